This is an optimization exercise on Yosys and OpenROAD, whose aim is small area, not a production implementation. At most, simulation tests tie the RTL to the original design; equivalence was not proved. Order is by start time. A run may have started before the one above it ended, and the first run may already hold edits. The series may have gaps, and a smaller design here may also do less where the tests do not look. The RTL of runs 3 to 6 was laid out without a check of its function. Power and IR drop assume default switching activity.

--- flow/run.sh ---
#!/bin/bash
# synth_recipe.tcl (not shown) runs the flow's synth.tcl, then flattens the netlist and writes it again
# the make line also repeats each setting of config.mk as NAME=value (left out here)
make -C /OpenROAD-flow-scripts/flow DESIGN_CONFIG=/design/flow/config.mk WORK_HOME=/design/flow/orfs CLKGATE_MAP_FILE= SYNTH_SCRIPT=/design/flow/synth_recipe.tcl finish
--- flow/config.mk ---
export PLATFORM = sky130hd
export DESIGN_NAME = MIPS_ALU
export DESIGN_NICKNAME = MIPS_ALU
export VERILOG_FILES = /design/flow/design.v
export SDC_FILE = /design/flow/constraint.sdc
export NUM_CORES = 4
export LEC_CHECK = 0
export CAP_MARGIN = 20
export CORE_MARGIN = 2
export CORE_UTILIZATION = 40
export SLEW_MARGIN = 20
--- flow/constraint.sdc ---
create_clock -name core_clock -period 6.0 [get_ports {clk}]
set_input_delay 1.2000 -clock core_clock [delete_from_list [all_inputs] [get_ports {clk}]]
set_output_delay 1.2000 -clock core_clock [all_outputs]
set_load 0.01 [all_outputs]
--- flow/design.v ---
module MIPS_ALU (
    input clk,
    input pipeline_flush_i,
    input r_type_i,
    input [6 - 1 : 0] opcode_i,
    input [6 - 1 : 0] funct_i,
    input [32 - 1 : 0] alu_input1_i,
    input [32 - 1 : 0] alu_input2_i,
    input [32 - 1 : 0] pc_i,
    output overflow_o,
    output zero_o,
    output negative_o,
    output [32 - 1 : 0] alu_result_o
);
    reg overflow;
    reg zero;
    reg negative;
    reg [32 - 1 : 0] alu_result;
    assign alu_result_o = alu_result;
    assign overflow_o = overflow;
    assign zero_o = zero;
    assign negative_o = negative;
    always @(posedge clk) begin
        if (r_type_i) begin
            case (funct_i)
                6'h20: begin
                    alu_result = alu_input1_i + alu_input2_i;
                    overflow = (~alu_result[32 - 1] & alu_input1_i[32 - 1] 
                    & alu_input2_i[32 - 1]) | (alu_result[32 - 1] 
                    & ~alu_input1_i[32 - 1] & ~alu_input2_i[32 - 1]);
                end 
                6'h21: begin
                    alu_result = alu_input1_i + alu_input2_i;
                end
                6'h22: begin
                    alu_result = alu_input1_i - alu_input2_i;
                    overflow = (~alu_result[32 - 1] & ~alu_input1_i[32 - 1] 
                    & alu_input2_i[32 - 1]) | (alu_result[32 - 1] 
                    & alu_input1_i[32 - 1] & ~alu_input2_i[32 - 1]);
                end
                6'h23: begin
                    alu_result = alu_input1_i - alu_input2_i;
                end
                6'h24: begin  
                    alu_result = alu_input1_i & alu_input2_i;
                end
                6'h27: begin  
                    alu_result = ~(alu_input1_i | alu_input2_i);
                end
                6'h25: begin  
                    alu_result = alu_input1_i | alu_input2_i;
                end
                6'h26: begin  
                    alu_result = alu_input1_i ^ alu_input2_i;
                end
                6'h00: begin  
                    alu_result = alu_input1_i << alu_input2_i[4:0];
                end
                6'h04: begin  
                    alu_result = alu_input1_i << alu_input2_i[4:0];
                end
                6'h02: begin  
                    alu_result = alu_input1_i >> alu_input2_i[4:0];
                end
                6'h06: begin  
                    alu_result = alu_input1_i >> alu_input2_i[4:0];
                end
                6'h03: begin  
                    alu_result = $signed(alu_input1_i) >>> alu_input2_i[4:0];
                end
                6'h07: begin  
                    alu_result = $signed(alu_input1_i) >>> alu_input2_i[4:0];
                end
                6'h2A: begin  
                    alu_result <= $signed(alu_input1_i) < $signed(alu_input2_i);
                    negative <= $signed(alu_input1_i) < $signed(alu_input2_i);
                end
                6'h08: begin  
                    alu_result = alu_input1_i;
                end
            endcase
        end
        else begin
            case (opcode_i)
                6'h08: begin
                    alu_result = alu_input1_i + alu_input2_i;
                    overflow = (~alu_result[32 - 1] & alu_input1_i[32 - 1] 
                    & alu_input2_i[32 - 1]) | (alu_result[32 - 1] 
                    & ~alu_input1_i[32 - 1] & ~alu_input2_i[32 - 1]);
                end
                6'h09: begin
                    alu_result = alu_input1_i + alu_input2_i;
                end
                6'h0C: begin
                    alu_result = alu_input1_i & alu_input2_i;
                end
                6'h0D: begin
                    alu_result = alu_input1_i | alu_input2_i;
                end
                6'h0E: begin
                    alu_result = alu_input1_i ^ alu_input2_i;
                end
                6'h04: begin
                    alu_result <= alu_input1_i == alu_input2_i;
                    zero <= alu_input1_i == alu_input2_i;
                end
                6'h05: begin
                    alu_result <= alu_input1_i != alu_input2_i;
                    zero <= alu_input1_i == alu_input2_i;
                end
                6'h23: begin
                    alu_result = alu_input1_i + alu_input2_i;
                end
                6'h2B: begin
                    alu_result = alu_input1_i + alu_input2_i;
                end
            endcase
        end
    end
endmodule
==> flow_summary.toml, run 1 <==
[floorplan]
pin_count = 146
rows = 62
die_w_um = 175.8
start_util = 0.4091
core_sq_mm = 0.02886
die_h_um = 175.8
die_area_sq_mm = 0.03091

[drt]
ant_nets = 0
wl_mm = 59.62
drt_iter0_drc = 2329
vias_per_cell = 6.944
vias = 14160
routedWlPerCell_um = 29.24
drcViolationCount = 0
first_pass_iters = 9

[global_route]
antenna_found_initial = 0
grt_max_degree = 63
grt_busiest_layer = "met2"
grt_pass1_wl_mm = 86.82
use_met2 = 0.5427
grtUsageTotal = 0.3776
globalRoute.totalOverflow = 0
grt_use_met3 = 0.1061
use_met1 = 0.5346
grt_pass1_vias = 12860

[critical_path]
critPathCaptureType = "register"
crit_arrival_ns = 5.13
crit_end = "alu_result[29]$_DFFE_PP_"
path_max_fanout = 11
start_kind = "input pin"
critPathRequiredTime_ns = 6.05
path_class = "input pin to register"
slowest_stage = "clkdlybuf4s50_1"
cp_slowest_stage_delay_ns = 0.73
cp_cell_sequence = "clkdlybuf4s50_1 > inv_1 > ha_1 > and3_1 > a21boi_1 > nor4_2 > o21ai_1 > a31oi_1 > o41ai_1 > xnor2_1 > a221oi_1 > o22ai_1"
cp-startpoint = "alu_input1_i[4]"
critical_path.top_delay_family = "compound AO/OA/AOI/OAI gates"
crit_cells = 12
path_buf_inv = 2

[finish]
seq_area_sq_mm = 0.001051
multi_input_area_sq_mm = 0.009819
final_common_cell = "nor2_1"
area_growth_pct = 15.27
num-nets-final = 1863
layout_common_cells = "nor2_1 (184), a21oi_1 (142), nand2_1 (117)"
fillers = 2983
drive_above_1_share = 0.1325

[pwr]
ir_worst_vdd_mv = 0.09255
power_density_mw_per_mm2 = 136.8
p_leak_uw = 0.005238

[clock_tree]
hold_buffers = 0
cts.sink_count = 35
cts_tree = "done"
cts.repair.resized = 0
clk_path_buf_depth = 2
post_cts_buffers = 0
cts_root_buf = "clkbuf_16"
cts_max_level = 2
path_clk_slew_ns = 0.07
cts_buffers = 5

[synth]
synth_edf_count = 35
synth_area_sq_mm = 0.01181
syn_inst = 1585
ys.flop_type = "edfxtp_1"
async_reset_ff_frac = 0
synth_seq_cells = 35
ys.warnings.count = 1
postSynthAreaPerCell_sq_um = 7.449
yosysSeqAreaShare = 0.08902
synth_fp_nets = 1796
yosysUniqueCellTypes = 100

[sta]
fmax_mhz = 197.1
worst_slew_pin_slew_ns = 1.008
maxSlewHeadroom = 0.3231
period_minus_slack_ns = 5.074
final-setup-viol-count = 0
period_share = 0.8457
rsz0062_at_grt = "no"
maxSlewViolCount = 0
whs_ns = 1.600
tns_ns = 0
hold_violations = 0

[job]
maxCapViolCount = 0

[placed_design]
gp_congestion = 1.052
hpwlAfterDp_mm = 45.58
port_buffers = 112

[hold_path]
hold_path_class = "input pin to register"

[run_status]
run_status = "complete, no violations"
## worst min-delay path by stage
stage / from / endpoint / cells past startpoint
after floorplan: opcode_i[3] / zero$_DFFE_PP_ / 1
after global placement: r_type_i / alu_result[24]$_DFFE_PP_ / 3
after detailed placement: r_type_i / alu_result[24]$_DFFE_PP_ / 3
after CTS: r_type_i / alu_result[24]$_DFFE_PP_ / 3
after global routing: r_type_i / alu_result[24]$_DFFE_PP_ / 3
final: r_type_i / alu_result[24]$_DFFE_PP_ / 3
## logic make-up after synthesis
logic type	synth area share
simple gates	0.2024
buf+inv	0.08277
flops	0.08902
mux	0.1611
xor+xnor	0.02300
fa+ha+maj	0.1072
compound gates	0.3345
## per-layer routing
| layer | wire length, um | vias to the layer above |
|---|---|---|
| met2 | 24890 | 1029 |
| met1 | 24380 | 6821 |
| li1 | - | 6182 |
| met5 | 0 | - |
| met3 | 8144 | 126 |
| met4 | 2206 | 0 |
## through the flow
stage	setup WS, ns	power [uW]	utilization	cell area, sq um	cells
finish	0.9259	1862	0.4716	13610	2039
global route	0.7488	1942	0.4714	13600	2037
CTS	1.094	1823	0.4714	13600	2037
detailed placement	0.7827	1492	0.4657	13440	2029
global placement	0.7455	1489	0.4657	13440	2029
floorplan	1.265	1058	-	11810	1585
## cell usage after synthesis (6+ instances only)
cell / instances / area, sq um
nor2_1: 184 / 690.7
a21oi_1: 142 / 710.7
nand2_1: 117 / 439.2
ha_1: 98 / 1226
inv_1: 96 / 360.4
o21ai_0: 95 / 475.5
clkbuf_1: 82 / 307.8
mux4_2: 65 / 1464
nand3_1: 48 / 240.2
nor3_1: 48 / 240.2
a211oi_1: 39 / 292.8
mux2i_1: 37 / 370.4
edfxtp_1: 35 / 1051
buf_2: 28 / 140.1
xnor2_1: 28 / 245.2
o22ai_1: 26 / 162.7
o211ai_1: 22 / 165.2
a21o_1: 20 / 150.1
a221oi_1: 20 / 175.2
a31oi_1: 20 / 125.1
o31ai_1: 18 / 135.1
o21bai_1: 17 / 127.6
a222oi_1: 16 / 160.2
and3_1: 15 / 93.84
o221ai_1: 15 / 131.4
or3_1: 14 / 87.58
nand4_1: 13 / 81.33
nor4_1: 13 / 81.33
buf_1: 12 / 45.04
nand2b_1: 10 / 62.56
and2_1: 9 / 56.30
nor2b_1: 9 / 56.30
o2111ai_1: 8 / 70.07
buf_4: 6 / 45.04
mux2_2: 6 / 67.56
o21ai_1: 6 / 30.03
## state kept, by name (all words and copies together), names as in the netlist
signal,flops
negative,1
zero,1
alu_result,32
overflow,1
## area by class of cell
type / count / share of cell area
Sequential cell: 35 / 0.07723
Tap cell: 384 / 0.03530
Clock inverter: 3 / 0.002850
Clock buffer: 5 / 0.009194
Timing Repair Buffer: 193 / 0.1254
Multi-Input combinational cell: 1315 / 0.7215
Inverter: 102 / 0.02813
Antenna cell: 2 / 0.0003677
## power breakdown
| group | leakage [uW] | switching, uW | internal (uW) | total (uW) |
|---|---|---|---|---|
| clock | 0.0000812 | 133 | 195 | 327 |
| combinational | 0.00484 | 764 | 462 | 1230 |
| sequential | 0.000312 | 5.76 | 303 | 309 |
==> run 2, diff against run 1 <==
==> flow/design.v (replaced) <==
module MIPS_ALU (
    input clk,
    input pipeline_flush_i,
    input r_type_i,
    input [6 - 1 : 0] opcode_i,
    input [6 - 1 : 0] funct_i,
    input [32 - 1 : 0] alu_input1_i,
    input [32 - 1 : 0] alu_input2_i,
    input [32 - 1 : 0] pc_i,
    output overflow_o,
    output zero_o,
    output negative_o,
    output [32 - 1 : 0] alu_result_o
);
    reg overflow;
    reg zero;
    reg negative;
    reg [32 - 1 : 0] alu_result;
    assign alu_result_o = alu_result;
    assign overflow_o = overflow;
    assign zero_o = zero;
    assign negative_o = negative;
    wire [31:0] a = alu_input1_i;
    wire [31:0] b = alu_input2_i;
    wire [5:0] f = funct_i;
    wire [5:0] o = opcode_i;
    wire r_add  = r_type_i & (f == 6'h20);
    wire r_addu = r_type_i & (f == 6'h21);
    wire r_sub  = r_type_i & (f == 6'h22);
    wire r_subu = r_type_i & (f == 6'h23);
    wire r_and  = r_type_i & (f == 6'h24);
    wire r_or   = r_type_i & (f == 6'h25);
    wire r_xor  = r_type_i & (f == 6'h26);
    wire r_nor  = r_type_i & (f == 6'h27);
    wire r_sll  = r_type_i & (f[5:3] == 3'b000) & (f[1:0] == 2'b00);
    wire r_srl  = r_type_i & (f[5:3] == 3'b000) & (f[1:0] == 2'b10);
    wire r_sra  = r_type_i & (f[5:3] == 3'b000) & (f[1:0] == 2'b11);
    wire r_slt  = r_type_i & (f == 6'h2A);
    wire r_jr   = r_type_i & (f == 6'h08);
    wire i_addi  = ~r_type_i & (o == 6'h08);
    wire i_addiu = ~r_type_i & (o == 6'h09);
    wire i_andi  = ~r_type_i & (o == 6'h0C);
    wire i_ori   = ~r_type_i & (o == 6'h0D);
    wire i_xori  = ~r_type_i & (o == 6'h0E);
    wire i_beq   = ~r_type_i & (o == 6'h04);
    wire i_bne   = ~r_type_i & (o == 6'h05);
    wire i_lw    = ~r_type_i & (o == 6'h23);
    wire i_sw    = ~r_type_i & (o == 6'h2B);
    wire op_add  = r_add | r_addu | r_sub | r_subu | i_addi | i_addiu | i_lw | i_sw;
    wire op_and  = r_and | i_andi;
    wire op_or   = r_or | i_ori;
    wire op_xor  = r_xor | i_xori;
    wire op_nor  = r_nor;
    wire op_shr  = r_srl | r_sra | r_jr;
    wire op_shl  = r_sll;
    wire op_cmp  = r_slt | i_beq | i_bne;
    wire sub     = r_sub | r_subu | r_slt | i_beq | i_bne;
    wire wr_res  = op_add | op_and | op_or | op_xor | op_nor | op_shr | op_shl | op_cmp;
    wire wr_ov   = r_add | r_sub | i_addi;
    wire [31:0] bx = b ^ {32{sub}};
    wire [31:0] p = a ^ bx;
    wire [31:0] g = a & bx;
    wire [32:0] c;
    assign c[0] = sub;
    genvar i, k;
    generate for (k = 0; k < 8; k = k + 1) begin : g_cla
        wire [3:0] gg = g[4*k+3:4*k];
        wire [3:0] pp = p[4*k+3:4*k];
        wire ci = c[4*k];
        assign c[4*k+1] = gg[0] | (pp[0] & ci);
        assign c[4*k+2] = gg[1] | (pp[1] & gg[0]) | (pp[1] & pp[0] & ci);
        assign c[4*k+3] = gg[2] | (pp[2] & gg[1]) | (pp[2] & pp[1] & gg[0]) | (pp[2] & pp[1] & pp[0] & ci);
        assign c[4*k+4] = gg[3] | (pp[3] & gg[2]) | (pp[3] & pp[2] & gg[1]) | (pp[3] & pp[2] & pp[1] & gg[0]) | (pp[3] & pp[2] & pp[1] & pp[0] & ci);
    end endgenerate
    wire [31:0] r = p ^ c[31:0];
    wire ov_add = (~r[31] & a[31] & b[31]) | (r[31] & ~a[31] & ~b[31]);
    wire ov_sub = (~r[31] & ~a[31] & b[31]) | (r[31] & a[31] & ~b[31]);
    wire ov = r_add | i_addi ? ov_add : ov_sub;
    wire lt = (a[31] ^ b[31]) ? a[31] : r[31];
    wire eq = &p;
    wire [4:0] sh = b[4:0] & {5{~r_jr}};
    wire fill = r_sra & a[31];
    wire [31:0] x;
    generate for (i = 0; i < 32; i = i + 1) begin : g_rev_in
        assign x[i] = op_shl ? a[31 - i] : a[i];
    end endgenerate
    wire [31:0] z = $signed({fill, x}) >>> sh;
    wire [31:0] zl;
    generate for (i = 0; i < 32; i = i + 1) begin : g_rev_out
        assign zl[i] = z[31 - i];
    end endgenerate
    wire cmp_bit = r_slt ? lt : (eq ^ i_bne);
    wire [31:0] res =
          ({32{op_add}} & r)
        | ({32{op_and}} & g)
        | ({32{op_or}}  & (p | g))
        | ({32{op_xor}} & p)
        | ({32{op_nor}} & ~(p | g))
        | ({32{op_shr}} & z)
        | ({32{op_shl}} & zl)
        | {31'b0, op_cmp & cmp_bit};
    always @(posedge clk) begin
        if (wr_res) alu_result <= res;
        if (wr_ov) overflow <= ov;
        if (i_beq | i_bne) zero <= eq;
        if (r_slt) negative <= lt;
    end
endmodule
--- a/flow/config.mk
+++ b/flow/config.mk
@@ -6,4 +6,5 @@
 export NUM_CORES = 4
 export LEC_CHECK = 0
+export ABC_AREA = 1
 export CAP_MARGIN = 20
 export CORE_MARGIN = 2
==> run 2 against run 1 <==
Effect of this change: synthesized cell count fell by 32%; critical path type unchanged; worst setup slack got worse by 0.42 ns; sequential cell count did not move; routed wire length fell by 58%; combinational power fell by 49%; power fell by 33%; first-iteration DRC count fell by 68%; sequential power barely moved.
==> flow_summary.toml, run 2 <==
[sta]
maxSlewViolCount = 0
worst_slew_pin_slew_ns = 0.9763
maxSlewHeadroom = 0.3484
period_share = 0.9160
fmax_mhz = 182.0
period_minus_slack_ns = 5.496
rsz0062_at_grt = "no"
tns_ns = 0
final-setup-viol-count = 0
hold_violations = 0

[floorplan]
rows = 47
core_sq_mm = 0.01664
start_util = 0.4107
die_area_sq_mm = 0.01815
die_w_um = 134.7
die_h_um = 134.7
pin_count = 146

[placed_design]
hpwlAfterDp_mm = 20.09
port_buffers = 112
gp_congestion = 0.9866

[synth]
syn_inst = 1080
ys.flop_type = "edfxtp_1"
synth_edf_count = 35
synth_most_common_cell = "nand2_1"
postSynthAreaPerCell_sq_um = 6.329
yosysUniqueCellTypes = 50
yosysSeqAreaShare = 0.1538
yosysTopAreaCellShare = 0.1538
synth_fp_nets = 1262
yosysTopAreaCell = "edfxtp_1"
synth_seq_cells = 35
synth_area_sq_mm = 0.006835
synthTopCellsByArea = "edfxtp_1 (15%), nand2_1 (15%), ha_1 (12%)"
ys.warnings.count = 1
async_reset_ff_frac = 0
synth_commonest_cells = "nand2_1 (266), inv_1 (146), o21ai_1 (87)"

[pwr]
p_leak_uw = 0.003925
power_density_mw_per_mm2 = 145.1
ir_worst_vdd_mv = 0.1022

[critical_path]
cp-startpoint = "r_type_i"
crit_end = "alu_result[29]$_DFFE_PP_"
cp_slowest_stage_delay_ns = 0.57
path_class = "input pin to register"
crit_top_cell = "nand2_1"
crit_cells = 32
path_buf_inv = 5
critPathRequiredTime_ns = 6.04
crit_arrival_ns = 5.54
critPathCaptureType = "register"
path_max_fanout = 8
start_kind = "input pin"
slowest_stage = "clkdlybuf4s50_1"
critical_path.top_delay_family = "simple AND/OR/NAND/NOR gates"

[job]
maxCapViolCount = 0

[clock_tree]
cts_tree = "done"
cts_buffers = 5
clk_path_buf_depth = 2
path_clk_slew_ns = 0.06
hold_buffers = 0
post_cts_buffers = 0
cts_root_buf = "clkbuf_16"
cts_max_level = 2
cts.sink_count = 35
cts.repair.resized = 0

[global_route]
grt_max_degree = 47
grt_pass1_wl_mm = 38.86
globalRoute.totalOverflow = 0
grt_pass1_vias = 7113
antenna_found_initial = 0
grtUsageTotal = 0.2792

[drt]
vias_per_cell = 5.492
drcViolationCount = 0
drt_iter0_drc = 753
first_pass_iters = 5
routedWlPerCell_um = 17.63
ant_nets = 0
vias = 7793
wl_mm = 25.01

[hold_path]
hold_path_class = "input pin to register"

[finish]
post-route-util = 0.5161
layout_common_cells = "nand2_1 (266), inv_1 (146), clkdlybuf4s50_1 (112)"
num-nets-final = 1380
largest-register = "alu_result"
drive_above_1_share = 0.08590
n_antenna_cell = 0
final_common_cell = "nand2_1"
area_growth_pct = 25.66
largest_reg_flops = 32

[run_status]
run_status = "complete, no violations"
## run 2: cell types whose count changed in the layout (fill, tap and decap cells not counted), sizes merged, moves of 36 or more
cell    delta
a21oi     -98
nand2    +162
a211oi    -36
o21ai     +55
mux4      -65
nor3      -46
inv       +57
nor2     -129
## run 2: layout make-up
type,count,area (sq um)
fill,1736,8053
multi-input combinational,830,4959
timing repair buffer,165,1531
sequential,35,1051
inverter,161,604.3
tap,220,275.3
clock buffer,5,125.1
clock inverter,3,43.79
## run 2: stage by stage
stage | instances | total power (uW) | cell area [sq um] | setup WS [ns] | hold WS [ns]
final | 1419 | 1246 | 8589 | 0.5041 | 1.644
after global routing | 1419 | 1331 | 8589 | 0.1635 | 1.711
after CTS | 1419 | 1246 | 8589 | 0.5242 | 1.650
after detailed placement | 1411 | 934.0 | 8421 | 0.2347 | 1.973
after global placement | 1411 | 928.3 | 8421 | 0.2814 | 1.961
after floorplan | 1080 | 682.2 | 6835 | 1.034 | 1.444
## run 2: per-layer routing
metal,track usage,routed length [um],up-vias
li1,-,-,3890
met1,0.3872,11040,3509
met2,0.4388,10930,355
met3,0.05781,2359,39
met4,0.07895,672,0
met5,0,0,-
## run 2: cells by family after synthesis
logic type | count (synthesis) | share of synthesized area
AND/OR/NAND/NOR | 408 | 0.2559
XOR/XNOR | 41 | 0.05253
buffers and inverters | 215 | 0.1239
flip-flops | 35 | 0.1538
adder cells (fa/ha/maj) | 71 | 0.1377
multiplexers | 8 | 0.01172
AO/OA/AOI/OAI | 302 | 0.2645
## run 2: power breakdown
| group | internal (uW) | switching, uW | leakage (uW) |
|---|---|---|---|
| combinational | 262 | 367 | 0.00356 |
| sequential | 302 | 6.21 | 0.000279 |
| clock | 196 | 113 | 0.0000838 |
| total | 760 | 486 | 0.00392 |
## run 2: worst min-delay path by stage
stage,from,end,slack (ns),cells after the start
final,funct_i[0],overflow$_DFFE_PP_,1.64,4
after floorplan,alu_input1_i[31],negative$_DFFE_PP_,1.44,2
after detailed placement,funct_i[0],overflow$_DFFE_PP_,1.97,4
after global placement,funct_i[0],overflow$_DFFE_PP_,1.96,4
after CTS,funct_i[0],overflow$_DFFE_PP_,1.65,4
after global routing,funct_i[0],overflow$_DFFE_PP_,1.71,4
==> run 3, diff against run 2 <==
--- a/flow/design.v
+++ b/flow/design.v
@@ -100,9 +100,10 @@
         | ({32{op_shl}} & zl)
         | {31'b0, op_cmp & cmp_bit};
+    wire hold = ~wr_res;
     always @(posedge clk) begin
-        if (wr_res) alu_result <= res;
-        if (wr_ov) overflow <= ov;
-        if (i_beq | i_bne) zero <= eq;
-        if (r_slt) negative <= lt;
+        alu_result <= res | ({32{hold}} & alu_result);
+        overflow <= (wr_ov & ov) | (~wr_ov & overflow);
+        zero <= ((i_beq | i_bne) & eq) | (~(i_beq | i_bne) & zero);
+        negative <= (r_slt & lt) | (~r_slt & negative);
     end
 endmodule
==> flow/flow/run.sh (new file) <==
#!/bin/bash
# Own layout flow: the standard flow (standard.sh), with
#  - an area-oriented ABC mapping script for synthesis (flow/abc_area.script),
#  - port buffers built from the smallest buffer cell,
#  - power recovery (gate downsizing) after global routing.
# Each tool's full output stays in the ORFS logs under orfs/logs; make's output goes to make.log.
set -uo pipefail
W=$(pwd)
rm -rf "$W/scripts_local"
cp -r "$FLOW_HOME/scripts" "$W/scripts_local"
cp "$W/flow/abc_area.script" "$W/scripts_local/abc_area.script"
bash standard.sh SCRIPTS_DIR="$W/scripts_local" ABC_AREA=1 \
  "BUFFER_PORTS_ARGS=-buffer_cell sky130_fd_sc_hd__buf_1" \
  RECOVER_POWER=100 finish > "$W/make.log" 2>&1
rc=$?
tail -40 "$W/make.log"
exit $rc
==> flow/flow/abc_area.script (new file) <==
&get -n
&st
&dch
&nf -p
&put
topo
stime -c
==> flow/standard.sh (new file) <==
#!/bin/bash
# synth_recipe.tcl (not shown) runs the flow's synth.tcl, then flattens the netlist and writes it again
# the make line also repeats each setting of config.mk as NAME=value (left out here)
make -C /OpenROAD-flow-scripts/flow DESIGN_CONFIG=/design/flow/config.mk WORK_HOME=/design/flow/orfs CLKGATE_MAP_FILE= SYNTH_SCRIPT=/design/flow/synth_recipe.tcl "${@:-finish}"
--- a/flow/config.mk
+++ b/flow/config.mk
@@ -6,5 +6,4 @@
 export NUM_CORES = 4
 export LEC_CHECK = 0
-export ABC_AREA = 1
 export CAP_MARGIN = 20
 export CORE_MARGIN = 2
removed: flow/run.sh
==> run 3 against run 2 <==
Effect of this change: routed wire length fell by 12%; critical path depth fell by 9; die area fell by 8.9%; utilization fell by 2.2 points; sequential share of layout area fell by 2.5 points; highest routed layer unchanged; worst hold slack got worse by 1.2 ns; critical endpoint is now alu_result[28]$_DFF_P_.
==> flow_summary.toml, run 3 <==
[global_route]
grt_pass1_wl_mm = 34.13
grt_max_degree = 38
antenna_found_initial = 0
globalRoute.totalOverflow = 0
grt_pass1_vias = 6434
grtUsageTotal = 0.2626

[clock_tree]
cts.sink_count = 35
path_clk_slew_ns = 0.06
clock_latency_ns = 0.30
cts_buffers = 5
clk_path_buf_depth = 2
post_cts_buffers = 0
cts_tree = "done"
cts_root_buf = "clkbuf_16"
cts_max_level = 2

[critical_path]
cp-startpoint = "funct_i[1]"
path_class = "input pin to register"
crit_top_cell = "a21o_1"
critPathRequiredTime_ns = 6.24
slowest_stage = "or3_2"
crit_arrival_ns = 5.81
worst-r2r-cell-count = 4
cp_slowest_stage_delay_ns = 0.53
rrSetupSlack_ns = 4.97
cp_cell_sequence = "buf_1 > nor2b_1 > nor3b_1 > or3_2 > buf_4 > xor2_1 > clkinv_1 > ha_1 > a21o_1 > a21o_1 > a21o_1 > o21bai_1 > a21oi_1 > o21bai_1 > a21oi_1 > clkbuf_1 > o21bai_1 > and2_0 > fa_1 > o21ai_1 > a21oi_1 > o21ai_0 > a21o_1"
path_buf_inv = 4
r2r-end = "alu_result[7]$_DFF_P_"
path_max_fanout = 6
start_kind = "input pin"
critPathCaptureType = "register"
r2r-start = "alu_result[7]$_DFF_P_"
critical_path.top_delay_family = "compound AO/OA/AOI/OAI gates"

[synth]
synthMuxAreaShare = 0.1621
yosysSeqAreaShare = 0.1177
ys.flop_type = "dfxtp_1"
yosysTopAreaCell = "mux2i_1"
synth_top_family_by_area = "compound AO/OA/AOI/OAI gates"
yosys.area_share.simple = 0.1496
async_reset_ff_frac = 0
synth_xor_xnor_area_share = 0.06915
synth_edf_count = 3
synthTopCellsByArea = "mux2i_1 (15%), ha_1 (13%), dfxtp_1 (10%)"
synth_fp_nets = 1004
ys.warnings.count = 1
synth_most_common_cell = "mux2i_1"
syn_inst = 822
synth_area_sq_mm = 0.006206
yosysTopAreaCellShare = 0.1548
synth_compound_area_frac = 0.3032
synth_commonest_cells = "mux2i_1 (96), nand2_1 (81), clkinv_1 (77)"
postSynthAreaPerCell_sq_um = 7.550
synth_seq_cells = 35
synth_fa_ha_area_frac = 0.1516
yosysUniqueCellTypes = 53

[run_status]
run_status = "complete, no violations"

[sta]
hold_violations = 0
maxSlewViolCount = 0
fmax_mhz = 179.5
worst_slew_pin_slew_ns = 1.260
tns_ns = 0
rsz0062_at_grt = "no"
clock-skew-final_ns = 0
period_minus_slack_ns = 5.571
maxSlewHeadroom = 0.1576
final-setup-viol-count = 0
period_share = 0.9285

[hold_path]
min_to = "alu_result[12]$_DFF_P_"
hold_path_class = "register to register"
min_path_cells = 2
min-delay-start = "alu_result[12]$_DFF_P_"

[placed_design]
port_buffers = 112
hpwlAfterDp_mm = 17.18
gp_congestion = 0.9654

[drt]
wl_mm = 22.05
first_pass_iters = 5
drt_iter0_drc = 531
vias_per_cell = 5.837
ant_nets = 0
drcViolationCount = 0
routedWlPerCell_um = 18.50
vias = 6958

[floorplan]
die_area_sq_mm = 0.01653
start_util = 0.4082
core_sq_mm = 0.01520
rows = 45
die_w_um = 128.6
die_h_um = 128.6
pin_count = 146

[finish]
area_growth_pct = 21.07
final_common_cell = "buf_1"
largest_reg_flops = 32
largest-register = "alu_result"
num-nets-final = 1185
largestRegisters = "alu_result x32"
drive_above_1_share = 0.06673
n_antenna_cell = 0
post-route-util = 0.4942
layout_common_cells = "buf_1 (112), mux2i_1 (96), nand2_1 (81)"

[pwr]
p_leak_uw = 0.003255
power_density_mw_per_mm2 = 176.5
ir_worst_vdd_mv = 0.09805

[job]
maxCapViolCount = 0
[run 3: cells by family after synthesis]
group | count (synthesis)
compound gates | 290
xor+xnor | 49
buf+inv | 77
mux | 100
fa+ha+maj | 71
simple gates | 200
flops | 35
[run 3: metal layers]
| metal | global-route usage | share of wire |
|---|---|---|
| met1 | 0.3599 | 0.47 |
| met2 | 0.4324 | 0.46 |
| met3 | 0.03243 | 0.057 |
| met4 | 0.07992 | 0.021 |
| met5 | 0 | 0 |
[run 3: worst max-delay path by stage]
stage	endpoint	slack [ns]	depth (start not counted)
3_5_place_dp	alu_result[28]$_DFF_P_	0.03	24
3_3_place_gp	alu_result[28]$_DFF_P_	0.06	24
2_1_floorplan	alu_result[29]$_DFF_P_	0.04	21
5_1_grt	alu_result[29]$_DFF_P_	0.09	24
4_1_cts	alu_result[28]$_DFF_P_	0.32	24
6_report	alu_result[28]$_DFF_P_	0.43	23
[run 3: worst reg2reg max path, stage by stage, from the launching register on]
cell and delay [ns]:
dfxtp_1 0.31, a221oi_1 0.26, o21ai_0 0.14, a21oi_1 0.14
nand2_1 0.07
[run 3: metrics by stage]
step                      total power (uW)  instance area, sq um  worst slack (ns)  hold WS (ns)  std cells
after floorplan                      783.7                  6212           0.04342        0.4625        822
after global placement                1030                  7383           0.06367        0.4293       1184
after detailed placement              1034                  7383           0.02821        0.4279       1184
after CTS                             1330                  7540            0.3160        0.4363       1192
after global routing                  1418                  7513           0.08723        0.4546       1192
final                                 1326                  7513            0.4291        0.4334       1192
[run 3: power by group]
part           total [uW]  internal (uW)  switching [uW]
Clock                 292            177             114
Sequential            350            310            40.1
Combinational         684            276             407
[run 3: timing repair]
action | CTS | global route
endpoints found under the setup margin | 0 | 1
hold buffers | 0 | 0
resized for setup | 0 | 2
[run 3: layout make-up]
type                            count  area (sq um)
Fill cell                        1586          7689
Multi-Input combinational cell    710          5221
Timing Repair Buffer              174         880.8
Sequential cell                    35         730.7
Inverter                           77         289.0
Tap cell                          188         235.2
Clock buffer                        8         156.4
==> run 4, diff against run 3 <==
--- a/flow/flow/run.sh
+++ b/flow/flow/run.sh
@@ -3,4 +3,5 @@
 #  - an area-oriented ABC mapping script for synthesis (flow/abc_area.script),
 #  - port buffers built from the smallest buffer cell,
+#  - no full-adder extraction before ABC,
 #  - power recovery (gate downsizing) after global routing.
 # Each tool's full output stays in the ORFS logs under orfs/logs; make's output goes to make.log.
@@ -12,5 +13,5 @@
 bash standard.sh SCRIPTS_DIR="$W/scripts_local" ABC_AREA=1 \
   "BUFFER_PORTS_ARGS=-buffer_cell sky130_fd_sc_hd__buf_1" \
-  RECOVER_POWER=100 finish > "$W/make.log" 2>&1
+  RECOVER_POWER=100 ADDER_MAP_FILE= finish > "$W/make.log" 2>&1
 rc=$?
 tail -40 "$W/make.log"
--- a/flow/config.mk
+++ b/flow/config.mk
@@ -6,6 +6,7 @@
 export NUM_CORES = 4
 export LEC_CHECK = 0
-export CAP_MARGIN = 20
+export CAP_MARGIN = 0
 export CORE_MARGIN = 2
 export CORE_UTILIZATION = 40
-export SLEW_MARGIN = 20
+export GPL_TIMING_DRIVEN = 0
+export SLEW_MARGIN = 0
==> run 4 against run 3 <==
Effect of this change: the layout now fails its checks (max-capacitance violations, max-slew violations); cell area decreased by 7.8%; worst hold slack improved by 0.15 ns; synthesized area decreased by 8.7%; global-route usage increased by 2.7 points; via count increased by 3.7%; sequential cell count unchanged; sequential power about the same; cell count decreased by 4.1%; sequential share of layout area increased by 0.83 points; clock skew unchanged; largest cell class unchanged.
==> flow_summary.toml, run 4 <==
[finish]
layout_common_cells = "nand2_1 (118), o21ai_0 (113), buf_1 (109)"
post-route-util = 0.4988
final_common_cell = "nand2_1"
area_growth_pct = 22.24
num-nets-final = 1073
n_antenna_cell = 0
largest-register = "alu_result"
drive_above_1_share = 0.05711
largestRegisters = "alu_result x32"
fillers = 1449
largest_reg_flops = 32

[sta]
maxSlewViolCount = 37
worst_slew_pin_slew_ns = 1.685
tns_ns = 0
period_minus_slack_ns = 5.876
final-setup-viol-count = 0
period_share = 0.9793
hold_violations = 0
fmax_mhz = 170.2
clock-skew-final_ns = 0
maxSlewHeadroom = -0.1257

[critical_path]
start_kind = "input pin"
cp_cell_sequence = "buf_2 > nor3b_1 > nand2_1 > clkinv_2 > nor3_4 > buf_12 > buf_16 > xnor3_1 > nand2b_1 > o221a_2 > o221ai_4 > a211oi_4 > o21ai_1 > a221o_1 > a211o_4 > a221oi_4 > o22ai_2 > xor2_1 > maj3_2 > a21o_1"
crit_arrival_ns = 6.07
critical_path.top_delay_family = "compound AO/OA/AOI/OAI gates"
path_buf_inv = 4
cp_slowest_stage_delay_ns = 0.46
critPathCaptureType = "register"
critPathRequiredTime_ns = 6.20
slowest_stage = "a221o_1"
path_max_fanout = 13
path_class = "input pin to register"

[placed_design]
hpwlAfterDp_mm = 17.03
port_buffers = 112
gp_congestion = 0.9760

[floorplan]
start_util = 0.4081
die_area_sq_mm = 0.01513
pin_count = 146
rows = 43
die_h_um = 123.0
die_w_um = 123.0
core_sq_mm = 0.01388

[drt]
drcViolationCount = 0
vias_per_cell = 6.311
wl_mm = 22.35
ant_nets = 0
first_pass_iters = 5
drt_iter0_drc = 731
vias = 7213
routedWlPerCell_um = 19.56

[pwr]
ir_worst_vdd_mv = 0.1036
p_leak_uw = 0.002697
power_density_mw_per_mm2 = 197.9

[global_route]
grt_pass1_wl_mm = 34.12
grt_max_degree = 38
grt_pass1_vias = 6295
grtUsageTotal = 0.2897
antenna_found_initial = 0
globalRoute.totalOverflow = 0

[clock_tree]
clock_latency_ns = 0.30
clk_path_buf_depth = 2
cts.sink_count = 35
cts_root_buf = "clkbuf_16"
hold_buffers = 0
path_clk_slew_ns = 0.07
cts_tree = "done"
cts_max_level = 2
cts_buffers = 5

[synth]
ys.warnings.count = 1
async_reset_ff_frac = 0
synth_most_common_cell = "nand2_1"
yosysUniqueCellTypes = 49
ys.flop_type = "dfxtp_1"
yosysTopAreaCellShare = 0.1537
synth_commonest_cells = "nand2_1 (118), o21ai_0 (114), nor2_1 (93)"
synth_fp_nets = 936
yosysSeqAreaShare = 0.1290
synth_area_sq_mm = 0.005664
yosysTopAreaCell = "mux2i_1"
synth_seq_cells = 35
syn_inst = 825
synthTopCellsByArea = "mux2i_1 (15%), dfxtp_1 (11%), o21ai_0 (10%)"
synth_edf_count = 3
postSynthAreaPerCell_sq_um = 6.866

[run_status]
run_status = "finished with violations"
so.violations = "max-capacitance violations, max-slew violations"

[job]
maxCapViolCount = 1

[hold_path]
hold_path_class = "register to register"
-- run 4: changes by cell type after synthesis, moves of 34 or more --
cell / change
nand2_1: +37
o21ai_0: +46
ha_1: -64
clkinv_1: -66
a22oi_1: -34
xnor2_1: +35
nor2_1: +46
-- run 4: cells by family after synthesis --
kind of cell	Yosys count	synth area share
AND/OR/NAND/NOR	314	0.2523
AO/OA/AOI/OAI	311	0.3397
multiplexers	91	0.1617
XOR/XNOR	61	0.1065
flip-flops	35	0.1290
buffers and inverters	11	0.007290
adder cells (fa/ha/maj)	2	0.003534
-- run 4: timing repair --
action	in CTS	in global routing
pin swaps	1	3
resized for setup	7	6
buffers inserted	4	2
setup endpoints to repair	10	5
-- run 4: layout make-up --
type	instances	area (sq um)	area share
timing repair buffer	130	681.9	0.09848
multi-input combinational	779	5080	0.7336
sequential	35	730.7	0.1055
clock buffer	7	152.6	0.02205
inverter	11	47.55	0.006867
tap	180	225.2	0.03253
clock inverter	1	6.256	0.0009035
-- run 4: worst register-to-register path, delay by kind of cell, from the launching register on --
family          cells  cell delay (ns)
compound gates      4             0.89
flops               1             0.31
-- run 4: path summary, 6_finish.rpt --
| kind | from | end | slack (ns) | depth (start not counted) |
|---|---|---|---|---|
| worst max-delay path | r_type_i | alu_result[0]$_DFF_P_ | 0.12 | 20 |
| worst min-delay path | alu_result[19]$_DFF_P_ | alu_result[19]$_DFF_P_ | 0.59 | 3 |
| worst max register to register | alu_result[12]$_DFF_P_ | alu_result[12]$_DFF_P_ | 4.65 | 4 |
| worst min register to register | alu_result[19]$_DFF_P_ | alu_result[19]$_DFF_P_ | 0.59 | 3 |
-- run 4: power breakdown --
part           internal (uW)  total [uW]  switching, uW
combinational            285         716            431
clock                    178         304            127
sequential               310         350           40.0
total                    772        1370            598
-- run 4: layer usage --
metal / vias to the layer above / GRT usage / wire length (um)
li1: 3441 / - / -
met1: 3361 / 0.4193 / 10060
met2: 379 / 0.4551 / 9960
met3: 32 / 0.04013 / 1971
met4: 0 / 0.06534 / 357
met5: - / 0 / 0
-- run 4: stage by stage --
stage | hold WS [ns] | worst slack [ns] | total power [uW] | instance area [sq um] | cells
after floorplan | 0.6022 | -0.1975 | 813.0 | 5725 | 825
after global placement | 0.5765 | -2.913 | 1028 | 6371 | 1117
after detailed placement | 0.5698 | -1.220 | 1036 | 6631 | 1129
after CTS | 0.5895 | 0.02717 | 1347 | 6870 | 1141
after global routing | 0.6359 | -0.007632 | 1457 | 6924 | 1143
final | 0.5874 | 0.1242 | 1370 | 6924 | 1143
==> run 5, diff against run 4 <==
--- a/flow/config.mk
+++ b/flow/config.mk
@@ -8,5 +8,5 @@
 export CAP_MARGIN = 0
 export CORE_MARGIN = 2
-export CORE_UTILIZATION = 40
+export CORE_UTILIZATION = 60
 export GPL_TIMING_DRIVEN = 0
 export SLEW_MARGIN = 0
==> run 5 against run 4 <==
Effect of this change: the layout still fails its checks (max-capacitance violations, max-slew violations); cell area shrank 3.4%; maximum frequency shrank 0.63%; largest cell class unchanged; worst setup slack lost 0.037 ns.
==> flow_summary.toml, run 5 <==
[synth]
yosysTopAreaCell = "mux2i_1"
synth_commonest_cells = "nand2_1 (118), o21ai_0 (114), nor2_1 (93)"
yosysSeqAreaShare = 0.1290
ys.warnings.count = 1
yosysTopAreaCellShare = 0.1537
synth_edf_count = 3
synth_compound_area_frac = 0.3397
yosysUniqueCellTypes = 49
synthTopCellsByArea = "mux2i_1 (15%), dfxtp_1 (11%), o21ai_0 (10%)"
synth_most_common_cell = "nand2_1"
synthMuxAreaShare = 0.1617
synth_xor_xnor_area_share = 0.1065
yosys.area_share.simple = 0.2523
synth_seq_cells = 35
syn_inst = 825
synth_top_family_by_area = "compound AO/OA/AOI/OAI gates"
postSynthAreaPerCell_sq_um = 6.866
ys.flop_type = "dfxtp_1"
synth_fa_ha_area_frac = 0.003534
async_reset_ff_frac = 0
synth_fp_nets = 936
synth_area_sq_mm = 0.005664

[drt]
drcViolationCount = 0
drt_iter0_drc = 810
vias = 7529
wl_mm = 22.53
vias_per_cell = 7.036
routedWlPerCell_um = 21.05
first_pass_iters = 7
ant_nets = 0

[clock_tree]
cts.sink_count = 35
hold_buffers = 0
cts_tree = "done"
cts_buffers = 5
cts_root_buf = "clkbuf_8"
cts_max_level = 2
path_clk_slew_ns = 0.08
clock_latency_ns = 0.30
clk_path_buf_depth = 2

[sta]
period_minus_slack_ns = 5.913
worst_slew_pin_slew_ns = 1.749
rsz0062_at_grt = "no"
final-setup-viol-count = 0
clock-skew-final_ns = 0
period_share = 0.9855
hold_violations = 0
maxSlewHeadroom = -0.1690
whs_ns = 0.6013
maxSlewViolCount = 37
fmax_mhz = 169.1

[critical_path]
slowest_stage = "a221o_1"
start_kind = "input pin"
path_max_fanout = 10
crit_arrival_ns = 6.12
path_class = "input pin to register"
critPathCaptureType = "register"
cp_cell_sequence = "buf_2 > and3b_2 > nand3_4 > clkinv_4 > nor3_4 > buf_4 > buf_4 > xnor3_1 > nand2b_1 > o221a_2 > o221ai_4 > a211oi_4 > o21ai_1 > a221o_1 > a211o_1 > a221oi_4 > o22ai_2 > xor2_1 > maj3_2 > a21o_1"
crit_top_cell = "buf_4"
critPathRequiredTime_ns = 6.21
cp_slowest_stage_delay_ns = 0.45

[finish]
final_common_cell = "nand2_1"
fillers = 797
n_antenna_cell = 0
post-route-util = 0.7273
largestRegisters = "alu_result x32"
num-nets-final = 1069
fin_cells = 1070
largest-register = "alu_result"
largest_reg_flops = 32
layout_common_cells = "nand2_1 (118), o21ai_0 (113), buf_1 (109)"
area_growth_pct = 18.09
drive_above_1_share = 0.05318

[floorplan]
rows = 35
core_sq_mm = 0.009196
die_w_um = 101.2
die_h_um = 101.2
start_util = 0.6159
pin_count = 146
die_area_sq_mm = 0.01023

[pwr]
ir_worst_vdd_mv = 0.1461
p_leak_uw = 0.002624
power_density_mw_per_mm2 = 188.1
p_total_uw = 1258

[global_route]
grtUsageTotal = 0.4140
grt_pass1_wl_mm = 33.79
grt_pass1_vias = 6681
globalRoute.totalOverflow = 0
antenna_found_initial = 0
grt_max_degree = 38

[placed_design]
port_buffers = 112
dp_cells = 1056
hpwlAfterDp_mm = 16.52
gp_congestion = 1.004

[run_status]
so.violations = "max-capacitance violations, max-slew violations"
run_status = "finished with violations"

[hold_path]
hold_path_class = "register to register"

[job]
maxCapViolCount = 1
run 5: report_power, final:
group,total [uW],switching [uW],internal (uW)
combinational,721,441,281
clock,187,105,81.9
sequential,349,40.3,309
run 5: worst max-delay path, delay by kind of cell:
kind	cells	cell delay, ns
AOI/OAI and AO/OA	9	2.71
and+or+nand+nor	4	0.69
buffers and inverters	4	0.64
xor gates and xnor gates	2	0.51
adders and majority gates	1	0.35
run 5: routing by layer:
layer	share of wire	wire length, um	up-vias	track usage
met5	0	0	-	0
met4	0.036	811	0	0.1694
met3	0.12	2771	78	0.08006
met2	0.44	10000	573	0.6551
met1	0.40	8942	3455	0.5540
li1	-	-	3423	-
run 5: layout make-up:
cell class	count	area (sq um)	area share
sequential	35	730.7	0.1092
multi-input combinational	779	5090	0.7609
clock inverter	2	11.26	0.001684
tap	111	138.9	0.02076
timing repair buffer	126	598.1	0.08941
inverter	11	47.55	0.007108
clock buffer	6	72.57	0.01085
run 5: worst paths after layout:
check                           depth (start not counted)  slack (ns)               endpoint             startpoint
worst max register to register                          4        4.67  alu_result[5]$_DFF_P_  alu_result[5]$_DFF_P_
worst min register to register                          4        0.60  alu_result[8]$_DFF_P_  alu_result[8]$_DFF_P_
worst min-delay path                                    4        0.60  alu_result[8]$_DFF_P_  alu_result[8]$_DFF_P_
worst max-delay path                                   20        0.09  alu_result[0]$_DFF_P_               r_type_i
run 5: cell families (layout without fill, tap and decap cells):
| group | Yosys count | in the layout |
|---|---|---|
| compound gates | 311 | 311 |
| buf+inv | 11 | 145 |
| fa+ha+maj | 2 | 2 |
| simple gates | 314 | 314 |
| xor+xnor | 61 | 61 |
| mux | 91 | 91 |
| flops | 35 | 35 |
run 5: what timing repair did:
| action | 4_1_cts | 5_1_grt |
|---|---|---|
| setup endpoints to repair | 7 | 4 |
| gates resized for setup | 6 | 7 |
| pin swaps | 1 | 2 |
| setup buffers | 4 | 1 |
run 5: metrics by stage:
| stage | worst slack [ns] | TNS, ns | cell area, sq um |
|---|---|---|---|
| floorplan | -0.1975 | -0.3968 | 5725 |
| global placement | -2.580 | -80.48 | 6285 |
| detailed placement | -0.9565 | -5.548 | 6466 |
| CTS | 0.04216 | 0 | 6608 |
| global route | 0.007414 | 0 | 6689 |
| finish | 0.08709 | 0 | 6689 |
==> run 6, diff against run 5 <==
--- a/flow/design.v
+++ b/flow/design.v
@@ -61,16 +61,30 @@
     wire [31:0] p = a ^ bx;
     wire [31:0] g = a & bx;
+    wire [31:0] gk = g & {32{op_add | r_slt}};
+    genvar i, k;
     wire [32:0] c;
-    assign c[0] = sub;
-    genvar i, k;
-    generate for (k = 0; k < 8; k = k + 1) begin : g_cla
-        wire [3:0] gg = g[4*k+3:4*k];
+    assign c[0] = sub;   
+    wire [7:0] G, P;
+    wire [8:0] cg;
+    assign cg[0] = c[0];
+    generate for (k = 0; k < 8; k = k + 1) begin : g_grp
+        wire [3:0] gg = gk[4*k+3:4*k];
         wire [3:0] pp = p[4*k+3:4*k];
-        wire ci = c[4*k];
+        assign G[k] = gg[3] | (pp[3] & gg[2]) | (pp[3] & pp[2] & gg[1]) | (pp[3] & pp[2] & pp[1] & gg[0]);
+        assign P[k] = &pp;
+        wire ci = cg[k];
+        assign c[4*k] = ci;
         assign c[4*k+1] = gg[0] | (pp[0] & ci);
         assign c[4*k+2] = gg[1] | (pp[1] & gg[0]) | (pp[1] & pp[0] & ci);
         assign c[4*k+3] = gg[2] | (pp[2] & gg[1]) | (pp[2] & pp[1] & gg[0]) | (pp[2] & pp[1] & pp[0] & ci);
-        assign c[4*k+4] = gg[3] | (pp[3] & gg[2]) | (pp[3] & pp[2] & gg[1]) | (pp[3] & pp[2] & pp[1] & gg[0]) | (pp[3] & pp[2] & pp[1] & pp[0] & ci);
     end endgenerate
+    generate for (k = 0; k < 2; k = k + 1) begin : g_sup
+        wire ci = cg[4*k];
+        assign cg[4*k+1] = G[4*k] | (P[4*k] & ci);
+        assign cg[4*k+2] = G[4*k+1] | (P[4*k+1] & G[4*k]) | (P[4*k+1] & P[4*k] & ci);
+        assign cg[4*k+3] = G[4*k+2] | (P[4*k+2] & G[4*k+1]) | (P[4*k+2] & P[4*k+1] & G[4*k]) | (P[4*k+2] & P[4*k+1] & P[4*k] & ci);
+        assign cg[4*k+4] = G[4*k+3] | (P[4*k+3] & G[4*k+2]) | (P[4*k+3] & P[4*k+2] & G[4*k+1]) | (P[4*k+3] & P[4*k+2] & P[4*k+1] & G[4*k]) | (P[4*k+3] & P[4*k+2] & P[4*k+1] & P[4*k] & ci);
+    end endgenerate
+    assign c[32] = cg[8];
     wire [31:0] r = p ^ c[31:0];
     wire ov_add = (~r[31] & a[31] & b[31]) | (r[31] & ~a[31] & ~b[31]);
@@ -92,8 +106,6 @@
     wire cmp_bit = r_slt ? lt : (eq ^ i_bne);
     wire [31:0] res =
-          ({32{op_add}} & r)
-        | ({32{op_and}} & g)
-        | ({32{op_or}}  & (p | g))
-        | ({32{op_xor}} & p)
+          ({32{op_add | op_xor | op_or}} & r)
+        | ({32{op_and | op_or}} & g)
         | ({32{op_nor}} & ~(p | g))
         | ({32{op_shr}} & z)
--- a/flow/flow/run.sh
+++ b/flow/flow/run.sh
@@ -4,4 +4,5 @@
 #  - port buffers built from the smallest buffer cell,
 #  - no full-adder extraction before ABC,
+#  - a small clock tree (small clock buffers, no dummy loads),
 #  - power recovery (gate downsizing) after global routing.
 # Each tool's full output stays in the ORFS logs under orfs/logs; make's output goes to make.log.
@@ -13,4 +14,5 @@
 bash standard.sh SCRIPTS_DIR="$W/scripts_local" ABC_AREA=1 \
   "BUFFER_PORTS_ARGS=-buffer_cell sky130_fd_sc_hd__buf_1" \
+  "CTS_ARGS=-sink_clustering_enable -repair_clock_nets -sink_clustering_size 12 -buf_list {sky130_fd_sc_hd__clkbuf_8} -root_buf sky130_fd_sc_hd__clkbuf_8 -dont_use_dummy_load" \
   RECOVER_POWER=100 ADDER_MAP_FILE= finish > "$W/make.log" 2>&1
 rc=$?
==> flow/flow/abc_area.script (replaced) <==
&get -n
&st
&dch
&nf -R 1000 -p
&put
topo
stime -c
--- a/flow/config.mk
+++ b/flow/config.mk
@@ -6,7 +6,7 @@
 export NUM_CORES = 4
 export LEC_CHECK = 0
-export CAP_MARGIN = 0
+export CAP_MARGIN = 10
 export CORE_MARGIN = 2
-export CORE_UTILIZATION = 60
+export CORE_UTILIZATION = 55
 export GPL_TIMING_DRIVEN = 0
-export SLEW_MARGIN = 0
+export SLEW_MARGIN = 10
==> run 6 against run 5 <==
Effect of this change: the run now finishes clean; non-clock buffer count shrank 4; synthesized area shrank 5.6%; maximum frequency grew 0.85%; routed wire length shrank 0.37%; cell area shrank 5.8%; via count shrank 4.9%; combinational power shrank 19%; power shrank 12%; synthesized cell count shrank 5.1%; clock power shrank 5%; utilization shrank 5.2 points.
==> flow_summary.toml, run 6 <==
[pwr]
ir_worst_vdd_mv = 0.1120
p_leak_uw = 0.002464
power_frac_comb = 0.529
power_density_mw_per_mm2 = 176.2
p_sw_frac = 0.4631
internal-power_uw = 596.2
p_seq_frac = 0.311
power.share.clock = 0.161
netSwitchingPower_uw = 514.2

[drt]
ant_nets = 0
vias_per_cell = 6.888
first_pass_iters = 6
vias = 7163
drt_iter0_drc = 837
drcViolationCount = 0
routedWlPerCell_um = 21.58
wl_mm = 22.45

[placed_design]
port_buffers = 112
gp_congestion = 1.105
dp_cells = 1030
post-place-ws_ns = -1.840
hpwlAfterDp_mm = 16.47
placed_area_sq_mm = 0.006081

[floorplan]
die_h_um = 102.6
die_w_um = 102.6
die_area_sq_mm = 0.01053
rows = 35
core_sq_mm = 0.009328
start_util = 0.5733
pin_count = 146

[global_route]
grt_pass1_vias = 6380
grt_busiest_layer = "met2"
grt_use_met3 = 0.08136
globalRoute.totalOverflow = 0
use_met1 = 0.5486
grt_pass1_wl_mm = 33.88
grtUsageTotal = 0.4169
antenna_found_initial = 0
grt_max_degree = 38
use_met2 = 0.6742

[finish]
drive_above_1_share = 0.04281
fin_area_sq_mm = 0.006302
n_antenna_cell = 0
largestRegisters = "alu_result x32"
final_common_cell = "nand2_1"
num-nets-final = 1024
layout_common_cells = "nand2_1 (110), buf_1 (109), mux2i_1 (90)"
fin_cells = 1040
largest-register = "alu_result"
area_growth_pct = 17.85
largest_reg_flops = 32

[synth]
yosysSeqAreaShare = 0.1366
syn_inst = 783
synth_commonest_cells = "nand2_1 (114), nor2_1 (92), mux2i_1 (90)"
yosysUniqueCellTypes = 45
ys.warnings.count = 1
synth_most_common_cell = "nand2_1"
synth_seq_cells = 35
synthTopCellsByArea = "mux2i_1 (17%), dfxtp_1 (12%), xor2_1 (9.0%)"
synth_fp_nets = 894
yosysTopAreaCell = "mux2i_1"
async_reset_ff_frac = 0
postSynthAreaPerCell_sq_um = 6.830
synth_edf_count = 3
ys.flop_type = "dfxtp_1"
yosysTopAreaCellShare = 0.1685
synth_area_sq_mm = 0.005348

[critical_path]
cp_cell_sequence = "buf_2 > and3b_1 > and3b_2 > nor2_4 > nand2_8 > xor2_1 > nand2_1 > nor2b_1 > nor2b_1 > or4b_1 > nor4_4 > nand3_1 > nand4_1 > and2_2 > a31oi_2 > o21ai_1 > and2_0 > a21oi_1 > xor2_1 > o22ai_1 > a221oi_2 > nand3_1"
start_kind = "input pin"
path_class = "input pin to register"
critPathCaptureType = "register"
path_max_fanout = 18
path_buf_inv = 1
critical_path.top_delay_family = "simple AND/OR/NAND/NOR gates"
slowest_stage = "or4b_1"
cp_slowest_stage_delay_ns = 0.53
cp-startpoint = "r_type_i"
critPathRequiredTime_ns = 6.19
r2r-start = "alu_result[3]$_DFF_P_"
crit_arrival_ns = 6.05

[clock_tree]
cts_root_buf = "clkbuf_8"
clock_latency_ns = 0.30
cts_max_level = 2
cts.sink_count = 35
hold_buffers = 0
cts_buffers = 5
cts_tree = "done"
path_clk_slew_ns = 0.08
clk_path_buf_depth = 2

[sta]
tns_ns = 0
clock-skew-final_ns = 0
period_share = 0.9772
final-setup-viol-count = 0
rsz0062_at_grt = "no"
maxSlewHeadroom = 0.1261
fmax_mhz = 170.6
whs_ns = 0.4512
maxSlewViolCount = 0
fin_ws_ns = 0.1371
worst_slew_pin_slew_ns = 1.306
period_minus_slack_ns = 5.863
hold_violations = 0

[run_status]
run_status = "complete, no violations"

[hold_path]
hold_path_class = "register to register"
min-delay-start = "alu_result[20]$_DFF_P_"

[job]
maxCapViolCount = 0
[run 6: cell types whose count changed after synthesis, moves of 7 or more]
cell and delta:
a221o_1 +7, xor2_1 +45, a21oi_1 +13, xnor2_1 -30, a221oi_1 -10, nand3_1 +8, clkinv_1 -7, nor3_1 +14
o21ai_0 -38, o221ai_1 -8, nand2b_1 -17, or2_0 +8
[run 6: what timing repair did]
| action | CTS | global route |
|---|---|---|
| setup endpoints to repair | 20 | 4 |
| pin swaps | 2 | 2 |
| resized for setup | 16 | 7 |
| buffers inserted | 1 | 3 |
| gates cloned | 1 | 0 |
[run 6: path summary, 6_finish.rpt]
check	end	slack, ns	depth (start not counted)
setup / recovery	alu_result[26]$_DFF_P_	0.14	22
hold / removal	alu_result[20]$_DFF_P_	0.45	2
setup reg to reg	alu_result[3]$_DFF_P_	4.90	3
hold reg to reg	alu_result[20]$_DFF_P_	0.45	2
[run 6: through the flow]
step	total power, uW	util
3_3_place_gp	887.2	0.6359
2_1_floorplan	710.1	-
4_1_cts	1087	0.6712
5_1_grt	1166	0.6757
6_report	1110	0.6757
3_5_place_dp	908.6	0.6519
[run 6: tightest hold or removal path, cell delays in order (launching register included)]
cell and delay, ns:
dfxtp_1 0.32, nand2_1 0.05, nand2_1 0.04
[run 6: final cells by class]
class	instances	area (sq um)
Multi-Input combinational cell	745	4752
Fill cell	885	3025
Clock buffer	5	68.82
Sequential cell	35	730.7
Tap cell	129	161.4
Inverter	4	15.01
Timing Repair Buffer	122	574.3
[run 6: logic make-up (layout without fill, tap and decap cells)]
family | after synthesis | in the layout | share of synthesized area
mux | 94 | 94 | 0.1769
compound gates | 262 | 262 | 0.3025
buf+inv | 4 | 131 | 0.002807
xor+xnor | 71 | 71 | 0.1163
flops | 35 | 35 | 0.1366
simple gates | 317 | 318 | 0.2649
[run 6: routing by layer]
metal / vias up / wire length [um]
met5: - / 0
met4: 0 / 1001
li1: 3226 / -
met3: 92 / 2755
met2: 550 / 9892
met1: 3295 / 8794
[run 6: power groups by stage]
| stage | Clock (uW) | Combinational, uW | Sequential, uW |
|---|---|---|---|
| after global placement | 0 | 542 | 345 |
| after floorplan | 0 | 331 | 379 |
| final | 178 | 587 | 345 |
| after CTS | 175 | 570 | 343 |
| after detailed placement | 0 | 560 | 349 |
| after global routing | 181 | 635 | 350 |
==> run 7, diff against run 6 <==
--- a/flow/design.v
+++ b/flow/design.v
@@ -115,7 +115,7 @@
     always @(posedge clk) begin
         alu_result <= res | ({32{hold}} & alu_result);
-        overflow <= (wr_ov & ov) | (~wr_ov & overflow);
-        zero <= ((i_beq | i_bne) & eq) | (~(i_beq | i_bne) & zero);
-        negative <= (r_slt & lt) | (~r_slt & negative);
+        if (wr_ov) overflow <= ov;
+        if (i_beq | i_bne) zero <= eq;
+        if (r_slt) negative <= lt;
     end
 endmodule
==> run 7 against run 6 <==
Effect of this change: now fails the layout checks on max-capacitance violations, max-slew violations; highest routed layer unchanged; utilization is 2.3 points lower; worst hold slack better by 0.0033 ns; via count is 1.8% lower; largest cell class unchanged.
==> flow_summary.toml, run 7 <==
[global_route]
use_met1 = 0.5102
grt_max_degree = 38
grt_pass1_wl_mm = 33.08
antenna_found_initial = 0
globalRoute.totalOverflow = 0
grtUsageTotal = 0.4037
grt_pass1_vias = 6473
use_met2 = 0.6461
grt_busiest_layer = "met2"
grt_use_met3 = 0.07051

[sta]
rsz0062_at_grt = "no"
whs_ns = 0.4545
clock-skew-final_ns = 0
maxSlewHeadroom = -0.1028
period_share = 0.9538
final-setup-viol-count = 0
fin_ws_ns = 0.2771
fmax_mhz = 174.7
maxSlewViolCount = 25
period_minus_slack_ns = 5.723
worst_slew_pin_slew_ns = 1.653
hold_violations = 0

[synth]
synthTopCellsByArea = "mux2i_1 (16%), dfxtp_1 (12%), nand2_1 (9.0%)"
yosysSeqAreaShare = 0.1364
yosysTopAreaCellShare = 0.1569
synth_fp_nets = 917
async_reset_ff_frac = 0
synth_most_common_cell = "nand2_1"
synth_area_sq_mm = 0.005359
ys.flop_type = "dfxtp_1"
yosysTopAreaCell = "mux2i_1"
ys.warnings.count = 1
postSynthAreaPerCell_sq_um = 6.649
synth_seq_cells = 35
syn_inst = 806
yosysUniqueCellTypes = 44
synth_commonest_cells = "nand2_1 (129), nor2_1 (115), mux2i_1 (84)"
synth_edf_count = 3

[clock_tree]
cts_buffers = 5
cts_tree = "done"
hold_buffers = 0
clock_latency_ns = 0.30
path_clk_slew_ns = 0.08
cts.sink_count = 35
cts_max_level = 2
cts_root_buf = "clkbuf_8"
clk_path_buf_depth = 2

[critical_path]
slowest_stage = "a2111oi_1"
r2r-start = "alu_result[0]$_DFF_P_"
critPathCaptureType = "register"
cp_cell_sequence = "clkbuf_2 > nand2b_1 > nor4_4 > nor2_4 > o21ai_4 > buf_12 > clkbuf_2 > xor2_1 > nand2_1 > nor2b_1 > nand2_1 > nor2_1 > nor2_1 > nor2_1 > a2111oi_1 > a21oi_1 > nor2_1 > o21a_1 > o22ai_1 > a31oi_1 > xor2_1 > o22ai_1 > a221oi_1 > nand3_1"
cp_slowest_stage_delay_ns = 0.55
path_max_fanout = 10
crit_top_cell = "nor2_1"
cp-startpoint = "r_type_i"
path_class = "input pin to register"
critPathRequiredTime_ns = 6.18
start_kind = "input pin"
crit_arrival_ns = 5.91

[floorplan]
core_sq_mm = 0.009594
start_util = 0.5586
rows = 36
die_w_um = 102.7
pin_count = 146
die_area_sq_mm = 0.01055
die_h_um = 102.7

[drt]
wl_mm = 21.61
drcViolationCount = 0
first_pass_iters = 5
drt_iter0_drc = 629
ant_nets = 0
routedWlPerCell_um = 20.31
vias_per_cell = 6.613
vias = 7036

[placed_design]
post-place-ws_ns = -0.8339
gp_congestion = 1.036
port_buffers = 112
hpwlAfterDp_mm = 15.98

[hold_path]
hold_path_class = "register to register"
min-delay-start = "alu_result[20]$_DFF_P_"

[finish]
area_growth_pct = 16.81
n_antenna_cell = 0
final_common_cell = "nand2_1"
drive_above_1_share = 0.03008
num-nets-final = 1044
layout_common_cells = "nand2_1 (126), nor2_1 (111), buf_1 (110)"
largest-register = "alu_result"
largest_reg_flops = 32

[pwr]
netSwitchingPower_uw = 496.2
internal-power_uw = 591.1
power_frac_comb = 0.527
p_sw_frac = 0.4563
p_seq_frac = 0.316
p_leak_uw = 0.002435
power_density_mw_per_mm2 = 173.7
power.share.clock = 0.157
ir_worst_vdd_mv = 0.1177

[job]
maxCapViolCount = 1

[run_status]
so.violations = "max-capacitance violations, max-slew violations"
run_status = "finished with violations"
==> run 7: final cells by class <==
| type | instances | area (sq um) |
|---|---|---|
| clock buffers | 5 | 68.82 |
| repair buffers | 120 | 571.8 |
| fillers | 900 | 3334 |
| well taps | 133 | 166.4 |
| inverters | 3 | 11.26 |
| multi-input cells | 768 | 4711 |
| flip-flops and latches | 35 | 730.7 |
==> run 7: power groups by stage <==
stage	Sequential, uW	Clock, uW	Combinational, uW
2_1_floorplan	379	0	330
3_3_place_gp	343	0	535
3_5_place_dp	348	0	553
4_1_cts	343	174	557
5_1_grt	351	179	626
6_report	343	170	573
==> run 7: layer usage <==
layer,part of all wire,vias up
met5,0,-
met4,0.058,0
met3,0.098,109
met2,0.45,460
met1,0.40,3193
li1,-,3274
==> run 7: critical path: cells and delay by family <==
kind            cells  cell delay [ns]
compound gates      8             1.78
buf+inv             3             0.68
simple gates       11             1.83
xor+xnor            2             0.40
==> run 7: cells by family after synthesis <==
logic type | count (synthesis) | share of synthesized area
AO/OA/AOI/OAI | 257 | 0.2965
XOR/XNOR | 71 | 0.1160
buffers and inverters | 3 | 0.002101
flip-flops | 35 | 0.1364
multiplexers | 85 | 0.1590
AND/OR/NAND/NOR | 355 | 0.2900
==> run 7: through the flow <==
step / TNS (ns) / instances / cell area (sq um) / power, uW / util
floorplan: 0 / 806 / 5363 / 708.9 / -
global placement: -59.65 / 1051 / 5949 / 878.6 / 0.6201
detailed placement: -7.323 / 1057 / 6108 / 900.6 / 0.6367
CTS: 0 / 1064 / 6217 / 1074 / 0.6480
global route: 0 / 1064 / 6260 / 1156 / 0.6525
finish: 0 / 1064 / 6260 / 1087 / 0.6525
==> run 7: final timing paths <==
kind                                          endpoint  slack (ns)  depth (start not counted)
worst max-delay path            alu_result[27]$_DFF_P_        0.28                         24
worst min register to register  alu_result[20]$_DFF_P_        0.45                          2
worst min-delay path            alu_result[20]$_DFF_P_        0.45                          2
worst max register to register   alu_result[0]$_DFF_P_        4.65                          6
==> run 7: what timing repair did <==
action / in CTS / in global routing
pin swaps: 1 / 2
setup buffers: 2 / 0
endpoints found under the setup margin: 11 / 10
resized for setup: 2 / 12
==> run 8, diff against run 7 <==
--- a/flow/config.mk
+++ b/flow/config.mk
@@ -6,7 +6,7 @@
 export NUM_CORES = 4
 export LEC_CHECK = 0
-export CAP_MARGIN = 10
+export CAP_MARGIN = 20
 export CORE_MARGIN = 2
 export CORE_UTILIZATION = 55
 export GPL_TIMING_DRIVEN = 0
-export SLEW_MARGIN = 10
+export SLEW_MARGIN = 25
==> run 8 against run 7 <==
Effect of this change: still fails the layout checks on max-capacitance violations, max-slew violations; maximum frequency fell by 0.72%; sequential power is essentially flat; worst setup slack got worse by 0.042 ns; cell count stayed put; register-to-register slack worse by 0.13 ns; sequential cell count unchanged.
==> flow_summary.toml, run 8 <==
[run_status]
run_status = "finished with violations"
so.violations = "max-capacitance violations, max-slew violations"

[global_route]
grt_max_degree = 53
globalRoute.totalOverflow = 0
grtUsageTotal = 0.4047
grt_busiest_layer = "met2"
antenna_found_initial = 0
grt_pass1_wl_mm = 33.03
use_met2 = 0.6672
grt_pass1_vias = 6510
grt_use_met3 = 0.08339
use_met1 = 0.4900

[clock_tree]
cts_tree = "done"
path_clk_slew_ns = 0.08
cts_buffers = 5
hold_buffers = 0
cts.sink_count = 35
clock_latency_ns = 0.30
cts_root_buf = "clkbuf_8"
clk_path_buf_depth = 2
cts_max_level = 2

[synth]
yosysUniqueCellTypes = 44
ys.warnings.count = 1
postSynthAreaPerCell_sq_um = 6.649
yosysTopAreaCellShare = 0.1569
synth_edf_count = 3
yosysSeqAreaShare = 0.1364
synth_commonest_cells = "nand2_1 (129), nor2_1 (115), mux2i_1 (84)"
ys.flop_type = "dfxtp_1"
syn_inst = 806
synth_seq_cells = 35
yosysTopAreaCell = "mux2i_1"
synth_area_sq_mm = 0.005359
async_reset_ff_frac = 0
synth_most_common_cell = "nand2_1"
synthTopCellsByArea = "mux2i_1 (16%), dfxtp_1 (12%), nand2_1 (9.0%)"
synth_fp_nets = 917

[finish]
fin_cells = 1064
num-nets-final = 1044
final_common_cell = "nand2_1"
layout_common_cells = "nand2_1 (125), nor2_1 (110), buf_1 (110)"
drive_above_1_share = 0.03437
area_growth_pct = 16.83
n_antenna_cell = 0
largest-register = "alu_result"
largest_reg_flops = 32
fillers = 948

[critical_path]
path_class = "input pin to register"
crit_end = "alu_result[20]$_DFF_P_"
critPathRequiredTime_ns = 6.19
worst-r2r-cell-count = 6
crit_arrival_ns = 5.95
r2r-end = "alu_result[0]$_DFF_P_"
r2r-start = "alu_result[0]$_DFF_P_"
start_kind = "input pin"
critPathCaptureType = "register"
cp-startpoint = "funct_i[1]"
path_max_fanout = 29
rrSetupSlack_ns = 4.52

[sta]
hold_violations = 0
worst_slew_pin_slew_ns = 1.520
period_share = 0.9607
final-setup-viol-count = 0
tns_ns = 0
fmax_mhz = 173.5
rsz0062_at_grt = "no"
period_minus_slack_ns = 5.764
maxSlewViolCount = 30
whs_ns = 0.4541
maxSlewHeadroom = -0.01340
clock-skew-final_ns = 0

[pwr]
p_seq_frac = 0.314
internal-power_uw = 591.9
power_density_mw_per_mm2 = 174.7
p_total_uw = 1094
netSwitchingPower_uw = 501.7
p_sw_frac = 0.4588
ir_worst_vdd_mv = 0.1141
p_leak_uw = 0.002441
power.share.clock = 0.156
power_frac_comb = 0.530

[drt]
ant_nets = 0
routedWlPerCell_um = 20.45
first_pass_iters = 5
vias = 7099
drcViolationCount = 0
drt_iter0_drc = 652
vias_per_cell = 6.672
wl_mm = 21.76

[hold_path]
hold_path_class = "register to register"
min-delay-start = "alu_result[20]$_DFF_P_"

[placed_design]
hpwlAfterDp_mm = 16.17
dp_cells = 1058
port_buffers = 112
gp_congestion = 1.036

[floorplan]
die_h_um = 102.7
core_sq_mm = 0.009594
rows = 36
pin_count = 146
start_util = 0.5586
die_w_um = 102.7
die_area_sq_mm = 0.01055

[job]
maxCapViolCount = 1
==> run 8: cell counts after synthesis <==
No cell type changed its count.
==> run 8: timing repair <==
item	CTS	global route
resized for setup	4	12
setup buffers	0	1
pin swaps	0	3
endpoints found under the setup margin	15	12
==> run 8: layout make-up <==
class | instances | area, sq um | area share
multi-input cells | 768 | 4735 | 0.7562
flip-flops and latches | 35 | 730.7 | 0.1167
repair buffers | 120 | 549.3 | 0.08773
well taps | 133 | 166.4 | 0.02658
clock buffers | 5 | 68.82 | 0.01099
inverters | 3 | 11.26 | 0.001799
==> run 8: power groups by stage <==
stage	sequential, uW	combinational, uW	clock (uW)
final	343	580	171
after global routing	351	628	179
after CTS	342	561	173
after detailed placement	347	556	0
after global placement	343	535	0
after floorplan	379	330	0
==> run 8: kinds of logic after synthesis <==
| logic type | synth area share |
|---|---|
| muxes | 0.1590 |
| DFF | 0.1364 |
| and+or+nand+nor | 0.2900 |
| AOI/OAI and AO/OA | 0.2965 |
| xor gates and xnor gates | 0.1160 |
| buffers and inverters | 0.002101 |
==> run 8: worst min path at each step <==
stage,cells past startpoint,slack [ns],end
after floorplan,2,0.46,alu_result[20]$_DFF_P_
after CTS,2,0.45,alu_result[20]$_DFF_P_
after detailed placement,2,0.44,alu_result[20]$_DFF_P_
after global routing,2,0.49,alu_result[14]$_DFF_P_
final,2,0.45,alu_result[20]$_DFF_P_
after global placement,2,0.42,alu_result[20]$_DFF_P_
==> run 8: through the flow <==
stage,area [sq um],utilization,worst slack [ns]
global placement,5949,0.6201,-2.276
CTS,6213,0.6476,0.05816
detailed placement,6122,0.6381,-0.9097
finish,6261,0.6526,0.2356
global route,6261,0.6526,0.009556
floorplan,5363,-,0.03465
==> run 8: routing by layer <==
layer,up-vias,share of wire
li1,3283,-
met1,3220,0.38
met2,495,0.46
met3,101,0.10
met4,0,0.056
met5,-,0
==> run 8: critical path: stages <==
cell and delay [ns]:
clkbuf_1 0.18, nor2_1 0.22, nand3_1 0.46, nand2_1 0.48, dlymetal6s4s_1 1.25, mux2i_1 0.38
nor2_1 0.18, nor2_1 0.08, o21ai_0 0.21, a21oi_1 0.14, o21ai_0 0.41, a21oi_1 0.14
a2111oi_0 0.50, nand2_1 0.10
==> run 9, diff against run 8 <==
--- a/flow/design.v
+++ b/flow/design.v
@@ -95,13 +95,13 @@
     wire [4:0] sh = b[4:0] & {5{~r_jr}};
     wire fill = r_sra & a[31];
-    wire [31:0] x;
-    generate for (i = 0; i < 32; i = i + 1) begin : g_rev_in
-        assign x[i] = op_shl ? a[31 - i] : a[i];
+    wire [31:0] st [0:5];
+    assign st[0] = a;
+    generate for (k = 0; k < 5; k = k + 1) begin : g_sh
+        mips_alu_shift_stage #(.K(1 << k), .INV(k % 2)) u_stage (
+            .x(st[k]), .fill(fill ^ (k % 2 == 1)),
+            .sel_l(op_shl & sh[k]), .sel_r(op_shr & sh[k]), .sel_n(~sh[k]),
+            .y_n(st[k+1]));
     end endgenerate
-    wire [31:0] z = $signed({fill, x}) >>> sh;
-    wire [31:0] zl;
-    generate for (i = 0; i < 32; i = i + 1) begin : g_rev_out
-        assign zl[i] = z[31 - i];
-    end endgenerate
+    wire [31:0] z = ~st[5];
     wire cmp_bit = r_slt ? lt : (eq ^ i_bne);
     wire [31:0] res =
@@ -109,6 +109,5 @@
         | ({32{op_and | op_or}} & g)
         | ({32{op_nor}} & ~(p | g))
-        | ({32{op_shr}} & z)
-        | ({32{op_shl}} & zl)
+        | ({32{op_shr | op_shl}} & z)
         | {31'b0, op_cmp & cmp_bit};
     wire hold = ~wr_res;
@@ -120,2 +119,17 @@
     end
 endmodule
+module mips_alu_shift_stage #(parameter K = 1, parameter INV = 0) (
+    input [31:0] x,
+    input fill,
+    input sel_l,
+    input sel_r,
+    input sel_n,
+    output [31:0] y_n
+);
+    genvar i;
+    generate for (i = 0; i < 32; i = i + 1) begin : g_bit
+        wire from_l = (i >= K) ? x[(i - K) & 31] : (INV == 1);
+        wire from_r = (i + K < 32) ? x[(i + K) & 31] : fill;
+        assign y_n[i] = ~((sel_l & from_l) | (sel_r & from_r) | (sel_n & x[i]));
+    end endgenerate
+endmodule
--- a/flow/config.mk
+++ b/flow/config.mk
@@ -11,2 +11,3 @@
 export GPL_TIMING_DRIVEN = 0
 export SLEW_MARGIN = 25
+export SYNTH_HIERARCHICAL = 1
==> run 9 against run 8 <==
Effect of this change: now clean on timing, DRC and antenna; utilization rose by 2.7 points; non-clock buffer count rose by 11; synthesized cell count fell by 16%; synthesized area fell by 6.2%; clock skew did not move; via count rose by 0.46%; clock-buffer cell count did not move; critical path type unchanged.
==> flow_summary.toml, run 9 <==
[finish]
final_common_cell = "buf_1"
seq_area_sq_um = 730.7
largest-register = "alu_result"
largest_reg_flops = 32
area_growth_pct = 19.07
num-nets-final = 923
n_antenna_cell = 0
drive_above_1_share = 0.06173
fillers = 785
fin_cells = 918
layout_common_cells = "buf_1 (110), a222oi_1 (105), nand2_1 (98)"
multi_input_area_sq_mm = 0.004375
post-route-util = 0.6795

[clock_tree]
hold_buffers = 0
cts_root_buf = "clkbuf_8"
cts_buffers = 5
cts_tree = "done"
clk_path_buf_depth = 2
cts_max_level = 2
cts.sink_count = 35
clock_latency_ns = 0.29
path_clk_slew_ns = 0.08

[global_route]
grt_pass1_vias = 6155
grt_pass1_wl_mm = 30.63
antenna_found_initial = 0
grt_max_degree = 35
globalRoute.totalOverflow = 0
grtUsageTotal = 0.3770

[sta]
whs_ns = 0.4690
fin_ws_ns = 0.1710
hold_violations = 0
worst_slew_pin_slew_ns = 0.9958
period_minus_slack_ns = 5.829
period_share = 0.9715
clock-skew-final_ns = 0
fmax_mhz = 171.6
final-setup-viol-count = 0
maxSlewHeadroom = 0.3354
maxSlewViolCount = 0
tns_ns = 0

[synth]
syn_inst = 674
yosysUniqueCellTypes = 46
synthTopCellsByArea = "a222oi_1 (21%), dfxtp_1 (13%), a221oi_1 (9.2%)"
yosysTopAreaCell = "a222oi_1"
ys.warnings.count = 7
synth_edf_count = 3
yosysSeqAreaShare = 0.1454
ys.flop_type = "dfxtp_1"
synth_seq_cells = 35
postSynthAreaPerCell_sq_um = 7.455
synth_area_sq_mm = 0.005025
yosysTopAreaCellShare = 0.2092
async_reset_ff_frac = 0
synth_fp_nets = 785
synth_commonest_cells = "a222oi_1 (105), nand2_1 (104), nor2_1 (57)"
synth_most_common_cell = "a222oi_1"

[job]
maxCapViolCount = 0

[placed_design]
hpwlAfterDp_mm = 14.39
port_buffers = 112
dp_cells = 905
gp_congestion = 0.9631
post-place-ws_ns = -0.4399

[critical_path]
cp_slowest_stage_delay_ns = 0.70
critPathCaptureType = "register"
slowest_stage = "a221oi_1"
start_kind = "input pin"
cp-startpoint = "funct_i[1]"
crit_end = "alu_result[27]$_DFF_P_"
worst-r2r-cell-count = 4
rrSetupSlack_ns = 5.13
path_buf_inv = 2
r2r-end = "alu_result[0]$_DFF_P_"
crit_arrival_ns = 6.02
path_max_fanout = 34
path_class = "input pin to register"
crit_cells = 14
critPathRequiredTime_ns = 6.19
r2r-start = "alu_result[0]$_DFF_P_"
critical_path.top_delay_family = "compound AO/OA/AOI/OAI gates"
cp_cell_sequence = "clkbuf_1 > nor2_1 > nand3_1 > nand2_2 > nor2_2 > buf_6 > a222oi_1 > a222oi_1 > a222oi_1 > a221oi_1 > a221oi_1 > o22ai_1 > a221oi_1 > nand2_1"

[pwr]
p_leak_uw = 0.002005
ir_worst_vdd_mv = 0.1063
power_density_mw_per_mm2 = 170.5

[drt]
vias = 7132
drt_iter0_drc = 1412
wl_mm = 19.70
drcViolationCount = 0
vias_per_cell = 7.769
first_pass_iters = 22
routedWlPerCell_um = 21.46
ant_nets = 0

[floorplan]
start_util = 0.5706
core_sq_mm = 0.008806
die_h_um = 99.58
die_w_um = 99.58
rows = 34
die_area_sq_mm = 0.009916
pin_count = 146

[run_status]
run_status = "complete, no violations"

[hold_path]
hold_path_class = "register to register"
-- run 9: cell types whose count changed in the layout (fill, tap and decap cells not counted), sizes merged, moves of 10 or more --
cell    previous run  this run
a221oi            23        53
a222oi             0       105
mux2i             84         0
xor2              54        43
buf              117       129
a21oi             81        25
nand2            129       104
nand3             35        15
nor2             115        57
o211ai            11         1
a22oi              0        21
o21ai             68        29
nand2b             5        16
-- run 9: layout make-up --
type	count	share of cell area
tap	108	0.02258
multi-input combinational	633	0.7313
inverter	6	0.003764
sequential	35	0.1221
clock buffer	5	0.01150
timing repair buffer	131	0.1087
-- run 9: worst min-delay path, cell delays in order, from the launching register on --
cell,delay (ns)
dfxtp_1,0.33
a21oi_1,0.05
o21ai_0,0.06
-- run 9: what timing repair did --
item,CTS,global route
resized for setup,2,3
buffers inserted,0,8
setup endpoints to repair,3,6
gates cloned,0,0
endpoints found under the hold margin,0,0
pin swaps,0,1
-- run 9: how the worst min path moves through the flow --
| stage | start | to | slack, ns | cells past startpoint |
|---|---|---|---|---|
| global route | alu_result[2]$_DFF_P_ | alu_result[2]$_DFF_P_ | 0.51 | 2 |
| detailed placement | alu_result[1]$_DFF_P_ | alu_result[1]$_DFF_P_ | 0.46 | 2 |
| CTS | alu_result[1]$_DFF_P_ | alu_result[1]$_DFF_P_ | 0.48 | 2 |
| finish | alu_result[1]$_DFF_P_ | alu_result[1]$_DFF_P_ | 0.47 | 2 |
| global placement | alu_result[5]$_DFF_P_ | alu_result[5]$_DFF_P_ | 0.44 | 2 |
| floorplan | alu_result[5]$_DFF_P_ | alu_result[5]$_DFF_P_ | 0.50 | 2 |
-- run 9: logic make-up after synthesis --
logic type                 count (synthesis)  share of synthesized area
AOI/OAI and AO/OA                        309                     0.4960
adders and majority gates                  1                   0.001992
and+or+nand+nor                          259                     0.2405
xor gates and xnor gates                  64                     0.1116
buffers and inverters                      6                   0.004482
DFF                                       35                     0.1454
-- run 9: per-layer routing --
layer	global-route usage	up-vias	wire length, um
met3	0.07730	85	2347
met1	0.4902	3296	7669
met5	0	-	0
met4	0.1665	0	985
met2	0.6029	525	8701
li1	-	3226	-
-- run 9: per-stage QoR --
stage               cell area [sq um]  power, uW
floorplan                        5025      663.5
global placement                 5580      814.7
detailed placement               5814      837.9
CTS                              5894       1007
global route                     5983       1085
finish                           5983       1020
-- run 9: power by group --
group / leakage, uW / total, uW / internal, uW / switching, uW
sequential: 0.000292 / 341 / 304 / 36.6
combinational: 0.00168 / 509 / 197 / 312
clock: 0.0000359 / 170 / 75.2 / 94.8

## static timing again, ports no longer ideal
How much do the figures lean on ideal ports? The routed layouts below were timed once more, with nothing changed but the port constraints.
Step 1 (the two cells are an assumption about what drives the block):
set clk [get_ports {clk}]
set_driving_cell -lib_cell sky130_fd_sc_hd__clkbuf_16 $clk
set_driving_cell -lib_cell sky130_fd_sc_hd__buf_2 [delete_from_list [all_inputs] $clk]
Step 2 moves the port delays by t, midway between the first and last clock arrival at a register: inputs arrive t later, outputs are due t later. That takes back most of the time a late clock gives input paths.
Three values: ideal ports, drivers, drivers and shift; two values: the first two.
run	shift t [ns]	setup slack, ns	worst data-port slew with drivers (ns)
run 1	0.360	0.926 / 0.951 / 0.591	0.05
run 2	0.342	0.504 / 0.520 / 0.178	0.07
run 3	0.337	0.429 / 0.451 / 0.115	0.05
run 4	0.345	0.124 / 0.146 / -0.199	0.04
run 5	0.339	0.087 / 0.101 / -0.238	0.04
run 6	0.337	0.137 / 0.155 / -0.182	0.05
run 7	0.340	0.277 / 0.283 / -0.056	0.06
run 8	0.338	0.236 / 0.248 / -0.090	0.05
run 9	0.327	0.171 / 0.184 / -0.143	0.04
For run 1, which loses most, drivers alone change the setup slack by +0.025 ns; drivers and shift together by -0.335 ns.
